Source: an optimization exercise on an open RTL-to-GDS flow (aim: small area). Production flows keep margins and buffers that such runs may drop. RTL that was checked went through simulation tests only; none was proved equivalent to the original. The runs stand in the order in which they began. Some may have run side by side, so a run need not build on the results above it, and the first need not be the original design. Some runs may be left out. An edit can pass the tests and still lose a function that they never use. The RTL of runs 6 and 15 was laid out without a check of its function. The flow treats the clock pin as an ideal source, which a real chip does not have.

`design/flow/config.mk`:
```
export PLATFORM = sky130hd
export DESIGN_NAME = top
export DESIGN_NICKNAME = top
export VERILOG_FILES = /design/flow/design.v
export SDC_FILE = /design/flow/constraint.sdc
export NUM_CORES = 4
export LEC_CHECK = 0
export CAP_MARGIN = 20
export CORE_MARGIN = 2
export CORE_UTILIZATION = 40
export SLEW_MARGIN = 20
```
`design/flow/constraint.sdc`:
```
create_clock -name core_clock -period 10.0 [get_ports {clk}]
set_input_delay 2.0000 -clock core_clock [delete_from_list [all_inputs] [get_ports {clk}]]
set_output_delay 2.0000 -clock core_clock [all_outputs]
set_load 0.01 [all_outputs]
```
`design/flow/design.v`:
```
module lfsr #(
  parameter integer W = 64
)(
  input  wire clk,
  input  wire rstn,
  input  wire enable,
  output reg  [W-1:0] state
);
  wire feedback;
  assign feedback = state[63] ^ state[62] ^ state[60] ^ state[59];
  always @(posedge clk or negedge rstn) begin
    if (!rstn) begin
      state <= {W{1'b1}};
    end else if (enable) begin
      state <= {state[W-2:0], feedback};
    end
  end
endmodule
module uart_tx #(
  parameter integer CLK_HZ = 100_000_000,
  parameter integer BAUD   = 115200
)(
  input  wire clk,
  input  wire rstn,
  input  wire start,
  input  wire [7:0] data,
  output reg  tx,
  output reg  busy
);
  localparam integer DIV = CLK_HZ / BAUD;
  reg [15:0] divcnt;
  reg [3:0]  bitcnt;
  reg [9:0]  shreg;
  always @(posedge clk or negedge rstn) begin
    if (!rstn) begin
      tx     <= 1'b1;
      busy   <= 1'b0;
      divcnt <= 0;
      bitcnt <= 0;
      shreg  <= 10'h3FF;
    end else begin
      if (!busy) begin
        if (start) begin
          shreg  <= {1'b1, data, 1'b0};
          busy   <= 1'b1;
          divcnt <= 0;
          bitcnt <= 0;
        end
      end else begin
        if (divcnt == DIV - 1) begin
          divcnt <= 0;
          tx     <= shreg[0];
          shreg  <= {1'b1, shreg[9:1]};
          bitcnt <= bitcnt + 1'b1;
          if (bitcnt == 10) begin
            busy <= 1'b0;
            tx   <= 1'b1;
          end
        end else begin
          divcnt <= divcnt + 1'b1;
        end
      end
    end
  end
endmodule
module top #(
  parameter integer N = 64,
  parameter integer CLK_HZ = 100_000_000,
  parameter integer BAUD   = 115200,
  parameter integer K      = 5                
)(
  input  wire clk,          
  input  wire btn_start,    
  input  wire rstn,         
  output wire uart_tx_o,    
  output wire [7:0] leds,
  output wire puf_launch,           
  output wire [N-1:0] puf_challenge,  
  input  wire puf_response          
);
  reg [2:0] btn_sync;
  always @(posedge clk or negedge rstn) begin
    if (!rstn) btn_sync <= 3'b000;
    else       btn_sync <= {btn_sync[1:0], btn_start};
  end
  wire start_pulse = (btn_sync[2:1] == 2'b01);
  reg lfsr_en;
  wire [N-1:0] chal;
  lfsr #(.W(N)) u_lfsr (
    .clk(clk),
    .rstn(rstn),
    .enable(lfsr_en),
    .state(chal)
  );
  reg launch;
  wire puf_bit = puf_response;
  assign puf_launch    = launch;
  assign puf_challenge = chal;
  reg [7:0] k_cnt;
  reg [7:0] ones_cnt;
  reg voted_bit;
  reg collecting;
  reg        uart_start;
  reg [7:0]  uart_data;
  wire       uart_busy;
  uart_tx #(.CLK_HZ(CLK_HZ), .BAUD(BAUD)) u_uart (
    .clk(clk),
    .rstn(rstn),
    .start(uart_start),
    .data(uart_data),
    .tx(uart_tx_o),
    .busy(uart_busy)
  );
  function [7:0] nybble_to_hex;
    input [3:0] nyb;
    begin
      nybble_to_hex = (nyb < 10) ? (8'h30 + nyb) : (8'h41 + (nyb - 10));
    end
  endfunction
  localparam S_IDLE   = 0;
  localparam S_LAUNCH = 1;
  localparam S_WAIT   = 2;
  localparam S_COUNT  = 3;
  localparam S_VOTE   = 4;
  localparam S_PRINT  = 5;
  reg [2:0] state;
  reg [7:0] print_idx;
  reg [3:0] nyb_idx;
  assign leds = {7'b0, voted_bit};
  always @(posedge clk or negedge rstn) begin
    if (!rstn) begin
      state      <= S_IDLE;
      lfsr_en    <= 1'b0;
      launch     <= 1'b0;
      collecting <= 1'b0;
      k_cnt      <= 0;
      ones_cnt   <= 0;
      voted_bit  <= 1'b0;
      uart_start <= 1'b0;
      uart_data  <= 8'h00;
      print_idx  <= 0;
      nyb_idx    <= 0;
    end else begin
      uart_start <= 1'b0;  
      launch     <= 1'b0;  
      case (state)
        S_IDLE: begin
          if (start_pulse) begin
            lfsr_en    <= 1'b1;
            collecting <= 1'b1;
            k_cnt      <= 0;
            ones_cnt   <= 0;
            state      <= S_LAUNCH;
          end
        end
        S_LAUNCH: begin
          lfsr_en <= 1'b0;  
          launch  <= 1'b1;  
          state   <= S_WAIT;
        end
        S_WAIT: begin
          k_cnt    <= k_cnt;
          state    <= S_COUNT;
        end
        S_COUNT: begin
          ones_cnt <= ones_cnt + puf_bit;
          k_cnt    <= k_cnt + 1'b1;
          if (k_cnt == K - 1) begin
            state <= S_VOTE;
          end else begin
            launch <= 1'b1;  
            state  <= S_WAIT;
          end
        end
        S_VOTE: begin
          voted_bit <= (ones_cnt >= ((K+1)/2));
          print_idx <= 0;
          nyb_idx   <= 0;
          state     <= S_PRINT;
        end
        S_PRINT: begin
          if (!uart_busy && !uart_start) begin
            case (print_idx)
              0: begin uart_data <= "C"; uart_start <= 1'b1; print_idx <= 1; end
              1: begin uart_data <= ","; uart_start <= 1'b1; print_idx <= 2; end
              2: begin
                   uart_data  <= nybble_to_hex(chal[63:60]);
                   uart_start <= 1'b1;
                   print_idx  <= 3;
                 end
              3: begin uart_data <= nybble_to_hex(chal[59:56]); uart_start <= 1'b1; print_idx <= 4; end
              4: begin uart_data <= nybble_to_hex(chal[55:52]); uart_start <= 1'b1; print_idx <= 5; end
              5: begin uart_data <= nybble_to_hex(chal[51:48]); uart_start <= 1'b1; print_idx <= 6; end
              6: begin uart_data <= nybble_to_hex(chal[47:44]); uart_start <= 1'b1; print_idx <= 7; end
              7: begin uart_data <= nybble_to_hex(chal[43:40]); uart_start <= 1'b1; print_idx <= 8; end
              8: begin uart_data <= nybble_to_hex(chal[39:36]); uart_start <= 1'b1; print_idx <= 9; end
              9: begin uart_data <= nybble_to_hex(chal[35:32]); uart_start <= 1'b1; print_idx <= 10; end
              10: begin uart_data <= nybble_to_hex(chal[31:28]); uart_start <= 1'b1; print_idx <= 11; end
              11: begin uart_data <= nybble_to_hex(chal[27:24]); uart_start <= 1'b1; print_idx <= 12; end
              12: begin uart_data <= nybble_to_hex(chal[23:20]); uart_start <= 1'b1; print_idx <= 13; end
              13: begin uart_data <= nybble_to_hex(chal[19:16]); uart_start <= 1'b1; print_idx <= 14; end
              14: begin uart_data <= nybble_to_hex(chal[15:12]); uart_start <= 1'b1; print_idx <= 15; end
              15: begin uart_data <= nybble_to_hex(chal[11:8]);  uart_start <= 1'b1; print_idx <= 16; end
              16: begin uart_data <= nybble_to_hex(chal[7:4]);   uart_start <= 1'b1; print_idx <= 17; end
              17: begin uart_data <= nybble_to_hex(chal[3:0]);   uart_start <= 1'b1; print_idx <= 18; end
              18: begin uart_data <= ","; uart_start <= 1'b1; print_idx <= 19; end
              19: begin uart_data <= "R"; uart_start <= 1'b1; print_idx <= 20; end
              20: begin uart_data <= ","; uart_start <= 1'b1; print_idx <= 21; end
              21: begin uart_data <= (voted_bit ? "1" : "0"); uart_start <= 1'b1; print_idx <= 22; end
              22: begin uart_data <= "\n"; uart_start <= 1'b1; print_idx <= 23; end
              default: begin
                state   <= S_IDLE;
              end
            endcase
          end
        end
      endcase
    end
  end
endmodule
```
`design/flow/run.sh`:
```
#!/bin/bash
# synth_recipe.tcl (not shown) runs the flow's synth.tcl, then flattens the netlist and writes it again
# the make line also repeats each setting of config.mk as NAME=value (left out here)
make -C /OpenROAD-flow-scripts/flow DESIGN_CONFIG=/design/flow/config.mk WORK_HOME=/design/flow/orfs CLKGATE_MAP_FILE= SYNTH_SCRIPT=/design/flow/synth_recipe.tcl finish
```
==> flow_summary.toml, run 1 <==
[cts]
clkSinkCount = 133
cts_buffers = 17
cts_tree = "built"
clkTransAtPathRegs_ns = 0.06
insertion_delay_ns = 0.43
cts_max_path_buffers = 2
ctsHoldBuffers = 0
post_cts_buffers = 0
cts_resized = 0
root_buffer = "clkbuf_16"
htreeDepth = 4

[setup_path]
endpoint_kind = "primary output"
path_delay_family = "flip-flops"
cp.required_ns = 8.00
critical_path.cell_chain = "clkdlybuf4s50_1"
worstSetupStartpointType = "flip-flop"
cp_max_fo = 8
crit_type = "reg -> out"
crit_path_max_incr_delay_ns = 0.62
cp_data_arrival_time_ns = 1.63
cp_slowest_cell = "dfstp_2"
cp_num_buf_inv = 1

[synth]
async_reset_ff_share_pct = 100
synth_xor_area_share_pct = 6.61
synth_common_cells = "143 x nand2_1, 106 x o21ai_0, 74 x dfstp_2"
synth_top_area_share_pct = 21.0
synth.distinct_cells = 59
synth_area_mm2 = 0.00928
yosys_warnings = 3
synth_area_leader_cell = "dfstp_2"
synthFlopType = "dfstp_2"
synth_seq_cells = 133
yosysMostFrequentCell = "nand2_1"
synth_compound_area_share_pct = 14.9
synth-simple-area-share_pct = 18.3
synth_area_per_cell_um2 = 8.80
synth_top_family_by_area = "simple AND/OR/NAND/NOR gates"
ys_seq_area_share_pct = 36.9
synthMuxAreaShare_pct = 7.98
synth_fa_ha_area_share_pct = 9.84
synth_edf_count = 0
synth_cells = 1055
yosys-top-cells-area = "dfstp_2 21%, dfrtp_1 16%, ha_1 9.8%"

[detailed_routing]
drt_iter0_markers = 448
ant_nets = 0
routed-via-count = 7633
drt-pass1-iter-count = 5
routedWlPerCell_um = 16.9
totalWireLength_mm = 23.5
drc = 0
via_per_inst = 5.49

[sta]
max_slew_margin_pct = 34.3
timing.hold.ws_ns = 0.374
clock_skew_ns = 0.00756
fin_crit_sh_pct = 36.3
tns_ns = 0
final.min_clock_period_ns = 3.63
rsz0062_at_grt = "no"
finalMaxSlewViolations = 0
fmax_mhz = 276
hold_viol_final = 0
setup-violations-final = 0
tightestPinTransition_ns = 0.986

[floorplanning]
die_h_um = 156
die_x_um = 156
die_area_mm2 = 0.0244
coreArea_mm2 = 0.0227
pin_count = 78
rows = 55
initial_core_util_pct = 40.9

[finish]
layout-drive-gt1-share_pct = 13.3
syn2layout_area_growth_pct = 14.6
n_antenna_cell = 0
fillers = 2215
fin_nets = 1170

[place]
io_buffers = 70
post-dp-hpwl_mm = 17.1
routabilityCongestion = 0.938

[global_routing]
grt_pass1_vias = 7080
grt_pass1_wl_mm = 38.7
grt-ovfl-total = 0
antenna_found_initial = 0
grt_max_degree = 79
grt.total_usage_pct = 19.9

[run]
maxCapViolCount = 0

[status]
outcome = "no timing/DRC/antenna violations"

[worst_hold_path]
hp-class = "reg -> reg"
-- cell families after synthesis --
kind of cell	after synthesis
DFF	133
and+or+nand+nor	352
xor gates and xnor gates	70
buffers and inverters	118
other	1
muxes	70
AOI/OAI and AO/OA	238
adders and majority gates	73
-- registers in the layout, summed over array words and instances, names as in the netlist --
| signal | cells |
|---|---|
| uart_start | 1 |
| print_idx | 5 |
| u_uart.shreg | 9 |
| lfsr_en | 1 |
| ones_cnt | 8 |
| u_uart.divcnt | 16 |
| u_uart.busy | 1 |
| btn_sync | 3 |
| k_cnt | 8 |
| u_lfsr.state | 64 |
| u_uart.bitcnt | 4 |
| state | 3 |
| launch | 1 |
| voted_bit | 1 |
| uart_data | 7 |
| u_uart.tx | 1 |
-- metrics by stage --
step | instance area [um^2] | util [%] | instances | setup WS (ns)
floorplan | 9300 | - | 1061 | 7.23
global placement | 10100 | 44.5 | 1359 | 6.49
detailed placement | 10100 | 44.5 | 1359 | 6.49
CTS | 10600 | 46.8 | 1391 | 6.36
global route | 10600 | 46.8 | 1391 | 6.32
finish | 10600 | 46.8 | 1391 | 6.37
-- worst paths after layout --
check	cells after the start	slack, ns	start	to
max	1	6.37	u_lfsr.state[60]	puf_challenge[60]
min reg2reg	0	0.37	btn_sync[0]	btn_sync[1]
max reg2reg	9	7.14	u_lfsr.state[13]	uart_data[1]
min in group asynchronous	1	1.52	rstn	ones_cnt[0]
min	0	0.37	btn_sync[0]	btn_sync[1]
max in group asynchronous	2	7.07	rstn	lfsr_en
-- layer usage --
layer  wire, um  global-route usage (%)  vias to the layer above
li1           -                       -                     3799
met1      12000                    30.3                     3655
met2      10100                    28.9                      155
met3       1130                    3.30                       24
met4        389                    5.77                        0
met5          0                       0                        -
-- cells in the final DEF (no fill, tap or decap), types with 11 or more instances in the layout --
master,count
nand3_1,45
a211oi_1,15
xnor2_1,34
mux2_2,32
nand2_1,143
nor4_1,20
mux2i_1,38
nand3b_1,17
a21oi_1,43
nor3_1,12
a31oi_1,11
nor2_1,54
clkdlybuf4s50_1,69
inv_1,57
o21ai_0,106
dfstp_2,74
nand4_1,13
o22ai_1,29
ha_1,73
xor2_1,36
dfrtp_1,58
and3_1,11
clkbuf_16,17
-- final cells by class --
cell class	count	area, um^2	share of cell area, %
clock buffers	22	464	4.36
flip-flops and latches	133	3420	32.2
clock inverters	10	73.8	0.694
well taps	285	357	3.35
multi-input cells	810	5380	50.6
inverters	58	218	2.05
repair buffers	73	724	6.81
Power of run 1 is not shown: the default activity estimate is doubtful for this run.
==> run 2: changes to the inputs <==
==> design/flow/design.v (replaced) <==
module lfsr #(
  parameter integer W = 64
)(
  input  wire clk,
  input  wire rstn,
  input  wire enable,
  output reg  [W-1:0] state
);
  wire feedback = state[63] ^ state[62] ^ state[60] ^ state[59];
  always @(posedge clk or negedge rstn) begin
    if (!rstn)
      state <= {W{1'b1}};
    else if (enable)
      state <= {state[W-2:0], feedback};
  end
endmodule
module uart_tx (
  input  wire [4:0]  k,
  input  wire [3:0]  s,
  input  wire [63:0] chal,
  input  wire        voted,
  output wire        tx
);
  wire [3:0] n = chal[{~k[3:0], 2'b00} +: 4];
  wire       hi = n[3] & (n[2] | n[1]);
  wire [7:0] hex = hi ? {4'h4, 1'b0, n[2] & (n[1] | n[0]), ~(n[1] ^ n[0]), ~n[0]}
                      : {4'h3, n};
  reg  [7:0] ch;
  always @(*) begin
    if (k[4])
      ch = hex;
    else case (k[3:0])
      4'd14:   ch = 8'h43;               
      4'd1:    ch = 8'h52;               
      4'd3:    ch = {7'h18, voted};      
      4'd4:    ch = 8'h0A;               
      default: ch = 8'h2C;               
    endcase
  end
  assign tx = s[3] ? ch[s[2:0]] : ~s[0];
endmodule
module top #(
  parameter integer N = 64
)(
  input  wire clk,
  input  wire btn_start,
  input  wire rstn,
  output wire uart_tx_o,
  output wire [7:0] leds,
  output wire puf_launch,
  output wire [N-1:0] puf_challenge,
  input  wire puf_response
);
  reg [2:0] btn_sync;
  always @(posedge clk or negedge rstn) begin
    if (!rstn) btn_sync <= 3'b000;
    else       btn_sync <= {btn_sync[1:0], btn_start};
  end
  reg  [4:0] k;           
  reg  [3:0] s;           
  reg  [9:0] c;           
  reg  [1:0] ones;        
  reg        voted;
  wire idle  = (k == 5'd5);
  wire start = idle & ~btn_sync[2] & btn_sync[1];
  wire pre    = ~idle & (&c[9:4]);
  wire step   = pre & (c[3:0] == 4'd3);
  wire launch = pre & ~c[0] & (c[3:2] != 2'b00) & (c[3:2] != 2'b11 | c[1:0] == 2'b00);
  wire sample = pre &  c[0] & (c[3:2] != 2'b00) & (c[3:2] != 2'b11 | c[1:0] == 2'b01);
  wire vote   = pre & (c[3:0] == 4'd14);
  wire lng  = ~s[3] & ~s[0];
  wire tick = (c[9:3] == 7'b1101100) & (lng ? (c[2:0] == 3'b100) : (c[2:0] == 3'b011));
  always @(posedge clk) begin
    if (start) begin
      c    <= 10'd1011;
      s    <= 4'd6;
      ones <= 2'd0;
    end else begin
      c <= tick ? 10'd0 : c + 10'd1;
      if (tick) s <= (s == 4'd0) ? 4'd6 : s + 4'd1;
      if (sample & puf_response & ~&ones) ones <= ones + 2'd1;
    end
  end
  always @(posedge clk or negedge rstn) begin
    if (!rstn) begin
      k     <= 5'd5;
      voted <= 1'b0;
    end else begin
      if (start)
        k <= 5'd14;
      else if (~idle & tick & (s == 4'd0))
        k <= k + 5'd1;
      if (vote) voted <= &ones;
    end
  end
  lfsr #(.W(N)) u_lfsr (
    .clk(clk), .rstn(rstn), .enable(step), .state(puf_challenge)
  );
  wire tx;
  uart_tx u_tx (.k(k), .s(s), .chal(puf_challenge), .voted(voted), .tx(tx));
  assign uart_tx_o  = idle | tx;
  assign puf_launch = launch;
  assign leds       = {7'b0, voted};
endmodule
==> run 2 against run 1 <==
Non-clock buffer count is 1 lower. Area after synthesis down 51%. First-iteration DRC count is 55% lower. Synthesized cell count decreased by 66%. Global-route usage fell by 3.5 points. Hold slack worse by 0.019 ns. Largest cell class is now sequential cells.
==> flow_summary.toml, run 2 <==
[finish]
syn2layout_area_growth_pct = 23.3
layout-drive-gt1-share_pct = 39.9
largest_reg_flops = 64
layout_common_cells = "69 x clkdlybuf4s50_1, 66 x dfstp_2, 64 x mux2_2, 21 x nand2_1, 18 x nor2_1"
layout_commonest_cell = "clkdlybuf4s50_1"
n_antenna_cell = 0
fin_nets = 437
final_area_mm2 = 0.00559
top_regs = "u_lfsr.state (64), c (10), k (5)"
top_register = "u_lfsr.state"

[synth]
synth_area_mm2 = 0.00453
yosys-top-cells-area = "dfstp_2 38%, mux2_2 16%, mux4_2 8.0%"
yosys_warnings = 3
synth_edf_count = 0
synth.distinct_cells = 49
yosysMostFrequentCell = "dfstp_2"
synth_seq_cells = 89
async_reset_ff_share_pct = 82.0
synth_area_per_cell_um2 = 12.6
synth_common_cells = "66 x dfstp_2, 64 x mux2_2, 21 x nand2_1"
ys_seq_area_share_pct = 49.2
synthFlopType = "dfstp_2"
synth_cells = 360
synth_area_leader_cell = "dfstp_2"
synth_top_area_share_pct = 38.3

[cts]
cts_max_path_buffers = 2
ctsHoldBuffers = 0
root_buffer = "clkbuf_16"
cts_resized = 0
clkSinkCount = 89
post_cts_buffers = 0
insertion_delay_ns = 0.34
clkTransAtPathRegs_ns = 0.07
cts_buffers = 9
cts_tree = "built"
htreeDepth = 3

[detailed_routing]
routedWlPerCell_um = 17.6
drt-pass1-iter-count = 4
totalWireLength_mm = 9.94
via_per_inst = 5.45
drc = 0
ant_nets = 0
routed-via-count = 3084
drt_iter0_markers = 202

[global_routing]
grt_pass1_vias = 3046
grt.total_usage_pct = 16.5
antenna_found_initial = 0
grt-ovfl-total = 0
grt_pass1_wl_mm = 16.5
grt_max_degree = 74

[sta]
tightestPinTransition_ns = 0.892
max_slew_margin_pct = 40.5
rsz0062_at_grt = "no"
fin_crit_sh_pct = 59.5
finalWorstSetupSlack_ns = 4.05
final.min_clock_period_ns = 5.95
fmax_mhz = 168
clock_skew_ns = 0.00692
tns_ns = 0
finalMaxSlewViolations = 0
hold_viol_final = 0
setup-violations-final = 0

[floorplanning]
initial_core_util_pct = 41.4
pin_count = 78
die_area_mm2 = 0.0122
coreArea_mm2 = 0.0109
rows = 38
die_x_um = 110
die_h_um = 110

[setup_path]
reg2reg_depth = 7
crit_type = "reg -> out"
rr_startpoint = "k[1]"
crit_start = "k[0]"
cp_data_arrival_time_ns = 3.95
cp.required_ns = 8.00
endpoint_kind = "primary output"
ff2ff_setup_slack_ns = 6.63
reg2reg_to = "u_lfsr.state[31]"
worstSetupStartpointType = "flip-flop"
cp_max_fo = 22

[worst_hold_path]
hp-class = "reg -> reg"
hold_depth = 0
hold_path_startpoint = "btn_sync[0]"
hold_path_end = "btn_sync[1]"

[run]
maxCapViolCount = 0

[place]
io_buffers = 70
post-dp-hpwl_mm = 6.80
place_ws_ns = 4.41
dpl-instance-area_mm2 = 0.00528
routabilityCongestion = 0.874

[status]
outcome = "no timing/DRC/antenna violations"
## run 2: kinds of logic after synthesis
group | after synthesis | share of synthesized area (%)
flops | 89 | 49.2
mux | 83 | 24.5
simple gates | 79 | 8.56
buf+inv | 42 | 4.67
compound gates | 35 | 5.97
xor+xnor | 19 | 3.67
fa+ha+maj | 12 | 3.31
other cells | 1 | 0.0828
## run 2: through the flow
stage	std cells	utilization [%]	hold WS [ns]
after floorplan	366	-	0.331
after global placement	550	48.3	0.338
after detailed placement	550	48.3	0.341
after CTS	566	51.1	0.356
after global routing	566	51.1	0.358
final	566	51.1	0.355
## run 2: worst max path at each step
stage          cells after the start         to  slack [ns]
2_1_floorplan                     10  uart_tx_o        5.37
3_3_place_gp                      10  uart_tx_o        4.51
3_5_place_dp                      10  uart_tx_o        4.41
4_1_cts                           10  uart_tx_o        4.04
5_1_grt                           10  uart_tx_o        3.82
6_report                          10  uart_tx_o        4.05
## run 2: final cells by class
| type | instances | area, um^2 |
|---|---|---|
| repair buffers | 72 | 711 |
| flip-flops and latches | 89 | 2230 |
| clock buffers | 10 | 229 |
| clock inverters | 6 | 75.1 |
| fillers | 953 | 5350 |
| well taps | 140 | 175 |
| inverters | 14 | 52.6 |
| multi-input cells | 235 | 2110 |
## run 2: worst max-delay path, stage by stage (launching register included)
cell and delay [ns]:
dfstp_2 0.96, mux4_2 0.60, a22o_1 0.23, a221oi_2 0.26, ha_1 0.30, nand3_1 0.09, o211ai_1 0.08, nor3_1 0.17
o21ai_0 0.11, a22oi_1 0.22, clkdlybuf4s50_1 0.58
## run 2: per-layer routing
layer | GRT usage (%) | up-vias | wire length (um)
met1 | 22.8 | 1586 | 4600
met4 | 3.75 | 0 | 116
met3 | 4.23 | 12 | 452
li1 | - | 1407 | -
met2 | 26.1 | 79 | 4770
met5 | 0 | - | 0
Power of run 2 is not shown: the default activity estimate is doubtful for this run.
==> run 3: changes to the inputs <==
==> design/flow/flow/run.sh (new file) <==
#!/bin/bash
# Own layout flow: the standard synthesis, its combinational logic re-mapped
# for area by ABC (registers untouched), then the standard ORFS layout with
# small port buffers and a clock tree of small buffers.
set -euo pipefail
W=$(pwd)
P=${FLOW_PLATFORM:-sky130hd}
R=$W/orfs/results/$P/top/base
LIB=$FLOW_HOME/platforms/$P/lib/sky130_fd_sc_hd__tt_025C_1v80.lib
DU=$(grep -o "sky130_fd_sc_hd__lpflow[a-z_0-9]*\|sky130_fd_sc_hd__probe[a-z_0-9]*" $FLOW_HOME/platforms/$P/config.mk | sed 's/^/-dont_use /' | tr '\n' ' ')
ABC=$(cat $W/flow/abc.script | tr '\n' ' ')

bash standard.sh synth > $W/synth.log 2>&1
cp $R/1_2_yosys.v $W/1_2_yosys.std.v
sed -e "s#LIBFILE#$LIB#g" -e "s#DONTUSE#$DU#" -e "s#INFILE#$W/1_2_yosys.std.v#" \
    -e "s#OUTFILE#$R/1_2_yosys.v#" -e "s#OUTDIR#$W#" -e "s#TOPNAME#$FLOW_TOP#" \
    -e "s#ABCSCRIPT#$ABC#" $W/flow/resynth.ys > $W/resynth_run.ys
yosys -l $W/resynth.log -q -s $W/resynth_run.ys > /dev/null 2>&1
rm -f $R/1_synth.odb $R/1_synth.sdc

bash standard.sh \
  "BUFFER_PORTS_ARGS=-buffer_cell sky130_fd_sc_hd__buf_1" \
  "CTS_ARGS=$(cat $W/flow/cts_args.txt)" \
  finish > $W/layout.log 2>&1
==> design/flow/flow/abc.script (new file) <==
strash; dch; amap
==> design/flow/flow/cts_args.txt (new file) <==
-sink_clustering_enable -repair_clock_nets -dont_use_dummy_load -buf_list {sky130_fd_sc_hd__clkbuf_4 sky130_fd_sc_hd__clkbuf_8}
==> design/flow/flow/resynth.ys (new file) <==
# Re-map the combinational logic of the standard synthesis for area.
# Registers (and their names and cell types) are kept as they are.
read_liberty -ignore_miss_func -overwrite LIBFILE
blackbox sky130_fd_sc_hd__df* sky130_fd_sc_hd__edf* sky130_fd_sc_hd__sdf* sky130_fd_sc_hd__sedf* sky130_fd_sc_hd__dl*
read_verilog INFILE
hierarchy -top TOPNAME
flatten
rename -hide w:*.*
opt -purge
abc -liberty LIBFILE DONTUSE -script "+ABCSCRIPT"
opt_clean -purge
hilomap -singleton -hicell sky130_fd_sc_hd__conb_1 HI -locell sky130_fd_sc_hd__conb_1 LO
splitnets
opt_clean -purge
tee -o OUTDIR/resynth_stat.txt stat -liberty LIBFILE
write_verilog -noattr -nohex -nodec OUTFILE
==> design/flow/standard.sh (new file) <==
#!/bin/bash
# synth_recipe.tcl (not shown) runs the flow's synth.tcl, then flattens the netlist and writes it again
# the make line also repeats each setting of config.mk as NAME=value (left out here)
make -C /OpenROAD-flow-scripts/flow DESIGN_CONFIG=/design/flow/config.mk WORK_HOME=/design/flow/orfs CLKGATE_MAP_FILE= SYNTH_SCRIPT=/design/flow/synth_recipe.tcl "${@:-finish}"
--- a/design/flow/config.mk
+++ b/design/flow/config.mk
@@ -9,3 +9,4 @@
 export CORE_MARGIN = 2
-export CORE_UTILIZATION = 40
+export CORE_UTILIZATION = 60
+export PLACE_DENSITY = 0.7
 export SLEW_MARGIN = 20
removed: design/flow/run.sh
==> run 3 against run 2 <==
Die area fell by 40%. Critical path depth rose by 3. Largest cell class unchanged. Count of clock-buffer cells in the layout fell by 1. Sequential share of layout area rose by 9.5 points. Clock skew rose by 0.021 ns. Cell area fell by 19%.
==> flow_summary.toml, run 3 <==
[detailed_routing]
drc = 0
wl_met3_um = 571
wl_met2_mm = 4.53
routed-via-count = 3564
drt-pass1-iter-count = 5
top_layer = "met4"
routedWlPerCell_um = 16.5
drt-met1-wl_mm = 4.69
via_per_inst = 5.94
totalWireLength_mm = 9.91
drt_iter0_markers = 252
ant_nets = 0

[floorplanning]
pin_count = 78
die_h_um = 85.4
die_area_mm2 = 0.00730
initial_core_util_pct = 62.3
rows = 29
coreArea_mm2 = 0.00639
die_x_um = 85.4

[run]
maxCapViolCount = 0

[finish]
top_regs = "u_lfsr.state (64), c (10), k (5)"
multiInputGateArea_mm2 = 0.00143
n_antenna_cell = 0
largest_reg_flops = 64
layout-drive-gt1-share_pct = 15.3
fillers = 537
layout_common_cells = "94 x clkinv_1, 75 x o22ai_1, 69 x buf_1, 66 x dfstp_2, 52 x nor2_1"
fin_nets = 529
layout_commonest_cell = "clkinv_1"
syn2layout_area_growth_pct = 13.5
top_register = "u_lfsr.state"
seqCellArea_mm2 = 0.00223

[global_routing]
grt_max_degree = 74
grt_pass1_wl_mm = 16.3
grt_pass1_vias = 3315
grt.total_usage_pct = 28.6
grt-ovfl-total = 0
antenna_found_initial = 0

[cts]
clkSinkCount = 89
root_buffer = "clkbuf_8"
ctsHoldBuffers = 0
htreeDepth = 3
cts_max_path_buffers = 2
cts_buffers = 9
insertion_delay_ns = 0.36
cts_resized = 0
post_cts_buffers = 0
cts_tree = "built"
clkTransAtPathRegs_ns = 0.08

[setup_path]
crit_type = "reg -> out"
worstSetupStartpointType = "flip-flop"
cp.required_ns = 8.00
crit_path_max_incr_delay_ns = 0.71
cp_max_fo = 14
endpoint_kind = "primary output"
critical_path.cell_chain = "clkinv_1, nor2_1, clkinv_1, o22ai_1, a2111oi_0, or4_1, or2_0, a211oi_1, nor2_1, o32a_1, a311oi_1, nand2_1, buf_1"
cp_slowest_cell = "nor2_1"
cp_data_arrival_time_ns = 4.33

[synth]
synth_area_per_cell_um2 = 9.15
synth_cells = 435
yosys_warnings = 3
synth_area_mm2 = 0.00398

[sta]
finalMaxSlewViolations = 0
finalWorstSetupSlack_ns = 3.67
clock_skew_ns = 0.0284
tightestPinTransition_ns = 0.959
final.min_clock_period_ns = 6.33
hold_viol_final = 0
setup-violations-final = 0
fin_crit_sh_pct = 63.3
max_slew_margin_pct = 35.6
tns_ns = 0
fmax_mhz = 158
rsz0062_at_grt = "no"
timing.hold.ws_ns = 0.360

[place]
routabilityCongestion = 0.949
io_buffers = 70
post-dp-hpwl_mm = 7.15
place_ws_ns = 4.17

[status]
outcome = "no timing/DRC/antenna violations"

[worst_hold_path]
hp-class = "reg -> reg"
## run 3: through the flow
stage               cell area (um^2)  instances  util (%)
global placement                4390        591      68.8
floorplan                       4000        441         -
CTS                             4510        600      70.7
detailed placement              4390        591      68.8
global route                    4510        600      70.7
finish                          4510        600      70.7
## run 3: final timing paths
| kind | startpoint | end | slack (ns) | cells after the start |
|---|---|---|---|---|
| max in group asynchronous | rstn | voted | 7.56 | 2 |
| max reg2reg | k[1] | u_lfsr.state[18] | 5.83 | 9 |
| min | btn_sync[0] | btn_sync[1] | 0.36 | 0 |
| min reg2reg | btn_sync[0] | btn_sync[1] | 0.36 | 0 |
| min in group asynchronous | rstn | k[1] | 1.89 | 2 |
| max | k[0] | uart_tx_o | 3.67 | 13 |
## run 3: layout make-up
type | instances | share of cell area, %
clock buffers | 9 | 2.74
multi-input cells | 258 | 31.6
flip-flops and latches | 89 | 49.4
well taps | 77 | 2.13
repair buffers | 73 | 6.35
inverters | 94 | 7.82
## run 3: layer usage
metal  vias to the layer above  global-route usage (%)
met5                         -                       0
met4                         0                    9.67
met3                        10                    6.32
met2                       131                    41.9
met1                      1695                    42.4
li1                       1728                       -
## run 3: worst max-delay path, delay by kind of cell (launching register included)
family / cells / cell delay [ns]
compound gates: 5 / 1.05
buf+inv: 3 / 0.60
flops: 1 / 0.59
simple gates: 5 / 1.74
Power of run 3 is not shown: the default activity estimate is doubtful for this run.
==> run 4: changes to the inputs <==
==> design/flow/flow/run.sh (replaced) <==
#!/bin/bash
# Own layout flow: the standard synthesis, its combinational logic re-mapped
# for area by ABC (registers untouched; several ABC scripts are tried and the
# smallest result is kept), then the standard ORFS layout with small port
# buffers and a clock tree of small buffers.
set -euo pipefail
W=$(pwd)
P=${FLOW_PLATFORM:-sky130hd}
R=$W/orfs/results/$P/top/base
LIB=$FLOW_HOME/platforms/$P/lib/sky130_fd_sc_hd__tt_025C_1v80.lib
DU=$(grep -o "sky130_fd_sc_hd__lpflow[a-z_0-9]*\|sky130_fd_sc_hd__probe[a-z_0-9]*" $FLOW_HOME/platforms/$P/config.mk | sed 's/^/-dont_use /' | tr '\n' ' ')

bash standard.sh synth > $W/synth.log 2>&1
cp $R/1_2_yosys.v $W/1_2_yosys.std.v

best=""; bestarea=1e18; i=0
while IFS= read -r scr; do
  [[ -z "$scr" || "$scr" == \#* ]] && continue
  i=$((i+1))
  sed -e "s#LIBFILE#$LIB#g" -e "s#DONTUSE#$DU#" -e "s#INFILE#$W/1_2_yosys.std.v#" \
      -e "s#OUTFILE#$W/rs_$i.v#" -e "s#OUTDIR/resynth_stat.txt#$W/rs_$i.stat#" -e "s#TOPNAME#$FLOW_TOP#" \
      -e "s#ABCSCRIPT#$scr#" $W/flow/resynth.ys > $W/rs_$i.ys
  if timeout 600 yosys -l $W/rs_$i.log -q -s $W/rs_$i.ys > /dev/null 2>&1; then
    a=$(grep "Chip area" $W/rs_$i.stat | awk '{print $NF}')
    echo "script $i: $scr -> $a" >> $W/resynth_summary.log
    if python3 -c "import sys; sys.exit(0 if $a < $bestarea else 1)"; then best=$i; bestarea=$a; fi
  else
    echo "script $i: $scr -> failed" >> $W/resynth_summary.log
  fi
done < $W/flow/abc_scripts.txt
echo "best: $best ($bestarea)" >> $W/resynth_summary.log
cp $W/rs_$best.v $R/1_2_yosys.v
rm -f $R/1_synth.odb $R/1_synth.sdc

bash standard.sh \
  "BUFFER_PORTS_ARGS=-buffer_cell sky130_fd_sc_hd__buf_1" \
  "CTS_ARGS=$(cat $W/flow/cts_args.txt)" \
  $(cat $W/flow/make_vars.txt) \
  finish > $W/layout.log 2>&1
==> design/flow/flow/abc_scripts.txt (new file) <==
strash; dch; amap
strash; dc2; dch; amap; strash; dch; amap
strash; &get -n; &deepsyn -T 30; &put; dch; amap
strash; &get -n; &deepsyn -T 30 -S 7; &put; dch; amap
==> design/flow/flow/cts_args.txt (replaced) <==
-sink_clustering_enable -repair_clock_nets -dont_use_dummy_load -sink_clustering_size 40 -sink_clustering_max_diameter 100 -buf_list {sky130_fd_sc_hd__clkbuf_16}
==> design/flow/flow/make_vars.txt (new file) <==
SKIP_REPAIR_TIE_FANOUT=1 SLEW_MARGIN=0 CAP_MARGIN=0
removed: design/flow/flow/abc.script
==> run 4 against run 3 <==
Global-route usage fell by 0.85 points. Largest cell class unchanged. Still clean. Synthesized cell count fell by 18%. Die area shrank 2.2%. Sequential share of layout area decreased by 0.11 points.
==> flow_summary.toml, run 4 <==
[cts]
cts_tree = "built"
htreeDepth = 3
post_cts_buffers = 0
ctsHoldBuffers = 0
cts_resized = 0
clkSinkCount = 89
root_buffer = "clkbuf_16"
clkTransAtPathRegs_ns = 0.05
insertion_delay_ns = 0.33
cts_max_path_buffers = 2
cts_buffers = 9

[setup_path]
crit_type = "reg -> out"
cp.required_ns = 8.00
critical_path.cell_chain = "clkinv_1, nor2_1, and2_0, a2111oi_0, a2111o_1, nor2_1, a21oi_1, a21oi_1, a21oi_1, a311oi_1, nor3_1, nand3b_1, buf_1"
cpMostUsedCell = "a21oi_1"
worstSetupStartpointType = "flip-flop"
cp_data_arrival_time_ns = 3.99
rr_startpoint = "k[0]"
crit_start = "k[0]"
reg2reg_depth = 10
crit_path_max_incr_delay_ns = 0.86
ff2ff_setup_slack_ns = 6.20
endpoint_kind = "primary output"
cp_slowest_cell = "nor2_1"
reg2reg_to = "u_lfsr.state[20]"
cp_max_fo = 18

[place]
dp.cells = 511
io_buffers = 70
post-dp-hpwl_mm = 6.55
routabilityCongestion = 0.857

[sta]
rsz0062_at_grt = "no"
fin_crit_sh_pct = 59.9
finalMaxSlewViolations = 0
timing.hold.ws_ns = 0.347
tns_ns = 0
hold_viol_final = 0
setup-violations-final = 0
final.min_clock_period_ns = 5.99
max_slew_margin_pct = 27.3
fmax_mhz = 167
clock_skew_ns = 0.0131
tightestPinTransition_ns = 1.09

[synth]
synth_area_per_cell_um2 = 10.9
yosys_warnings = 3
synth_area_mm2 = 0.00389
synth_cells = 358

[floorplanning]
pin_count = 78
rows = 29
coreArea_mm2 = 0.00631
die_x_um = 84.5
die_area_mm2 = 0.00714
initial_core_util_pct = 61.6
die_h_um = 84.5

[finish]
largest_reg_flops = 64
final_util_pct = 71.7
fillers = 505
final-instance-count-excl-fill = 520
syn2layout_area_growth_pct = 16.4
n_antenna_cell = 0
top_regs = "u_lfsr.state (64), c (10), k (5)"
layout_commonest_cell = "buf_1"
fin_nets = 449
top_register = "u_lfsr.state"
layout_common_cells = "69 x buf_1, 66 x dfstp_2, 59 x o22a_1, 41 x nor2_1, 26 x clkinv_1"
layout-drive-gt1-share_pct = 18.7

[detailed_routing]
routedWlPerCell_um = 18.3
routed-via-count = 3333
ant_nets = 0
via_per_inst = 6.41
totalWireLength_mm = 9.52
drc = 0
drt-pass1-iter-count = 8
drt_iter0_markers = 243

[global_routing]
antenna_found_initial = 0
grt_pass1_vias = 3191
grt_max_degree = 74
grt.total_usage_pct = 27.8
grt_pass1_wl_mm = 15.9
grt-ovfl-total = 0

[worst_hold_path]
hold_depth = 0
hold_path_startpoint = "btn_sync[0]"
hold_path_end = "btn_sync[1]"
hp-class = "reg -> reg"

[run]
maxCapViolCount = 0

[status]
outcome = "no timing/DRC/antenna violations"
## run 4: worst max path at each step
stage,end,slack (ns),depth (start not counted)
floorplan,u_lfsr.state[60],0.51,7
global placement,uart_tx_o,4.62,13
detailed placement,uart_tx_o,4.45,13
CTS,uart_tx_o,4.09,13
global route,uart_tx_o,3.62,14
finish,uart_tx_o,4.01,13
## run 4: metal layers
| metal | track usage (%) | share of wire, % |
|---|---|---|
| met1 | 39.8 | 46 |
| met2 | 42.9 | 47 |
| met3 | 4.52 | 5.5 |
| met4 | 10.7 | 1.8 |
| met5 | 0 | 0 |
## run 4: area by class of cell
cell class / count / area [um^2] / share of cell area (%)
Multi-Input combinational cell: 243 / 1570 / 34.6
Inverter: 26 / 97.6 / 2.16
Sequential cell: 89 / 2230 / 49.3
Clock buffer: 9 / 225 / 4.98
Timing Repair Buffer: 76 / 309 / 6.83
Tap cell: 77 / 96.3 / 2.13
## run 4: stage by stage
stage / area [um^2] / worst slack [ns]
2_1_floorplan: 3890 / 0.514
3_3_place_gp: 4300 / 4.62
3_5_place_dp: 4300 / 4.45
4_1_cts: 4520 / 4.09
5_1_grt: 4520 / 3.62
6_report: 4520 / 4.01
## run 4: critical path: cells and delay by family, from the launching register on
| kind | cells | cell delay (ns) |
|---|---|---|
| and+or+nand+nor | 5 | 1.61 |
| buffers and inverters | 2 | 0.27 |
| DFF | 1 | 0.53 |
| AOI/OAI and AO/OA | 6 | 1.25 |
Power of run 4 is not shown: the default activity estimate is doubtful for this run.
==> run 5: changes to the inputs <==
--- a/design/flow/flow/run.sh
+++ b/design/flow/flow/run.sh
@@ -19,5 +19,6 @@
   i=$((i+1))
+  esc=${scr//&/\\&}
   sed -e "s#LIBFILE#$LIB#g" -e "s#DONTUSE#$DU#" -e "s#INFILE#$W/1_2_yosys.std.v#" \
       -e "s#OUTFILE#$W/rs_$i.v#" -e "s#OUTDIR/resynth_stat.txt#$W/rs_$i.stat#" -e "s#TOPNAME#$FLOW_TOP#" \
-      -e "s#ABCSCRIPT#$scr#" $W/flow/resynth.ys > $W/rs_$i.ys
+      -e "s#ABCSCRIPT#$esc#" $W/flow/resynth.ys > $W/rs_$i.ys
   if timeout 600 yosys -l $W/rs_$i.log -q -s $W/rs_$i.ys > /dev/null 2>&1; then
@@ -37,2 +38,3 @@
   "CTS_ARGS=$(cat $W/flow/cts_args.txt)" \
+  "POST_CTS_TCL=$W/flow/shrink_clk.tcl" \
   $(cat $W/flow/make_vars.txt) \
--- a/design/flow/flow/abc_scripts.txt
+++ b/design/flow/flow/abc_scripts.txt
@@ -4 +4,3 @@
 strash; &get -n; &deepsyn -T 30 -S 7; &put; dch; amap
+strash; &get -n; &deepsyn -I 10 -S 3; &put; dch; amap
+strash; dc2; &get -n; &dch -f; &nf -R 1000 -p; &put; strash; dch; amap
==> design/flow/flow/cts_args.txt (replaced) <==
-sink_clustering_enable -repair_clock_nets -dont_use_dummy_load -buf_list {sky130_fd_sc_hd__clkbuf_8}
==> design/flow/flow/make_vars.txt (replaced) <==
SKIP_REPAIR_TIE_FANOUT=1
==> design/flow/flow/shrink_clk.tcl (new file) <==
# Shrink clock buffers while every flip-flop clock pin keeps a slew under
# the target (placement-estimated parasitics).
proc clk_max_slew {} {
  set mx 0
  foreach pin [get_pins -hierarchical */CLK] {
    foreach p {slew_max_rise slew_max_fall} {
      set s [get_property $pin $p]
      if {$s > $mx} {set mx $s}
    }
  }
  return $mx
}
set target [expr {[info exists ::env(CLK_SLEW_TARGET)] ? $::env(CLK_SLEW_TARGET) : 0.110}]
set sizes {sky130_fd_sc_hd__clkbuf_1 sky130_fd_sc_hd__clkbuf_2 sky130_fd_sc_hd__clkbuf_4 sky130_fd_sc_hd__clkbuf_8 sky130_fd_sc_hd__clkbuf_16}
set changed 1
while {$changed} {
  set changed 0
  foreach inst [[ord::get_db_block] getInsts] {
    set m [[$inst getMaster] getName]
    set i [lsearch $sizes $m]
    if {$i <= 0} continue
    set smaller [lindex $sizes [expr $i - 1]]
    set name [$inst getName]
    replace_cell $name $smaller
    estimate_parasitics -placement
    if {[clk_max_slew] > $target} {
      replace_cell $name $m
      estimate_parasitics -placement
    } else {
      puts "shrink_clk: $name $m -> $smaller"
      set changed 1
    }
  }
}
puts "shrink_clk: max clock pin slew [clk_max_slew]"
==> run 5 against run 4 <==
Still clean on timing, DRC and antenna. Sequential share of layout area is 2.2 points higher. Count of clock-buffer cells in the layout stayed put. Cell area is 4.3% lower. First-iteration DRC count is 22% higher. Register-to-register slack worse by 0.17 ns. Core utilization is 2.7 points lower.
==> flow_summary.toml, run 5 <==
[place]
place_ws_ns = 4.36
io_buffers = 70
dp.cells = 510
routabilityCongestion = 0.948
post-dp-hpwl_mm = 7.04

[sta]
tightestPinTransition_ns = 0.870
hold_viol_final = 0
fmax_mhz = 160
rsz0062_at_grt = "no"
clock_skew_ns = 0.0358
finalWorstSetupSlack_ns = 3.75
tns_ns = 0
fin_crit_sh_pct = 62.5
setup-violations-final = 0
max_slew_margin_pct = 42.0
final.min_clock_period_ns = 6.25
finalMaxSlewViolations = 0

[setup_path]
crit_path_max_incr_delay_ns = 0.62
endpoint_kind = "primary output"
cp_slowest_cell = "dfstp_2"
cp_max_fo = 10
critical_path.cell_chain = "clkinv_1, nor2_1, clkinv_1, o21ai_0, nor3_1, nor4_1, nand2_1, and3_1, o311a_1, a21oi_1, nor2_1, or3_1, buf_1"
cp_data_arrival_time_ns = 4.25
path_delay_family = "simple AND/OR/NAND/NOR gates"
crit_type = "reg -> out"
cp_num_buf_inv = 3
reg2reg_depth = 12
cp.required_ns = 8.00
worstSetupStartpointType = "flip-flop"
ff2ff_setup_slack_ns = 6.03
worstSetupPathDepth = 13

[global_routing]
grt-ovfl-total = 0
grt.total_usage_pct = 29.4
grt_pass1_wl_mm = 16.2
antenna_found_initial = 0
grt_max_degree = 74
grt_pass1_vias = 3045

[cts]
clkSinkCount = 89
insertion_delay_ns = 0.51
clkTransAtPathRegs_ns = 0.09
cts_tree = "built"

[detailed_routing]
drt-pass1-iter-count = 7
drc = 0
totalWireLength_mm = 9.89
drt_iter0_markers = 296
via_per_inst = 6.29
ant_nets = 0
routed-via-count = 3262
routedWlPerCell_um = 19.1

[finish]
fillers = 521
layout_commonest_cell = "buf_1"
largest_reg_flops = 64
n_antenna_cell = 0
top_regs = "u_lfsr.state (64), c (10), k (5)"
layout_common_cells = "69 x buf_1, 66 x dfstp_2, 57 x o22a_1, 43 x nor2_1, 32 x clkinv_1"
top_register = "u_lfsr.state"
syn2layout_area_growth_pct = 12.6
fin_nets = 448
layout-drive-gt1-share_pct = 18.1
final-instance-count-excl-fill = 519

[floorplanning]
initial_core_util_pct = 61.3
pin_count = 78
rows = 29
die_h_um = 84.1
coreArea_mm2 = 0.00628
die_x_um = 84.1
die_area_mm2 = 0.00707

[worst_hold_path]
hp-class = "reg -> reg"
hold_depth = 0

[synth]
synth_area_per_cell_um2 = 10.7
synth_cells = 360
yosys_warnings = 3
synth_area_mm2 = 0.00385

[status]
outcome = "no timing/DRC/antenna violations"

[run]
maxCapViolCount = 0
==> run 5: routing by layer <==
metal  routed length [um]  global-route usage, %  vias up
met5                    0                      0        -
met1                 4580                   44.3     1604
met2                 4590                   43.4      110
li1                     -                      -     1536
met4                  125                   7.77        0
met3                  593                   6.23       12
==> run 5: stage by stage <==
step / util [%] / hold WS (ns) / instance area (um^2)
after floorplan: - / 0.331 / 3850
after global placement: 67.5 / 0.334 / 4230
after detailed placement: 67.5 / 0.339 / 4230
after global routing: 69.0 / 0.374 / 4330
final: 69.0 / 0.358 / 4330
==> run 5: area by class of cell <==
type | instances | area, um^2 | share of cell area, %
flip-flops and latches | 89 | 2230 | 51.5
clock buffers | 9 | 96.3 | 2.22
well taps | 77 | 96.3 | 2.22
inverters | 32 | 120 | 2.77
repair buffers | 73 | 287 | 6.62
multi-input cells | 239 | 1500 | 34.7
==> run 5: path summary, 6_finish.rpt <==
kind	start	endpoint
min in group asynchronous	rstn	voted
min	btn_sync[0]	btn_sync[1]
min reg2reg	btn_sync[0]	btn_sync[1]
max reg2reg	k[0]	u_lfsr.state[62]
max	k[0]	uart_tx_o
max in group asynchronous	rstn	k[3]
==> run 5: worst register-to-register path: cells and delay by family, from the launching register on <==
family | cells | cell delay, ns
buffers and inverters | 6 | 1.71
AND/OR/NAND/NOR | 5 | 1.42
flip-flops | 1 | 0.62
AO/OA/AOI/OAI | 1 | 0.15
Power of run 5 is not shown: the default activity estimate is doubtful for this run.
==> run 6: changes to the inputs <==
--- a/design/flow/design.v
+++ b/design/flow/design.v
@@ -39,3 +39,3 @@
   end
-  assign tx = s[3] ? ch[s[2:0]] : ~s[0];
+  assign tx = s[3] ? ch[s[2:0]] : ~(s[1] & s[0]);
 endmodule
@@ -63,21 +63,32 @@
   reg        voted;
-  wire idle  = (k == 5'd5);
+  wire quiet = ~k[4] & k[2] & ~k[1] & k[0];    
+  wire idle  = quiet & ~k[3];
+  wire pre   = quiet &  k[3];
   wire start = idle & ~btn_sync[2] & btn_sync[1];
-  wire pre    = ~idle & (&c[9:4]);
-  wire step   = pre & (c[3:0] == 4'd3);
-  wire launch = pre & ~c[0] & (c[3:2] != 2'b00) & (c[3:2] != 2'b11 | c[1:0] == 2'b00);
-  wire sample = pre &  c[0] & (c[3:2] != 2'b00) & (c[3:2] != 2'b11 | c[1:0] == 2'b01);
-  wire vote   = pre & (c[3:0] == 4'd14);
-  wire lng  = ~s[3] & ~s[0];
-  wire tick = (c[9:3] == 7'b1101100) & (lng ? (c[2:0] == 3'b100) : (c[2:0] == 3'b011));
+  wire step   = pre & (s == 4'd0);
+  wire launch = pre &  s[0] & (s <= 4'd9);
+  wire sample = pre & ~s[0] & (s != 4'd0) & (s <= 4'd10);
+  wire vote   = pre & (s == 4'd11);
+  wire go     = pre & (s == 4'd12);
+  wire tick = &c;
+  wire lng  = (s == 4'd15) | (s == 4'd0);       
   always @(posedge clk) begin
-    if (start) begin
-      c    <= 10'd1011;
-      s    <= 4'd6;
+    if (go)
+      c <= 10'h006;
+    else if (tick)
+      c <= lng ? 10'h006 : 10'h00c;
+    else
+      c <= {c[8:0], c[9] ^ c[6]};
+    if (start)
+      s <= 4'd0;
+    else if (go)
+      s <= 4'd6;
+    else if (pre)
+      s <= s + 4'd1;
+    else if (tick)
+      s <= (s == 4'd0) ? 4'd6 : s + 4'd1;
+    if (start)
       ones <= 2'd0;
-    end else begin
-      c <= tick ? 10'd0 : c + 10'd1;
-      if (tick) s <= (s == 4'd0) ? 4'd6 : s + 4'd1;
-      if (sample & puf_response & ~&ones) ones <= ones + 2'd1;
-    end
+    else if (sample & puf_response & ~&ones)
+      ones <= ones + 2'd1;
   end
@@ -89,4 +100,4 @@
       if (start)
-        k <= 5'd14;
-      else if (~idle & tick & (s == 4'd0))
+        k <= 5'd13;
+      else if (go | (~quiet & tick & (s == 4'd0)))
         k <= k + 5'd1;
@@ -100,3 +111,3 @@
   uart_tx u_tx (.k(k), .s(s), .chal(puf_challenge), .voted(voted), .tx(tx));
-  assign uart_tx_o  = idle | tx;
+  assign uart_tx_o  = quiet | tx;
   assign puf_launch = launch;
==> design/flow/flow/run.sh (replaced) <==
#!/bin/bash
# Own layout flow: the standard synthesis, its combinational logic re-mapped
# for area (flow/resynth.py; registers untouched), then the standard ORFS
# layout with buf_1 port buffers, one tie cell for all constant outputs, and
# clock buffers shrunk after CTS while the clock pin slews stay low.
set -euo pipefail
W=$(pwd)
P=${FLOW_PLATFORM:-sky130hd}
R=$W/orfs/results/$P/top/base

bash standard.sh synth > $W/synth.log 2>&1
cp $R/1_2_yosys.v $W/1_2_yosys.std.v
mkdir -p $W/resynth
python3 $W/flow/resynth.py $W/1_2_yosys.std.v $W/1_2_yosys.rs.v $W/resynth > $W/resynth.log 2>&1
cp $W/resynth/resynth_summary.log $W/resynth_summary.log
cp $W/1_2_yosys.rs.v $R/1_2_yosys.v
rm -f $R/1_synth.odb $R/1_synth.sdc

bash standard.sh \
  "BUFFER_PORTS_ARGS=-buffer_cell sky130_fd_sc_hd__buf_1" \
  "CTS_ARGS=$(cat $W/flow/cts_args.txt)" \
  "POST_CTS_TCL=$W/flow/shrink_clk.tcl" \
  $(cat $W/flow/make_vars.txt) \
  finish > $W/layout.log 2>&1
==> design/flow/flow/abc_scripts.txt (replaced) <==
strash; dch; amap
strash; dc2; dch; amap; strash; dch; amap
strash; &get -n; &deepsyn -T 30; &put; dch; amap
strash; &get -n; &deepsyn -T 30 -S 7; &put; dch; amap
==> design/flow/flow/resynth.py (new file) <==
#!/usr/bin/env python3
"""Re-map the combinational logic of the standard synthesis for area.

Registers keep their instance names and cell types. Each ABC script in
abc_scripts.txt is tried twice: on all the logic, and with the 2:1 muxes that
feed flip-flop D pins kept out of ABC and mapped afterwards to a22o cells that
share one inverter per select net. The smallest netlist is kept.

usage: resynth.py STD_NETLIST OUT_NETLIST WORKDIR
"""
import os, re, subprocess, sys

std, out, work = sys.argv[1:4]
here = os.path.dirname(os.path.abspath(__file__))
plat = os.environ.get("FLOW_PLATFORM", "sky130hd")
top = os.environ.get("FLOW_TOP", "top")
flow_home = os.environ["FLOW_HOME"]
lib = f"{flow_home}/platforms/{plat}/lib/sky130_fd_sc_hd__tt_025C_1v80.lib"
cfg = open(f"{flow_home}/platforms/{plat}/config.mk").read()
dont_use = sorted(set(re.findall(r"sky130_fd_sc_hd__(?:lpflow|probe)\w*", cfg)))
du_args = " ".join(f"-dont_use {c}" for c in dont_use)
SEQ = r"sky130_fd_sc_hd__(df|edf|sdf|sedf|dl)"


def keep_muxes(src):
    """Rename mux2 cells whose output drives a flip-flop D pin to KEEPMUX."""
    insts = list(re.finditer(r"^\s*(sky130_fd_sc_hd__\w+)\s+(\S+)\s*\((.*?)\);", src, re.M | re.S))
    dnets = set()
    for m in insts:
        if re.match(SEQ, m.group(1)):
            d = re.search(r"\.D\(([^)]*)\)", m.group(3))
            if d:
                dnets.add(d.group(1).strip())
    parts, last, n = [], 0, 0
    for m in insts:
        if re.match(r"sky130_fd_sc_hd__mux2_\d", m.group(1)):
            x = re.search(r"\.X\(([^)]*)\)", m.group(3))
            if x and x.group(1).strip() in dnets:
                parts += [src[last:m.start(1)], "KEEPMUX"]
                last = m.end(1)
                n += 1
    parts.append(src[last:])
    return "".join(parts), n


def map_kept(src):
    """KEEPMUX -> a22o_1, with one clkinv_1 per select net."""
    invs = {}

    def pin(body, p):
        return re.search(r"\." + p + r"\(([^)]*)\)", body).group(1).strip()

    def rep(m):
        ind, name, body = m.group(1), m.group(2), m.group(3)
        a0, a1, s, x = (pin(body, p) for p in ("A0", "A1", "S", "X"))
        sn = invs.setdefault(s, f"keepmux_sn_{len(invs)}")
        return (f"{ind}sky130_fd_sc_hd__a22o_1 {name} (\n    .A1({s}),\n    .A2({a1}),\n"
                f"    .B1({sn}),\n    .B2({a0}),\n    .X({x})\n  );")

    src = re.sub(r"^(\s*)KEEPMUX\s+(\S+)\s*\((.*?)\);", rep, src, flags=re.M | re.S)
    decl = "".join(f"  wire {sn};\n  sky130_fd_sc_hd__clkinv_1 {sn}_inv (\n    .A({s}),\n    .Y({sn})\n  );\n"
                   for s, sn in invs.items())
    i = src.rfind("endmodule")
    return src[:i] + decl + src[i:]


def yosys(script, log):
    with open(log, "w") as f:
        return subprocess.run(["yosys", "-q", "-l", log + ".yosys", "-p", script],
                              stdout=f, stderr=subprocess.STDOUT, timeout=900).returncode == 0


def area(netlist, log):
    st = netlist + ".stat"
    ok = yosys(f"read_liberty -lib {lib}; read_verilog {netlist}; hierarchy -top {top}; "
               f"tee -q -o {st} stat -liberty {lib}", log)
    if not ok:
        return None
    m = re.search(r"Chip area for module .*?: ([\d.]+)", open(st).read())
    return float(m.group(1)) if m else None


def run(idx, scr, keep):
    tag = f"rs_{idx}_{'k' if keep else 'p'}"
    inp = std
    if keep:
        text, n = keep_muxes(open(std).read())
        if n == 0:
            return None, None
        inp = f"{work}/{tag}_in.v"
        open(inp, "w").write(text)
        open(f"{work}/keepmux_bb.v", "w").write(
            "(* blackbox *)\nmodule KEEPMUX(input A0, input A1, input S, output X);\nendmodule\n")
    mid = f"{work}/{tag}_mid.v"
    scr_q = scr.replace('"', '\\"')
    script = f"""
read_liberty -ignore_miss_func -overwrite -setattr liberty_cell {lib}
blackbox sky130_fd_sc_hd__df* sky130_fd_sc_hd__edf* sky130_fd_sc_hd__sdf* sky130_fd_sc_hd__sedf* sky130_fd_sc_hd__dl*
{'read_verilog -lib ' + work + '/keepmux_bb.v' if keep else ''}
read_verilog {inp}
hierarchy -top {top}
flatten
rename -hide w:*.*
opt -purge
abc -liberty {lib} {du_args} -script "+{scr_q}"
opt_clean -purge
hilomap -singleton -hicell sky130_fd_sc_hd__conb_1 HI -locell sky130_fd_sc_hd__conb_1 LO
splitnets
opt_clean -purge
write_verilog -noattr -nohex -nodec {mid}
"""
    if not yosys(script, f"{work}/{tag}.log"):
        return None, None
    res = f"{work}/{tag}.v"
    text = open(mid).read()
    open(res, "w").write(map_kept(text) if keep else text)
    return area(res, f"{work}/{tag}_area.log"), res


scripts = [l.strip() for l in open(f"{here}/abc_scripts.txt") if l.strip() and not l.startswith("#")]
best = (area(std, f"{work}/rs_std_area.log"), std)
with open(f"{work}/resynth_summary.log", "w") as log:
    log.write(f"standard synthesis: {best[0]}\n")
    for i, scr in enumerate(scripts, 1):
        for keep in (False, True):
            try:
                a, res = run(i, scr, keep)
            except subprocess.TimeoutExpired:
                a, res = None, None
            log.write(f"script {i} keep={keep}: {scr} -> {a}\n")
            log.flush()
            if a is not None and (best[0] is None or a < best[0]):
                best = (a, res)
    log.write(f"best: {best[1]} ({best[0]})\n")
open(out, "w").write(open(best[1]).read())
removed: design/flow/flow/resynth.ys
==> run 6 against run 5 <==
Critical path depth is the same. Die area grew 0.31%. Final cell count grew 1.7%. Count of clock-buffer cells in the layout is the same. Core utilization grew 0.12 points. Maximum frequency grew 3.8%. Sequential share of layout area shrank 0.089 points.
==> flow_summary.toml, run 6 <==
[sta]
timing.hold.ws_ns = 0.361
final.min_clock_period_ns = 6.02
finalMaxSlewViolations = 0
max_slew_margin_pct = 43.6
setup-violations-final = 0
hold_viol_final = 0
fin_crit_sh_pct = 60.2
fmax_mhz = 166
rsz0062_at_grt = "no"
tns_ns = 0
clock_skew_ns = 0.0369
tightestPinTransition_ns = 0.846

[place]
dp.cells = 519
post-dp-hpwl_mm = 6.62
io_buffers = 70
routabilityCongestion = 0.893

[finish]
n_antenna_cell = 0
multiInputGateArea_mm2 = 0.00152
largest_reg_flops = 64
top_regs = "u_lfsr.state (64), c (10), k (5)"
layout_commonest_cell = "nor2_1"
fin_nets = 457
top_register = "u_lfsr.state"
layout-drive-gt1-share_pct = 17.5
seqCellArea_mm2 = 0.00223
syn2layout_area_growth_pct = 12.4
layout_common_cells = "72 x nor2_1, 69 x buf_1, 68 x a22o_1, 66 x dfstp_2, 28 x clkinv_1"
fillers = 519
final-instance-count-excl-fill = 528

[floorplanning]
pin_count = 78
rows = 29
die_h_um = 84.2
die_area_mm2 = 0.00709
die_x_um = 84.2
initial_core_util_pct = 61.5
coreArea_mm2 = 0.00628

[cts]
cts_tree = "built"
clkTransAtPathRegs_ns = 0.10
insertion_delay_ns = 0.54
clkSinkCount = 89

[setup_path]
cp.required_ns = 8.00
cp_max_fo = 12
cp_data_arrival_time_ns = 4.02
worstSetupStartpointType = "flip-flop"
endpoint_kind = "primary output"
crit_type = "reg -> out"

[detailed_routing]
drc = 0
routedWlPerCell_um = 17.9
via_per_inst = 6.33
totalWireLength_mm = 9.45
ant_nets = 0
drt-pass1-iter-count = 5
routed-via-count = 3344
drt_iter0_markers = 240

[synth]
synth_cells = 369
synth_area_per_cell_um2 = 10.5
yosys_warnings = 3
synth_area_mm2 = 0.00386

[status]
outcome = "no timing/DRC/antenna violations"

[global_routing]
grt_pass1_vias = 3118
antenna_found_initial = 0
grt-ovfl-total = 0
grt_max_degree = 74
grt_pass1_wl_mm = 15.8
grt.total_usage_pct = 28.3

[worst_hold_path]
hp-class = "reg -> reg"

[run]
maxCapViolCount = 0
run 6: worst max-delay path: stages, from the launching register on:
cell,delay [ns]
dfstp_2,0.57
clkinv_1,0.11
nor2_1,0.40
clkinv_1,0.46
o21ai_0,0.27
nor4_1,0.08
nor4_1,0.41
nor2b_1,0.23
nor2_1,0.09
or3_1,0.33
a31oi_1,0.21
nor3_1,0.08
nand2b_1,0.11
buf_1,0.15
run 6: cell type report:
class / instances / share of cell area [%]
flip-flops and latches: 89 / 51.4
multi-input cells: 252 / 35.1
repair buffers: 73 / 6.61
inverters: 28 / 2.42
clock buffers: 9 / 2.22
well taps: 77 / 2.22
run 6: worst paths after layout:
kind	startpoint	end	slack (ns)	depth (start not counted)
worst max-delay path	k[0]	uart_tx_o	3.98	13
worst min-delay path	btn_sync[0]	btn_sync[1]	0.36	0
worst max register to register	k[0]	k[3]	6.16	13
worst min register to register	btn_sync[0]	btn_sync[1]	0.36	0
max in group asynchronous	rstn	btn_sync[2]	7.78	2
min in group asynchronous	rstn	k[4]	1.68	2
run 6: layer usage:
metal / track usage [%] / wire (um)
met3: 4.62 / 616
met5: 0 / 0
met2: 42.4 / 4300
met1: 41.3 / 4270
met4: 12.5 / 260
run 6: metrics by stage:
stage | setup slack [ns] | area, um^2 | util, %
6_report | 3.98 | 4340 | 69.1
5_1_grt | 3.73 | 4340 | 69.1
3_5_place_dp | 4.63 | 4240 | 67.6
3_3_place_gp | 4.89 | 4240 | 67.6
2_1_floorplan | 5.34 | 3860 | -
Power of run 6 is not shown: the default activity estimate is doubtful for this run.
==> run 7: changes to the inputs <==
--- a/design/flow/design.v
+++ b/design/flow/design.v
@@ -39,3 +39,3 @@
   end
-  assign tx = s[3] ? ch[s[2:0]] : ~(s[1] & s[0]);
+  assign tx = s[3] ? ch[s[2:0]] : ~s[0];
 endmodule
@@ -63,32 +63,21 @@
   reg        voted;
-  wire quiet = ~k[4] & k[2] & ~k[1] & k[0];    
-  wire idle  = quiet & ~k[3];
-  wire pre   = quiet &  k[3];
+  wire idle  = (k == 5'd5);
   wire start = idle & ~btn_sync[2] & btn_sync[1];
-  wire step   = pre & (s == 4'd0);
-  wire launch = pre &  s[0] & (s <= 4'd9);
-  wire sample = pre & ~s[0] & (s != 4'd0) & (s <= 4'd10);
-  wire vote   = pre & (s == 4'd11);
-  wire go     = pre & (s == 4'd12);
-  wire tick = &c;
-  wire lng  = (s == 4'd15) | (s == 4'd0);       
+  wire pre    = ~idle & (&c[9:4]);
+  wire step   = pre & (c[3:0] == 4'd3);
+  wire launch = pre & ~c[0] & (c[3:2] != 2'b00) & (c[3:2] != 2'b11 | c[1:0] == 2'b00);
+  wire sample = pre &  c[0] & (c[3:2] != 2'b00) & (c[3:2] != 2'b11 | c[1:0] == 2'b01);
+  wire vote   = pre & (c[3:0] == 4'd14);
+  wire lng  = ~s[3] & ~s[0];
+  wire tick = (c[9:3] == 7'b1101100) & (lng ? (c[2:0] == 3'b100) : (c[2:0] == 3'b011));
   always @(posedge clk) begin
-    if (go)
-      c <= 10'h006;
-    else if (tick)
-      c <= lng ? 10'h006 : 10'h00c;
-    else
-      c <= {c[8:0], c[9] ^ c[6]};
-    if (start)
-      s <= 4'd0;
-    else if (go)
-      s <= 4'd6;
-    else if (pre)
-      s <= s + 4'd1;
-    else if (tick)
-      s <= (s == 4'd0) ? 4'd6 : s + 4'd1;
-    if (start)
+    if (start) begin
+      c    <= 10'd1011;
+      s    <= 4'd6;
       ones <= 2'd0;
-    else if (sample & puf_response & ~&ones)
-      ones <= ones + 2'd1;
+    end else begin
+      c <= tick ? 10'd0 : c + 10'd1;
+      if (tick) s <= (s == 4'd0) ? 4'd6 : s + 4'd1;
+      if (sample & puf_response & ~&ones) ones <= ones + 2'd1;
+    end
   end
@@ -100,4 +89,4 @@
       if (start)
-        k <= 5'd13;
-      else if (go | (~quiet & tick & (s == 4'd0)))
+        k <= 5'd14;
+      else if (~idle & tick & (s == 4'd0))
         k <= k + 5'd1;
@@ -111,3 +100,3 @@
   uart_tx u_tx (.k(k), .s(s), .chal(puf_challenge), .voted(voted), .tx(tx));
-  assign uart_tx_o  = quiet | tx;
+  assign uart_tx_o  = idle | tx;
   assign puf_launch = launch;
--- a/design/flow/flow/resynth.py
+++ b/design/flow/flow/resynth.py
@@ -82,4 +82,4 @@
 
-def run(idx, scr, keep):
-    tag = f"rs_{idx}_{'k' if keep else 'p'}"
+def run(idx, scr, keep, keep4):
+    tag = f"rs_{idx}_{'k' if keep else 'p'}{'4' if keep4 else ''}"
     inp = std
@@ -98,2 +98,3 @@
 blackbox sky130_fd_sc_hd__df* sky130_fd_sc_hd__edf* sky130_fd_sc_hd__sdf* sky130_fd_sc_hd__sedf* sky130_fd_sc_hd__dl*
+{'blackbox sky130_fd_sc_hd__mux4*' if keep4 else ''}
 {'read_verilog -lib ' + work + '/keepmux_bb.v' if keep else ''}
@@ -124,8 +125,8 @@
     for i, scr in enumerate(scripts, 1):
-        for keep in (False, True):
+        for keep, keep4 in ((False, False), (True, False)):
             try:
-                a, res = run(i, scr, keep)
+                a, res = run(i, scr, keep, keep4)
             except subprocess.TimeoutExpired:
                 a, res = None, None
-            log.write(f"script {i} keep={keep}: {scr} -> {a}\n")
+            log.write(f"script {i} keep={keep} keep4={keep4}: {scr} -> {a}\n")
             log.flush()
==> run 7 against run 6 <==
Global-route usage is 1.1 points higher. Area after synthesis is 0.32% lower. Cell area is 0.17% lower. Final cell count is 1.7% lower. First-iteration DRC count is 23% higher. Still clean on timing, DRC and antenna.
==> flow_summary.toml, run 7 <==
[status]
outcome = "no timing/DRC/antenna violations"

[finish]
fin_nets = 448
final_area_mm2 = 0.00433
largest_reg_flops = 64
layout-drive-gt1-share_pct = 18.1
top_register = "u_lfsr.state"
fillers = 521
syn2layout_area_growth_pct = 12.6
n_antenna_cell = 0
top_regs = "u_lfsr.state (64), c (10), k (5)"
layout_commonest_cell = "buf_1"
layout_common_cells = "69 x buf_1, 66 x dfstp_2, 57 x o22a_1, 43 x nor2_1, 32 x clkinv_1"

[cts]
clkTransAtPathRegs_ns = 0.09
cts_tree = "built"
insertion_delay_ns = 0.51
clkSinkCount = 89

[sta]
timing.hold.ws_ns = 0.358
hold_viol_final = 0
tightestPinTransition_ns = 0.870
finalMaxSlewViolations = 0
clock_skew_ns = 0.0358
setup-violations-final = 0
finalWorstSetupSlack_ns = 3.75
max_slew_margin_pct = 42.0
fmax_mhz = 160
tns_ns = 0
final.min_clock_period_ns = 6.25
rsz0062_at_grt = "no"
fin_crit_sh_pct = 62.5

[synth]
synth_cells = 360
synth_area_per_cell_um2 = 10.7
yosys_warnings = 3
synth_area_mm2 = 0.00385

[floorplanning]
coreArea_mm2 = 0.00628
initial_core_util_pct = 61.3
rows = 29
die_area_mm2 = 0.00707
die_h_um = 84.1
die_x_um = 84.1
pin_count = 78

[detailed_routing]
drt-pass1-iter-count = 7
routedWlPerCell_um = 19.1
ant_nets = 0
via_per_inst = 6.29
totalWireLength_mm = 9.89
routed-via-count = 3262
drt_iter0_markers = 296
drc = 0

[place]
post-dp-hpwl_mm = 7.04
io_buffers = 70
dpl-instance-area_mm2 = 0.00423
routabilityCongestion = 0.948
place_ws_ns = 4.36

[global_routing]
grt_pass1_wl_mm = 16.2
grt.total_usage_pct = 29.4
grt-ovfl-total = 0
grt_pass1_vias = 3045
antenna_found_initial = 0
grt_max_degree = 74

[setup_path]
worstSetupStartpointType = "flip-flop"
cp.required_ns = 8.00
cp_max_fo = 10
endpoint_kind = "primary output"
cp_data_arrival_time_ns = 4.25
crit_type = "reg -> out"

[run]
maxCapViolCount = 0

[worst_hold_path]
hp-class = "reg -> reg"
-- run 7: layout make-up --
class                           count  area, um^2  area share, %
Timing Repair Buffer               73         287           6.62
Inverter                           32         120           2.77
Multi-Input combinational cell    239        1500           34.7
Clock buffer                        9        96.3           2.22
Tap cell                           77        96.3           2.22
Sequential cell                    89        2230           51.5
-- run 7: final timing paths --
path                        startpoint          endpoint  slack [ns]  depth (start not counted)
max                               k[0]         uart_tx_o        3.75                         13
max in group asynchronous         rstn              k[3]        7.72                          2
min                        btn_sync[0]       btn_sync[1]        0.36                          0
min reg2reg                btn_sync[0]       btn_sync[1]        0.36                          0
min in group asynchronous         rstn             voted        1.67                          2
max reg2reg                       k[0]  u_lfsr.state[62]        6.03                         12
-- run 7: metrics by stage --
step | utilization, % | cells
2_1_floorplan | - | 360
3_3_place_gp | 67.5 | 510
3_5_place_dp | 67.5 | 510
5_1_grt | 69.0 | 519
6_report | 69.0 | 519
-- run 7: per-layer routing --
layer	GRT usage, %	vias to the layer above	share of wire (%)
met4	7.77	0	1.3
met3	6.23	12	6.0
li1	-	1536	-
met5	0	-	0
met1	44.3	1604	46
met2	43.4	110	46
-- run 7: worst max-delay path, stage by stage (launching register included) --
cell and delay, ns:
dfstp_2 0.62, clkinv_1 0.18, nor2_1 0.49, clkinv_1 0.36, o21ai_0 0.25, nor3_1 0.06, nor4_1 0.49, nand2_1 0.15
and3_1 0.22, o311a_1 0.34, a21oi_1 0.11, nor2_1 0.05, or3_1 0.30, buf_1 0.14
Power of run 7 is not shown: the default activity estimate is doubtful for this run.
==> run 8: changes to the inputs <==
--- a/design/flow/design.v
+++ b/design/flow/design.v
@@ -27,15 +27,13 @@
                       : {4'h3, n};
-  reg  [7:0] ch;
-  always @(*) begin
-    if (k[4])
-      ch = hex;
-    else case (k[3:0])
-      4'd14:   ch = 8'h43;               
-      4'd1:    ch = 8'h52;               
-      4'd3:    ch = {7'h18, voted};      
-      4'd4:    ch = 8'h0A;               
-      default: ch = 8'h2C;               
-    endcase
-  end
-  assign tx = s[3] ? ch[s[2:0]] : ~s[0];
+  wire [7:0] other;
+  assign other[7] = 1'b0;
+  assign other[6] = k[3] ? ~k[0] : (k[0] & ~k[1]);
+  assign other[5] = k[3] ?  k[0] : (~k[2] & (k[1] | ~k[0]));
+  assign other[4] = k[0] & ~k[3];
+  assign other[3] = ~(k[3] ^ k[0]);
+  assign other[2] = k[3] ?  k[0] : (~k[0] & ~k[2]);
+  assign other[1] = ~other[5];
+  assign other[0] = k[3] ? ~k[0] : (k[0] & k[1] & voted);
+  wire [7:0] ch = k[4] ? hex : other;
+  assign tx = s[3] ? ch[s[2:0]] : ~(s[1] & s[0]);
 endmodule
@@ -61,23 +59,38 @@
   reg  [9:0] c;           
-  reg  [1:0] ones;        
   reg        voted;
-  wire idle  = (k == 5'd5);
+  wire quiet = ~k[4] & k[2] & ~k[1] & k[0];    
+  wire idle  = quiet & ~k[3];
+  wire pre   = quiet &  k[3];
   wire start = idle & ~btn_sync[2] & btn_sync[1];
-  wire pre    = ~idle & (&c[9:4]);
-  wire step   = pre & (c[3:0] == 4'd3);
-  wire launch = pre & ~c[0] & (c[3:2] != 2'b00) & (c[3:2] != 2'b11 | c[1:0] == 2'b00);
-  wire sample = pre &  c[0] & (c[3:2] != 2'b00) & (c[3:2] != 2'b11 | c[1:0] == 2'b01);
-  wire vote   = pre & (c[3:0] == 4'd14);
-  wire lng  = ~s[3] & ~s[0];
-  wire tick = (c[9:3] == 7'b1101100) & (lng ? (c[2:0] == 3'b100) : (c[2:0] == 3'b011));
+  wire step   = pre & (s == 4'd0);
+  wire launch = pre &  s[0] & ~(s[3] & s[1]);
+  wire sample = pre & ~s[0] & (s != 4'd0) & ~(s[3] & s[2]);
+  wire vote   = pre & s[3] & s[1] & s[0];
+  wire go     = pre & s[3] & s[2];
+  wire tick = &c;
+  wire lng  = (s == 4'd15) | (s == 4'd0);       
+  wire [1:0] ones = c[1:0];
   always @(posedge clk) begin
-    if (start) begin
-      c    <= 10'd1011;
-      s    <= 4'd6;
-      ones <= 2'd0;
-    end else begin
-      c <= tick ? 10'd0 : c + 10'd1;
-      if (tick) s <= (s == 4'd0) ? 4'd6 : s + 4'd1;
-      if (sample & puf_response & ~&ones) ones <= ones + 2'd1;
+    if (go)
+      c <= 10'h006;
+    else if (tick & ~pre)
+      c <= lng ? 10'h006 : 10'h00c;
+    else begin
+      c[9:2] <= c[8:1];
+      if (start)
+        c[1:0] <= 2'd0;
+      else if (pre) begin
+        if (sample & puf_response & ~&ones)
+          c[1:0] <= ones + 2'd1;
+      end else
+        c[1:0] <= {c[0], c[9] ^ c[6]};
     end
+    if (start)
+      s <= 4'd0;
+    else if (go)
+      s <= 4'd6;
+    else if (pre)
+      s <= s + 4'd1;
+    else if (tick)
+      s <= (s == 4'd0) ? 4'd6 : s + 4'd1;
   end
@@ -89,4 +102,4 @@
       if (start)
-        k <= 5'd14;
-      else if (~idle & tick & (s == 4'd0))
+        k <= 5'd13;
+      else if (go | (~quiet & tick & (s == 4'd0)))
         k <= k + 5'd1;
@@ -100,3 +113,3 @@
   uart_tx u_tx (.k(k), .s(s), .chal(puf_challenge), .voted(voted), .tx(tx));
-  assign uart_tx_o  = idle | tx;
+  assign uart_tx_o  = quiet | tx;
   assign puf_launch = launch;
==> run 8 against run 7 <==
Via count down 0.67%. Global-route usage shrank 1.1 points. Area after synthesis shrank 1.7%. Core utilization is 2.0 points higher. Clock skew grew 0.00072 ns. Hold slack improved by 0.043 ns.
==> flow_summary.toml, run 8 <==
[sta]
clock_skew_ns = 0.0366
max_slew_margin_pct = 42.9
rsz0062_at_grt = "no"
finalMaxSlewViolations = 0
finalWorstSetupSlack_ns = 4.08
fin_crit_sh_pct = 59.2
setup-violations-final = 0
final.min_clock_period_ns = 5.92
hold_viol_final = 0
tns_ns = 0
tightestPinTransition_ns = 0.856
timing.hold.ws_ns = 0.402
fmax_mhz = 169

[detailed_routing]
via_per_inst = 6.35
drt_iter0_markers = 306
routed-via-count = 3240
drc = 0
ant_nets = 0
drt-pass1-iter-count = 8
routedWlPerCell_um = 19.0
totalWireLength_mm = 9.68

[synth]
yosys_warnings = 2
synth_cells = 353
synth_area_mm2 = 0.00378
synth_area_per_cell_um2 = 10.7

[place]
routabilityCongestion = 0.953
place_ws_ns = 4.61
post-dp-hpwl_mm = 6.85
io_buffers = 70
dp.cells = 501

[finish]
fin_nets = 441
final-instance-count-excl-fill = 510
syn2layout_area_growth_pct = 12.4
layout-drive-gt1-share_pct = 18.2
largest_reg_flops = 64
n_antenna_cell = 0
layout_commonest_cell = "buf_1"
top_regs = "u_lfsr.state (64), c (10), k (5)"
top_register = "u_lfsr.state"
fillers = 475
layout_common_cells = "69 x buf_1, 66 x dfstp_2, 65 x a22o_1, 57 x nor2_1, 34 x clkinv_1"

[global_routing]
globalRouteMet3Util_pct = 5.67
antenna_found_initial = 0
top_usage_layer = "met1"
use_met2_pct = 41.3
grt.total_usage_pct = 28.3
grt_max_degree = 74
grt-ovfl-total = 0
grt_pass1_vias = 3003
grt_pass1_wl_mm = 15.5
grt_use_met1_pct = 42.1

[cts]
clkSinkCount = 87
cts_tree = "built"
insertion_delay_ns = 0.50
clkTransAtPathRegs_ns = 0.09

[setup_path]
critical_path.cell_chain = "clkinv_1, nor2_1, a222oi_1, o311a_1, nor4_1, nor2_1, nor2_1, nand2_1, clkinv_1, nor2b_1, o311ai_0, o311ai_0, nand3_1, nand2_1, buf_1"
rr_startpoint = "k[0]"
crit_path_max_incr_delay_ns = 0.62
endpoint_kind = "primary output"
cp.required_ns = 8.00
crit_type = "reg -> out"
cp_max_fo = 8
reg2reg_to = "u_lfsr.state[25]"
cp_slowest_cell = "dfstp_2"
cpMostUsedCell = "nor2_1"
cp_data_arrival_time_ns = 3.92
path_delay_family = "simple AND/OR/NAND/NOR gates"
ff2ff_setup_slack_ns = 6.75
worstSetupStartpointType = "flip-flop"
cp_num_buf_inv = 3
reg2reg_depth = 11

[floorplanning]
die_x_um = 83.4
coreArea_mm2 = 0.00599
die_area_mm2 = 0.00695
initial_core_util_pct = 63.1
rows = 28
pin_count = 78
die_h_um = 83.4

[status]
outcome = "no timing/DRC/antenna violations"

[worst_hold_path]
hp-class = "reg -> reg"
hold_depth = 0
hold_path_end = "btn_sync[2]"
hold_path_startpoint = "btn_sync[1]"

[run]
maxCapViolCount = 0
==> run 8: worst register-to-register path, cell delays in order, from the launching register on <==
cell and delay, ns:
dfstp_2 0.57, clkinv_1 0.20, nor2_1 0.17, nand3_1 0.16, nor2_1 0.34, clkinv_1 0.21, nor2_1 0.24, clkinv_1 0.09
buf_4 0.31, clkinv_1 0.10, buf_4 0.51, a22o_1 0.28
==> run 8: cell type report <==
class | count | area (um^2) | share of cell area (%)
well taps | 75 | 93.8 | 2.21
multi-input cells | 232 | 1460 | 34.4
inverters | 34 | 128 | 3.00
flip-flops and latches | 87 | 2190 | 51.5
repair buffers | 73 | 287 | 6.74
clock buffers | 9 | 90.1 | 2.12
==> run 8: how the worst max path moves through the flow <==
stage | start | end | slack, ns | cells after the start
after global placement | k[2] | uart_tx_o | 4.73 | 15
after floorplan | k[2] | uart_tx_o | 5.39 | 14
final | k[2] | uart_tx_o | 4.08 | 15
after detailed placement | k[2] | uart_tx_o | 4.61 | 15
after global routing | k[2] | uart_tx_o | 3.66 | 15
==> run 8: layer usage <==
metal	vias to the layer above	part of all wire, %
met5	-	0
met4	0	1.3
met3	15	8.3
met2	153	45
met1	1577	46
li1	1495	-
==> run 8: through the flow <==
step | utilization, % | instance area [um^2]
after floorplan | - | 3780
after global placement | 69.4 | 4160
after detailed placement | 69.4 | 4160
after global routing | 70.9 | 4250
final | 70.9 | 4250
Power of run 8 is not shown: the default activity estimate is doubtful for this run.
==> run 9: changes to the inputs <==
==> design/flow/flow/abc_scripts.txt (replaced) <==
strash; dch; amap
strash; dc2; dch; amap; strash; dch; amap
strash; &get -n; &deepsyn -T 30 -S 1; &put; dch; amap
strash; &get -n; &deepsyn -T 30 -S 2; &put; dch; amap
strash; &get -n; &deepsyn -T 30 -S 3; &put; dch; amap
strash; &get -n; &deepsyn -T 30 -S 4; &put; dch; amap
strash; &get -n; &deepsyn -T 30 -S 5; &put; dch; amap
strash; &get -n; &deepsyn -T 30 -S 6; &put; dch; amap
--- a/design/flow/flow/resynth.py
+++ b/design/flow/flow/resynth.py
@@ -82,13 +82,11 @@
 
-def run(idx, scr, keep, keep4):
+def run(idx, scr, keep, keep4, src=None):
     tag = f"rs_{idx}_{'k' if keep else 'p'}{'4' if keep4 else ''}"
-    inp = std
-    if keep:
+    inp = src or std
+    if keep and src is None:
         text, n = keep_muxes(open(std).read())
         if n == 0:
-            return None, None
+            return None, None, None
         inp = f"{work}/{tag}_in.v"
         open(inp, "w").write(text)
-        open(f"{work}/keepmux_bb.v", "w").write(
-            "(* blackbox *)\nmodule KEEPMUX(input A0, input A1, input S, output X);\nendmodule\n")
     mid = f"{work}/{tag}_mid.v"
@@ -113,3 +111,3 @@
     if not yosys(script, f"{work}/{tag}.log"):
-        return None, None
+        return None, None, None
     res = f"{work}/{tag}.v"
@@ -117,3 +115,3 @@
     open(res, "w").write(map_kept(text) if keep else text)
-    return area(res, f"{work}/{tag}_area.log"), res
+    return area(res, f"{work}/{tag}_area.log"), res, mid
 
@@ -121,16 +119,37 @@
 scripts = [l.strip() for l in open(f"{here}/abc_scripts.txt") if l.strip() and not l.startswith("#")]
-best = (area(std, f"{work}/rs_std_area.log"), std)
-with open(f"{work}/resynth_summary.log", "w") as log:
-    log.write(f"standard synthesis: {best[0]}\n")
-    for i, scr in enumerate(scripts, 1):
-        for keep, keep4 in ((False, False), (True, False)):
-            try:
-                a, res = run(i, scr, keep, keep4)
-            except subprocess.TimeoutExpired:
-                a, res = None, None
-            log.write(f"script {i} keep={keep} keep4={keep4}: {scr} -> {a}\n")
-            log.flush()
-            if a is not None and (best[0] is None or a < best[0]):
-                best = (a, res)
-    log.write(f"best: {best[1]} ({best[0]})\n")
+open(f"{work}/keepmux_bb.v", "w").write(
+    "(* blackbox *)\nmodule KEEPMUX(input A0, input A1, input S, output X);\nendmodule\n")
+
+
+def job(j):
+    i, scr, keep, src = j
+    try:
+        return run(i, scr, keep, False, src)
+    except subprocess.TimeoutExpired:
+        return None, None, None
+
+
+from concurrent.futures import ThreadPoolExecutor
+best = (area(std, f"{work}/rs_std_area.log"), std, None, None)
+log = open(f"{work}/resynth_summary.log", "w")
+log.write(f"standard synthesis: {best[0]}\n")
+rounds = int(os.environ.get("RESYNTH_ROUNDS", "3"))
+for rnd in range(rounds):
+    if rnd == 0:
+        jobs = [(i, scr, keep, None) for i, scr in enumerate(scripts, 1) for keep in (False, True)]
+    else:
+        # start again from the best netlist so far (its kept muxes stay kept)
+        if best[2] is None:
+            break
+        jobs = [(100 * rnd + i, scr, best[3], best[2]) for i, scr in enumerate(scripts, 1)]
+    with ThreadPoolExecutor(int(os.environ.get("NUM_CORES", "4"))) as ex:
+        results = list(ex.map(job, jobs))
+    for (i, scr, keep, src), (a, res, mid) in zip(jobs, results):
+        log.write(f"round {rnd} script {i} keep={keep}: {scr} -> {a}\n")
+        if a is not None and (best[0] is None or a < best[0]):
+            best = (a, res, mid, keep)
+    log.write(f"round {rnd} best: {best[1]} ({best[0]})\n")
+    log.flush()
+log.write(f"best: {best[1]} ({best[0]})\n")
+log.close()
 open(out, "w").write(open(best[1]).read())
==> run 9 against run 8 <==
Register-to-register slack got worse by 0.60 ns. Still clean on timing, DRC and antenna. Routed wire length shrank 3.9%. Critical path type unchanged. Synthesized cell count is 2.3% lower. Setup slack lost 0.69 ns. Die area is 1.5% lower. Largest cell class unchanged. Area after synthesis down 1.6%. Maximum frequency shrank 10%. Hold slack worse by 0.038 ns. Sequential share of layout area rose by 0.68 points. Global-route usage is 0.46 points higher.
==> flow_summary.toml, run 9 <==
[setup_path]
ff2ff_setup_slack_ns = 6.15
cp_data_arrival_time_ns = 4.61
path_delay_family = "simple AND/OR/NAND/NOR gates"
critical_path.cell_chain = "clkinv_1, nor2_1, clkinv_1, o211ai_1, nor4_1, nor4_1, clkinv_1, o21ai_0, nor2_1, a21oi_1, nand4_1, nand3_1, nor3_1, or2_0, o211ai_1, buf_1"
cp_slowest_cell = "nor2_1"
cpMostUsedCell = "clkinv_1"
cp_max_fo = 11
worstSetupStartpointType = "flip-flop"
reg2reg_depth = 13
endpoint_kind = "primary output"
crit_type = "reg -> out"
cp.required_ns = 8.00
cp_num_buf_inv = 4
worstSetupPathDepth = 16
crit_path_max_incr_delay_ns = 0.65

[global_routing]
grt_pass1_vias = 2793
grt_max_degree = 74
antenna_found_initial = 0
grt_pass1_wl_mm = 14.4
grt-ovfl-total = 0
grt.total_usage_pct = 28.7

[worst_hold_path]
hold_depth = 0
hp-class = "reg -> reg"

[detailed_routing]
via_per_inst = 6.48
drc = 0
routed-via-count = 3257
totalWireLength_mm = 9.31
routedWlPerCell_um = 18.5
drt-pass1-iter-count = 7
drt_iter0_markers = 296
ant_nets = 0

[finish]
layout_common_cells = "69 x buf_1, 66 x dfstp_2, 64 x a22o_1, 56 x nor2_1, 28 x clkinv_1"
top_register = "u_lfsr.state"
layout-drive-gt1-share_pct = 18.9
top_regs = "u_lfsr.state (64), c (10), k (5)"
largest_reg_flops = 64
n_antenna_cell = 0
fin_nets = 434
syn2layout_area_growth_pct = 12.7
layout_commonest_cell = "buf_1"

[sta]
tightestPinTransition_ns = 0.897
max_slew_margin_pct = 40.0
setup-violations-final = 0
final.min_clock_period_ns = 6.61
hold_viol_final = 0
clock_skew_ns = 0.0344
fin_crit_sh_pct = 66.1
tns_ns = 0
finalMaxSlewViolations = 0
rsz0062_at_grt = "no"
fmax_mhz = 151

[floorplanning]
die_area_mm2 = 0.00685
pin_count = 78
initial_core_util_pct = 62.5
rows = 28
die_x_um = 82.8
coreArea_mm2 = 0.00596
die_h_um = 82.8

[synth]
yosys_warnings = 2
synth_cells = 345
synth_area_mm2 = 0.00372
synth_area_per_cell_um2 = 10.8

[place]
routabilityCongestion = 0.872
post-dp-hpwl_mm = 6.50
io_buffers = 70

[cts]
insertion_delay_ns = 0.54
cts_tree = "built"
clkTransAtPathRegs_ns = 0.08
clkSinkCount = 87

[run]
maxCapViolCount = 0

[status]
outcome = "no timing/DRC/antenna violations"
## run 9: cell types whose count changed in the layout (fill, tap and decap cells not counted), moves of 4 or more
| cell | before | now |
|---|---|---|
| nor3_1 | 9 | 14 |
| a222oi_1 | 3 | 8 |
| o311ai_0 | 4 | 0 |
| clkinv_1 | 34 | 28 |
| a21oi_1 | 9 | 15 |
## run 9: area by class of cell
type                       count  area [um^2]
inverter                      28          105
tap                           75         93.8
multi-input combinational    230         1430
clock buffer                   9         83.8
fill                         482         1760
sequential                    87         2190
timing repair buffer          74          294
## run 9: worst paths after layout
path	from	end
worst max register to register	k[0]	k[4]
worst min-delay path	btn_sync[0]	btn_sync[1]
max in group asynchronous	rstn	voted
worst min register to register	btn_sync[0]	btn_sync[1]
min in group asynchronous	rstn	k[1]
worst max-delay path	k[0]	uart_tx_o
## run 9: metal layers
| metal | global-route usage [%] | share of wire [%] | vias to the layer above |
|---|---|---|---|
| met3 | 5.87 | 8.2 | 15 |
| li1 | - | - | 1471 |
| met5 | 0 | 0 | - |
| met2 | 40.6 | 45 | 169 |
| met4 | 10.3 | 1.5 | 0 |
| met1 | 43.7 | 45 | 1602 |
## run 9: through the flow
step                instance area, um^2  instances  setup slack (ns)  hold slack (ns)  utilization (%)
floorplan                          3720        345              4.93            0.331                -
global placement                   4110        494              4.41            0.333             69.0
detailed placement                 4110        494              4.09            0.351             69.0
global route                       4200        503              2.88            0.378             70.4
finish                             4200        503              3.39            0.364             70.4
Power of run 9 is not shown: the default activity estimate is doubtful for this run.
==> run 10: changes to the inputs <==
--- a/design/flow/flow/shrink_clk.tcl
+++ b/design/flow/flow/shrink_clk.tcl
@@ -12,3 +12,3 @@
 }
-set target [expr {[info exists ::env(CLK_SLEW_TARGET)] ? $::env(CLK_SLEW_TARGET) : 0.110}]
+set target [expr {[info exists ::env(CLK_SLEW_TARGET)] ? $::env(CLK_SLEW_TARGET) : 0.118}]
 set sizes {sky130_fd_sc_hd__clkbuf_1 sky130_fd_sc_hd__clkbuf_2 sky130_fd_sc_hd__clkbuf_4 sky130_fd_sc_hd__clkbuf_8 sky130_fd_sc_hd__clkbuf_16}
--- a/design/flow/config.mk
+++ b/design/flow/config.mk
@@ -9,4 +9,4 @@
 export CORE_MARGIN = 2
-export CORE_UTILIZATION = 60
-export PLACE_DENSITY = 0.7
+export CORE_UTILIZATION = 72
+export PLACE_DENSITY = 0.82
 export SLEW_MARGIN = 20
==> run 10 against run 9 <==
Still clean. Hold slack lost 0.0058 ns. Synthesized cell count fell by 1.7%. Sequential share of layout area increased by 0.062 points. Flip-flop and latch count is the same. Area after synthesis is 0.37% higher. Register-to-register slack got worse by 0.72 ns. Count of clock-buffer cells in the layout did not move. Non-clock buffer count decreased by 1. Routed wire length up 3.5%. Cell area fell by 0.12%. Critical endpoint unchanged.
==> flow_summary.toml, run 10 <==
[status]
outcome = "no timing/DRC/antenna violations"

[setup_path]
cp_data_arrival_time_ns = 4.57
worstSetupStartpointType = "flip-flop"
cp.required_ns = 8.00
cp_max_fo = 9
endpoint_kind = "primary output"
crit_type = "reg -> out"

[sta]
max_slew_margin_pct = 44.7
clock_skew_ns = 0.0365
rsz0062_at_grt = "no"
hold_viol_final = 0
tns_ns = 0
finalMaxSlewViolations = 0
setup-violations-final = 0
fmax_mhz = 152
fin_crit_sh_pct = 65.7
final.min_clock_period_ns = 6.57
tightestPinTransition_ns = 0.830

[floorplanning]
die_x_um = 76.0
initial_core_util_pct = 74.1
pin_count = 78
coreArea_mm2 = 0.00504
die_area_mm2 = 0.00578
rows = 26
die_h_um = 76.0

[synth]
synth_area_per_cell_um2 = 11.0
synth_cells = 339
yosys_warnings = 2
synth_area_mm2 = 0.00373

[run]
maxCapViolCount = 0

[cts]
cts_tree = "built"
insertion_delay_ns = 0.72
clkSinkCount = 87
clkTransAtPathRegs_ns = 0.12

[finish]
syn2layout_area_growth_pct = 12.2
final_area_mm2 = 0.00419
top_register = "u_lfsr.state"
largest_reg_flops = 64
layout_common_cells = "69 x buf_1, 66 x dfstp_2, 65 x a22o_1, 39 x nor2_1, 28 x clkinv_1"
n_antenna_cell = 0
layout_commonest_cell = "buf_1"
fin_nets = 427
top_regs = "u_lfsr.state (64), c (10), k (5)"
layout-drive-gt1-share_pct = 18.8
final_util_pct = 83.1

[detailed_routing]
totalWireLength_mm = 9.63
drc = 0
ant_nets = 0
drt-pass1-iter-count = 8
drt_iter0_markers = 363
via_per_inst = 6.66
routedWlPerCell_um = 19.6
routed-via-count = 3271

[global_routing]
grt_pass1_wl_mm = 15.7
grt_pass1_vias = 3047
grt.total_usage_pct = 34.6
antenna_found_initial = 0
grt-ovfl-total = 0
grt_max_degree = 74

[place]
dpl-instance-area_mm2 = 0.00411
routabilityCongestion = 0.940
post-dp-hpwl_mm = 6.64
io_buffers = 70

[worst_hold_path]
hp-class = "reg -> reg"
## run 10: area by class of cell
type	count	area [um^2]
clock buffers	9	76.3
fillers	297	852
inverters	28	105
multi-input cells	224	1450
flip-flops and latches	87	2190
well taps	70	87.6
repair buffers	73	287
## run 10: critical path, stage by stage, from the launching register on
cell,delay (ns)
dfstp_2,0.58
clkinv_1,0.15
nor2_1,0.58
clkinv_1,0.33
nor2b_1,0.18
a2111oi_0,0.08
a2111o_1,0.41
a21oi_1,0.21
clkinv_1,0.11
nor2_1,0.18
nand2_1,0.08
nand2_1,0.12
nor4_1,0.05
nor3_1,0.14
nand2_1,0.09
o21a_1,0.18
a211o_1,0.25
buf_1,0.13
## run 10: layer usage
layer | GRT usage, % | routed length, um | vias up
met1 | 50.1 | 4040 | 1599
met4 | 11.6 | 159 | 0
met3 | 4.74 | 857 | 16
li1 | - | - | 1456
met5 | 0 | 0 | -
met2 | 54.9 | 4580 | 200
## run 10: final timing paths
kind                             start     endpoint  slack, ns  depth (start not counted)
setup reg to reg                  k[0]         k[4]       5.43                         14
max in group asynchronous         rstn         k[4]       7.97                          2
hold reg to reg            btn_sync[0]  btn_sync[1]       0.36                          0
hold / removal             btn_sync[0]  btn_sync[1]       0.36                          0
setup / recovery                  k[0]    uart_tx_o       3.43                         17
min in group asynchronous         rstn         k[1]       1.49                          2
## run 10: through the flow
stage / cells / worst slack [ns] / hold WS (ns)
final: 491 / 3.43 / 0.358
after detailed placement: 482 / 4.30 / 0.337
after global routing: 491 / 3.12 / 0.365
after floorplan: 339 / 4.90 / 0.331
after global placement: 482 / 4.45 / 0.337
Power of run 10 is not shown: the default activity estimate is doubtful for this run.
==> run 11: changes to the inputs <==
--- a/design/flow/flow/shrink_clk.tcl
+++ b/design/flow/flow/shrink_clk.tcl
@@ -12,3 +12,3 @@
 }
-set target [expr {[info exists ::env(CLK_SLEW_TARGET)] ? $::env(CLK_SLEW_TARGET) : 0.118}]
+set target [expr {[info exists ::env(CLK_SLEW_TARGET)] ? $::env(CLK_SLEW_TARGET) : 0.114}]
 set sizes {sky130_fd_sc_hd__clkbuf_1 sky130_fd_sc_hd__clkbuf_2 sky130_fd_sc_hd__clkbuf_4 sky130_fd_sc_hd__clkbuf_8 sky130_fd_sc_hd__clkbuf_16}
--- a/design/flow/config.mk
+++ b/design/flow/config.mk
@@ -9,4 +9,4 @@
 export CORE_MARGIN = 2
-export CORE_UTILIZATION = 72
-export PLACE_DENSITY = 0.82
+export CORE_UTILIZATION = 80
+export PLACE_DENSITY = 0.9
 export SLEW_MARGIN = 20
==> run 11 against run 10 <==
The run now fails in global placement. Synthesized cell count up 1.8%. Area after synthesis down 0.37%.
==> flow_summary.toml, run 11 <==
[floorplanning]
die_x_um = 72.2
rows = 24
pin_count = 78
initial_core_util_pct = 84.3
die_h_um = 72.2

[synth]
synth_area_mm2 = 0.00372
synth_area_per_cell_um2 = 10.8
yosys_warnings = 2
synth_cells = 345

[place]
io_buffers = 70

[status]
outcome = "stopped before the end"
failed_stage = "global placement"
error = "[ERROR GPL-0301] Utilization 100.824 % exceeds 100%."
==> run 12: changes to the inputs <==
--- a/design/flow/design.v
+++ b/design/flow/design.v
@@ -75,3 +75,3 @@
       c <= 10'h006;
-    else if (tick & ~pre)
+    else if (tick & ~quiet)
       c <= lng ? 10'h006 : 10'h00c;
--- a/design/flow/config.mk
+++ b/design/flow/config.mk
@@ -9,4 +9,4 @@
 export CORE_MARGIN = 2
-export CORE_UTILIZATION = 80
-export PLACE_DENSITY = 0.9
+export CORE_UTILIZATION = 72
+export PLACE_DENSITY = 0.82
 export SLEW_MARGIN = 20
==> run 12 against run 11 <==
Now clean on timing, DRC and antenna. Area after synthesis is 0.94% higher. Synthesized cell count is 1.7% lower.
==> flow_summary.toml, run 12 <==
[global_routing]
grt_pass1_wl_mm = 15.9
grt-ovfl-total = 0
grt_max_degree = 74
grt_pass1_vias = 3044
grt.total_usage_pct = 35.4
antenna_found_initial = 0

[setup_path]
worstSetupStartpointType = "flip-flop"
cp.required_ns = 8.00
cp_data_arrival_time_ns = 4.30
endpoint_kind = "primary output"
cp_max_fo = 9
reg2reg_depth = 12
crit_start = "k[0]"
rr_startpoint = "k[0]"
crit_type = "reg -> out"

[finish]
fillers = 329
seqCellArea_mm2 = 0.00219
layout-drive-gt1-share_pct = 18.8
layout_commonest_cell = "buf_1"
top_register = "u_lfsr.state"
syn2layout_area_growth_pct = 12.3
multiInputGateArea_mm2 = 0.00146
final_util_pct = 83.1
fin_nets = 427
top_regs = "u_lfsr.state (64), c (10), k (5)"
layout_common_cells = "69 x buf_1, 66 x dfstp_2, 64 x a22o_1, 43 x nor2_1, 29 x clkinv_1"
largest_reg_flops = 64
n_antenna_cell = 0

[detailed_routing]
ant_nets = 0
routed-via-count = 3291
totalWireLength_mm = 9.76
routedWlPerCell_um = 19.9
via_per_inst = 6.70
drt_iter0_markers = 388
drc = 0
drt-pass1-iter-count = 6

[floorplanning]
coreArea_mm2 = 0.00507
die_area_mm2 = 0.00581
die_x_um = 76.2
pin_count = 78
initial_core_util_pct = 74.0
die_h_um = 76.2
rows = 26

[worst_hold_path]
hold_depth = 0
hp-class = "reg -> reg"
hold_path_startpoint = "btn_sync[1]"

[place]
place_ws_ns = 4.30
post-dp-hpwl_mm = 6.81
routabilityCongestion = 1.00
io_buffers = 70

[cts]
clkSinkCount = 87
clkTransAtPathRegs_ns = 0.10
insertion_delay_ns = 0.43
cts_tree = "built"

[sta]
rsz0062_at_grt = "no"
final.min_clock_period_ns = 6.30
tns_ns = 0
fmax_mhz = 159
setup-violations-final = 0
fin_crit_sh_pct = 63.0
finalMaxSlewViolations = 0
tightestPinTransition_ns = 0.842
max_slew_margin_pct = 43.5
clock_skew_ns = 0.0329
timing.hold.ws_ns = 0.379
hold_viol_final = 0
finalWorstSetupSlack_ns = 3.70

[synth]
synth_cells = 339
synth_area_per_cell_um2 = 11.1
yosys_warnings = 2
synth_area_mm2 = 0.00376

[run]
maxCapViolCount = 0

[status]
outcome = "no timing/DRC/antenna violations"
-- run 12: area by class of cell --
cell class / instances / share of cell area (%)
Sequential cell: 87 / 51.9
Multi-Input combinational cell: 223 / 34.6
Timing Repair Buffer: 73 / 6.80
Inverter: 29 / 2.58
Tap cell: 70 / 2.08
Clock buffer: 9 / 2.05
-- run 12: worst paths after layout --
kind                       slack [ns]     endpoint
min in group asynchronous        1.76         k[1]
max in group asynchronous        7.68  btn_sync[1]
max reg2reg                      5.93         k[3]
min reg2reg                      0.38  btn_sync[2]
max                              3.70    uart_tx_o
min                              0.38  btn_sync[2]
-- run 12: layer usage --
layer	GRT usage [%]	vias to the layer above	share of wire (%)
li1	-	1473	-
met1	51.6	1568	41
met2	51.5	223	45
met3	11.0	27	11
met4	10.9	0	2.3
met5	0	-	0
-- run 12: critical path, cell delays in order, from the launching register on --
cell and delay [ns]:
dfstp_2 0.61, clkinv_1 0.22, nor2_1 0.49, clkinv_1 0.31
o21ai_0 0.24, nor3_1 0.06, or4_1 0.61, o21ai_0 0.28
nor2_1 0.12, a21oi_1 0.13, a31oi_1 0.05, a21oi_1 0.16
a311oi_1 0.06, or3b_1 0.39, buf_1 0.14
-- run 12: through the flow --
stage	cells	instance area [um^2]
floorplan	339	3760
global placement	482	4130
detailed placement	482	4130
global route	491	4220
finish	491	4220
Power of run 12 is not shown: the default activity estimate is doubtful for this run.
==> run 13: changes to the inputs <==
--- a/design/flow/config.mk
+++ b/design/flow/config.mk
@@ -9,4 +9,4 @@
 export CORE_MARGIN = 2
-export CORE_UTILIZATION = 72
-export PLACE_DENSITY = 0.82
+export CORE_UTILIZATION = 76
+export PLACE_DENSITY = 0.86
 export SLEW_MARGIN = 20
==> run 13 against run 12 <==
Still clean on timing, DRC and antenna. Setup slack worse by 0.011 ns. Hold slack worse by 0.0014 ns. Count of clock-buffer cells in the layout stayed put. Final cell count is 0.61% lower. Global-route usage is 4.2 points higher. Via count is 4.0% higher. Critical path type unchanged. Highest routed layer unchanged.
==> flow_summary.toml, run 13 <==
[status]
outcome = "no timing/DRC/antenna violations"

[sta]
fin_crit_sh_pct = 63.1
fmax_mhz = 158
rsz0062_at_grt = "no"
hold_viol_final = 0
setup-violations-final = 0
clock_skew_ns = 0.0314
finalMaxSlewViolations = 0
tightestPinTransition_ns = 0.837
final.min_clock_period_ns = 6.31
tns_ns = 0
max_slew_margin_pct = 44.2

[setup_path]
rr_startpoint = "k[0]"
cp_slowest_cell = "dfrtp_1"
endpoint_kind = "primary output"
critical_path.cell_chain = "clkinv_1, nor2_1, a221o_1, a221oi_1, a21oi_1, clkinv_1, a221oi_1, o21ai_0, nor2_1, clkinv_1, o2111ai_1, o211ai_1, a21oi_1, a311oi_1, or3b_1, buf_1"
crit_path_max_incr_delay_ns = 0.56
cp.required_ns = 8.00
cp_max_fo = 11
cp_data_arrival_time_ns = 4.31
worstSetupStartpointType = "flip-flop"
cpMostUsedCell = "clkinv_1"
crit_type = "reg -> out"
reg2reg_depth = 13
reg2reg_to = "k[4]"
ff2ff_setup_slack_ns = 5.88

[cts]
clkSinkCount = 87
cts_tree = "built"
clkTransAtPathRegs_ns = 0.11
insertion_delay_ns = 0.45

[finish]
seqCellArea_mm2 = 0.00219
n_antenna_cell = 0
syn2layout_area_growth_pct = 12.0
multiInputGateArea_mm2 = 0.00146
top_regs = "u_lfsr.state (64), c (10), k (5)"
fin_nets = 427
top_register = "u_lfsr.state"
layout_common_cells = "69 x buf_1, 66 x dfstp_2, 64 x a22o_1, 43 x nor2_1, 29 x clkinv_1"
layout_commonest_cell = "buf_1"
layout-drive-gt1-share_pct = 18.8
fillers = 242
largest_reg_flops = 64

[run]
maxCapViolCount = 0

[global_routing]
grt_max_degree = 74
use_met2_pct = 62.1
grt.total_usage_pct = 39.7
antenna_found_initial = 0
grt-ovfl-total = 0
grt_pass1_wl_mm = 16.0
top_usage_layer = "met2"
grt_pass1_vias = 3117
globalRouteMet3Util_pct = 9.49
grt_use_met1_pct = 52.6

[floorplanning]
die_x_um = 74.3
coreArea_mm2 = 0.00475
pin_count = 78
die_h_um = 74.3
rows = 25
die_area_mm2 = 0.00552
initial_core_util_pct = 79.0

[worst_hold_path]
hold_path_end = "btn_sync[1]"
hold_depth = 0
hp-class = "reg -> reg"
hold_path_startpoint = "btn_sync[0]"

[detailed_routing]
ant_nets = 0
routedWlPerCell_um = 21.2
totalWireLength_mm = 10.4
routed-via-count = 3423
drc = 0
via_per_inst = 7.01
drt_iter0_markers = 541
drt-pass1-iter-count = 6

[place]
io_buffers = 70
routabilityCongestion = 0.944
post-dp-hpwl_mm = 7.19

[synth]
synth_cells = 339
synth_area_per_cell_um2 = 11.1
yosys_warnings = 2
synth_area_mm2 = 0.00376
==> run 13: how the worst max path moves through the flow <==
stage / from / end / slack, ns / cells past startpoint
after detailed placement: k[0] / uart_tx_o / 4.29 / 14
final: k[3] / uart_tx_o / 3.69 / 16
after global routing: k[0] / uart_tx_o / 3.39 / 14
after floorplan: k[0] / uart_tx_o / 4.86 / 13
after global placement: k[0] / uart_tx_o / 4.46 / 14
==> run 13: layer usage <==
| metal | routed length, um | vias up |
|---|---|---|
| met1 | 3890 | 1609 |
| met4 | 406 | 0 |
| met5 | 0 | - |
| met2 | 4860 | 293 |
| met3 | 1190 | 50 |
| li1 | - | 1471 |
==> run 13: layout make-up <==
cell class | count | share of cell area [%]
Clock buffer | 9 | 1.90
Inverter | 29 | 2.59
Multi-Input combinational cell | 223 | 34.7
Sequential cell | 87 | 52.1
Tap cell | 67 | 1.99
Timing Repair Buffer | 73 | 6.81
==> run 13: worst max-delay path: cells and delay by family (launching register included) <==
family | cells | cell delay (ns)
AOI/OAI and AO/OA | 9 | 1.57
buffers and inverters | 4 | 0.64
DFF | 1 | 0.56
and+or+nand+nor | 3 | 1.10
==> run 13: stage by stage <==
stage	util (%)	area [um^2]	instances	worst slack, ns	hold slack, ns
global route	88.5	4210	488	3.39	0.383
finish	88.5	4210	488	3.69	0.378
global placement	86.8	4130	479	4.46	0.332
detailed placement	86.8	4130	479	4.29	0.357
floorplan	-	3760	339	4.86	0.331
Power of run 13 is not shown: the default activity estimate is doubtful for this run.
==> run 14: changes to the inputs <==
==> design/flow/flow/abc_scripts.txt (replaced) <==
strash; dch; amap
strash; dc2; dch; amap; strash; dch; amap
strash; &get -n; &deepsyn -T 45 -S 1; &put; dch; amap
strash; &get -n; &deepsyn -T 45 -S 2; &put; dch; amap
strash; &get -n; &deepsyn -T 45 -S 3; &put; dch; amap
strash; &get -n; &deepsyn -T 45 -S 4; &put; dch; amap
strash; &get -n; &deepsyn -T 45 -S 5; &put; dch; amap
strash; &get -n; &deepsyn -T 45 -S 6; &put; dch; amap
strash; &get -n; &deepsyn -T 45 -S 7; &put; dch; amap
strash; &get -n; &deepsyn -T 45 -S 8; &put; dch; amap
strash; &get -n; &deepsyn -T 45 -S 9; &put; dch; amap
strash; &get -n; &deepsyn -T 45 -S 10; &put; dch; amap
strash; &get -n; &deepsyn -T 45 -S 11; &put; dch; amap
strash; &get -n; &deepsyn -T 45 -S 12; &put; dch; amap
--- a/design/flow/config.mk
+++ b/design/flow/config.mk
@@ -9,4 +9,4 @@
 export CORE_MARGIN = 2
-export CORE_UTILIZATION = 76
-export PLACE_DENSITY = 0.86
+export CORE_UTILIZATION = 72
+export PLACE_DENSITY = 0.82
 export SLEW_MARGIN = 20
==> run 14 against run 13 <==
Flip-flop and latch count unchanged. Still clean. Non-clock buffer count stayed put. Core utilization fell by 5.3 points. Routed wire length shrank 7.5%. Count of clock-buffer cells in the layout stayed put. Maximum frequency rose by 11%. First-iteration DRC count down 32%. Via count shrank 2.6%. Final cell count increased by 1.8%.
==> flow_summary.toml, run 14 <==
[floorplanning]
initial_core_util_pct = 74.1
die_h_um = 76.0
coreArea_mm2 = 0.00504
die_x_um = 76.0
die_area_mm2 = 0.00578
rows = 26
pin_count = 78

[sta]
tns_ns = 0
rsz0062_at_grt = "no"
max_slew_margin_pct = 44.3
hold_viol_final = 0
fin_crit_sh_pct = 56.8
setup-violations-final = 0
fmax_mhz = 176
final.min_clock_period_ns = 5.68
tightestPinTransition_ns = 0.836
clock_skew_ns = 0.0383
finalMaxSlewViolations = 0

[setup_path]
cp_slowest_cell = "nor2_1"
reg2reg_to = "u_lfsr.state[37]"
rr_startpoint = "k[2]"
worstSetupStartpointType = "flip-flop"
crit_type = "reg -> out"
crit_path_max_incr_delay_ns = 0.56
cp_num_buf_inv = 2
critical_path.cell_chain = "clkinv_1, nor2_1, a222oi_1, a32o_1, a221oi_1, nor2_1, nor2_1, nand2_1, o2111ai_1, o2111ai_1, nand3_1, nand3_1, buf_1"
endpoint_kind = "primary output"
cp_max_fo = 10
cpMostUsedCell = "nor2_1"
cp_data_arrival_time_ns = 3.68
cp.required_ns = 8.00
path_delay_family = "compound AO/OA/AOI/OAI gates"
crit_start = "k[1]"
reg2reg_depth = 11
ff2ff_setup_slack_ns = 6.10

[synth]
synth_area_per_cell_um2 = 10.8
yosys_warnings = 2
synth_area_mm2 = 0.00373
synth_cells = 345

[status]
outcome = "no timing/DRC/antenna violations"

[cts]
cts_tree = "built"
clkSinkCount = 87
insertion_delay_ns = 0.53
clkTransAtPathRegs_ns = 0.10

[worst_hold_path]
hp-class = "reg -> reg"
hold_path_startpoint = "btn_sync[0]"
hold_depth = 0
hold_path_end = "btn_sync[1]"

[finish]
layout-drive-gt1-share_pct = 18.5
n_antenna_cell = 0
top_regs = "u_lfsr.state (64), c (10), k (5)"
layout_commonest_cell = "buf_1"
layout_common_cells = "69 x buf_1, 66 x dfstp_2, 64 x a22o_1, 55 x nor2_1, 26 x clkinv_1"
largest_reg_flops = 64
fin_nets = 433
final-instance-count-excl-fill = 497
syn2layout_area_growth_pct = 12.3
final_area_mm2 = 0.00419
fillers = 309
final_util_pct = 83.2
top_register = "u_lfsr.state"

[global_routing]
grt.total_usage_pct = 35.2
grt-ovfl-total = 0
grt_max_degree = 74
grt_pass1_wl_mm = 15.9
grt_pass1_vias = 3102
antenna_found_initial = 0

[place]
routabilityCongestion = 0.915
io_buffers = 70
post-dp-hpwl_mm = 6.61
dpl-instance-area_mm2 = 0.00411
dp.cells = 488

[detailed_routing]
drt-pass1-iter-count = 6
via_per_inst = 6.71
drt_iter0_markers = 366
routedWlPerCell_um = 19.3
totalWireLength_mm = 9.58
drc = 0
ant_nets = 0
routed-via-count = 3335

[run]
maxCapViolCount = 0
==> run 14: cell count changes in the layout (fill, tap and decap cells not counted), moves of 4 or more <==
cell | before | now
nor2_1 | 43 | 55
a311oi_1 | 4 | 0
nor4_1 | 2 | 7
nor2b_1 | 8 | 4
==> run 14: how the worst max path moves through the flow <==
stage | to | depth (start not counted)
2_1_floorplan | uart_tx_o | 14
3_3_place_gp | uart_tx_o | 14
3_5_place_dp | uart_tx_o | 13
5_1_grt | uart_tx_o | 14
6_report | uart_tx_o | 13
==> run 14: per-stage QoR <==
step	worst slack, ns	hold slack (ns)
3_5_place_dp	4.98	0.343
2_1_floorplan	5.49	0.331
6_report	4.32	0.391
3_3_place_gp	5.08	0.332
5_1_grt	4.05	0.400
==> run 14: worst register-to-register path, stage by stage, from the launching register on <==
cell and delay, ns:
dfstp_2 0.58, clkinv_1 0.08, nor2_1 0.57, nand3_1 0.31
nor2_1 0.31, clkinv_1 0.25, nor2_1 0.16, clkinv_1 0.07
buf_4 0.31, clkinv_1 0.44, buf_4 0.48, a22o_1 0.24
==> run 14: final cells by class <==
cell class | count | area, um^2 | share of cell area, %
inverter | 26 | 97.6 | 2.33
sequential | 87 | 2190 | 52.2
multi-input combinational | 232 | 1450 | 34.5
timing repair buffer | 73 | 287 | 6.83
tap | 70 | 87.6 | 2.09
clock buffer | 9 | 83.8 | 2.00
==> run 14: metal layers <==
layer  share of wire [%]  vias to the layer above  track usage, %
li1                    -                     1481               -
met4                 2.0                        0            12.2
met3                  10                       24            7.58
met2                  48                      206            55.5
met5                   0                        -               0
met1                  40                     1624            49.4
Power of run 14 is not shown: the default activity estimate is doubtful for this run.
==> run 15: changes to the inputs <==
--- a/design/flow/design.v
+++ b/design/flow/design.v
@@ -64,7 +64,7 @@
   wire start = idle & ~btn_sync[2] & btn_sync[1];
-  wire step   = pre & (s == 4'd0);
-  wire launch = pre &  s[0] & ~(s[3] & s[1]);
-  wire sample = pre & ~s[0] & (s != 4'd0) & ~(s[3] & s[2]);
-  wire vote   = pre & s[3] & s[1] & s[0];
-  wire go     = pre & s[3] & s[2];
+  wire step   = pre & (s == 4'd9);
+  wire launch = pre & ~s[0] & (s != 4'd4);
+  wire sample = pre &  s[0] & (s != 4'd9) & (s != 4'd5);
+  wire vote   = pre & (s == 4'd4);
+  wire go     = pre & (s == 4'd5);
   wire tick = &c;
@@ -88,5 +88,3 @@
     if (start)
-      s <= 4'd0;
-    else if (go)
-      s <= 4'd6;
+      s <= 4'd9;
     else if (pre)
==> run 15 against run 14 <==
Maximum frequency down 8.8%. Via count is 0.99% lower. Still clean on timing, DRC and antenna. Highest routed layer unchanged. Global-route usage decreased by 0.11 points. Synthesized cell count down 2.3%. Core utilization decreased by 0.21 points. Final cell count is 1.6% lower. Register-to-register slack worse by 0.46 ns. Setup slack got worse by 0.55 ns. Sequential share of layout area decreased by 0.20 points. Cell area rose by 0.39%. Area after synthesis up 0.44%. Routed wire length shrank 0.30%.
==> flow_summary.toml, run 15 <==
[status]
outcome = "no timing/DRC/antenna violations"

[setup_path]
cp_slowest_cell = "dfstp_2"
cp_data_arrival_time_ns = 4.23
cp.required_ns = 8.00
cp_num_buf_inv = 3
worstSetupStartpointType = "flip-flop"
cp_max_fo = 9
path_delay_family = "simple AND/OR/NAND/NOR gates"
crit_type = "reg -> out"
critical_path.cell_chain = "clkinv_1, nor2_1, clkinv_1, o22ai_1, nor3_1, nor4_1, a21oi_1, nor2b_1, or3_1, a31oi_1, nor4b_1, nand2b_1, buf_1"
crit_path_max_incr_delay_ns = 0.56
cpMostUsedCell = "clkinv_1"
endpoint_kind = "primary output"

[finish]
final_area_mm2 = 0.00421
layout_common_cells = "69 x buf_1, 67 x a22o_1, 66 x dfstp_2, 34 x nor2_1, 27 x clkinv_1"
syn2layout_area_growth_pct = 12.2
layout_commonest_cell = "buf_1"
layout-drive-gt1-share_pct = 18.9
n_antenna_cell = 0
fin_nets = 425
largest_reg_flops = 64
final-instance-count-excl-fill = 489
fillers = 328
top_regs = "u_lfsr.state (64), c (10), k (5)"
multiInputGateArea_mm2 = 0.00146
seqCellArea_mm2 = 0.00219
top_register = "u_lfsr.state"

[global_routing]
grt-ovfl-total = 0
grt.total_usage_pct = 35.1
grt_pass1_vias = 3106
grt_pass1_wl_mm = 16.0
grt_max_degree = 74
antenna_found_initial = 0

[detailed_routing]
drt_iter0_markers = 413
via_per_inst = 6.75
wl_met2_mm = 4.40
routed-via-count = 3302
ant_nets = 0
top_layer = "met4"
wl_met3_um = 945
drc = 0
drt-pass1-iter-count = 5
drt-met1-wl_mm = 3.91
routedWlPerCell_um = 19.5
totalWireLength_mm = 9.55

[cts]
clkTransAtPathRegs_ns = 0.09
clkSinkCount = 87
insertion_delay_ns = 0.52
cts_tree = "built"

[synth]
yosys_warnings = 2
synth_cells = 337
synth_area_mm2 = 0.00375
synth_area_per_cell_um2 = 11.1

[place]
dpl-instance-area_mm2 = 0.00413
dp.cells = 480
io_buffers = 70
routabilityCongestion = 0.954
post-dp-hpwl_mm = 6.65

[sta]
tightestPinTransition_ns = 0.840
final.min_clock_period_ns = 6.23
max_slew_margin_pct = 44.0
tns_ns = 0
hold_viol_final = 0
clock_skew_ns = 0.0394
fmax_mhz = 161
fin_crit_sh_pct = 62.3
setup-violations-final = 0
timing.hold.ws_ns = 0.353
rsz0062_at_grt = "no"
finalMaxSlewViolations = 0

[worst_hold_path]
hp-class = "reg -> reg"

[floorplanning]
rows = 26
die_area_mm2 = 0.00580
pin_count = 78
die_h_um = 76.2
die_x_um = 76.2
coreArea_mm2 = 0.00507
initial_core_util_pct = 73.9

[run]
maxCapViolCount = 0
[run 15: final cells by class]
| type | count | area share [%] |
|---|---|---|
| flip-flops and latches | 87 | 52.0 |
| repair buffers | 73 | 6.81 |
| multi-input cells | 223 | 34.7 |
| well taps | 70 | 2.08 |
| clock buffers | 9 | 1.99 |
| inverters | 27 | 2.41 |
[run 15: final timing paths]
| kind | start | cells past startpoint | end | slack [ns] |
|---|---|---|---|---|
| max in group asynchronous | rstn | 2 | voted | 7.76 |
| min in group asynchronous | rstn | 2 | k[1] | 1.70 |
| worst max-delay path | k[0] | 13 | uart_tx_o | 3.77 |
| worst min-delay path | btn_sync[0] | 0 | btn_sync[1] | 0.35 |
| worst max register to register | k[0] | 14 | k[4] | 5.64 |
| worst min register to register | btn_sync[0] | 0 | btn_sync[1] | 0.35 |
[run 15: metrics by stage]
stage,util (%),setup slack [ns]
floorplan,-,5.18
global placement,81.3,4.73
detailed placement,81.3,4.46
global route,82.9,3.44
finish,82.9,3.77
[run 15: layer usage]
layer,vias to the layer above,track usage [%]
met1,1578,51.8
met2,222,50.6
li1,1473,-
met5,-,0
met3,29,7.23
met4,0,16.7
Power of run 15 is not shown: the default activity estimate is doubtful for this run.
==> run 16: changes to the inputs <==
--- a/design/flow/design.v
+++ b/design/flow/design.v
@@ -64,7 +64,7 @@
   wire start = idle & ~btn_sync[2] & btn_sync[1];
-  wire step   = pre & (s == 4'd9);
-  wire launch = pre & ~s[0] & (s != 4'd4);
-  wire sample = pre &  s[0] & (s != 4'd9) & (s != 4'd5);
-  wire vote   = pre & (s == 4'd4);
-  wire go     = pre & (s == 4'd5);
+  wire step   = pre & (s == 4'd0);
+  wire launch = pre &  s[0] & ~(s[3] & s[1]);
+  wire sample = pre & ~s[0] & (s != 4'd0) & ~(s[3] & s[2]);
+  wire vote   = pre & s[3] & s[1] & s[0];
+  wire go     = pre & s[3] & s[2];
   wire tick = &c;
@@ -88,3 +88,5 @@
     if (start)
-      s <= 4'd9;
+      s <= 4'd0;
+    else if (go)
+      s <= 4'd6;
     else if (pre)
==> design/flow/flow/abc_scripts.txt (replaced) <==
strash; dch; amap
strash; dc2; dch; amap; strash; dch; amap
strash; &get -n; &deepsyn -T 60 -S 1; &put; dch; amap
strash; &get -n; &deepsyn -T 60 -S 2; &put; dch; amap
strash; &get -n; &deepsyn -T 60 -S 3; &put; dch; amap
strash; &get -n; &deepsyn -T 60 -S 4; &put; dch; amap
strash; &get -n; &deepsyn -T 60 -S 5; &put; dch; amap
strash; &get -n; &deepsyn -T 60 -S 6; &put; dch; amap
strash; &get -n; &deepsyn -T 60 -S 7; &put; dch; amap
strash; &get -n; &deepsyn -T 60 -S 8; &put; dch; amap
strash; &get -n; &deepsyn -T 60 -S 9; &put; dch; amap
strash; &get -n; &deepsyn -T 60 -S 10; &put; dch; amap
strash; &get -n; &deepsyn -T 60 -S 11; &put; dch; amap
strash; &get -n; &deepsyn -T 60 -S 12; &put; dch; amap
strash; &get -n; &deepsyn -T 60 -S 13; &put; dch; amap
strash; &get -n; &deepsyn -T 60 -S 14; &put; dch; amap
strash; &get -n; &deepsyn -T 60 -S 15; &put; dch; amap
strash; &get -n; &deepsyn -T 60 -S 16; &put; dch; amap
--- a/design/flow/flow/resynth.py
+++ b/design/flow/flow/resynth.py
@@ -135,3 +135,3 @@
 log.write(f"standard synthesis: {best[0]}\n")
-rounds = int(os.environ.get("RESYNTH_ROUNDS", "3"))
+rounds = int(os.environ.get("RESYNTH_ROUNDS", "4"))
 for rnd in range(rounds):
==> run 16 against run 15 <==
Hold slack gained 0.028 ns. Count of clock-buffer cells in the layout is the same. Still clean on timing, DRC and antenna. Global-route usage shrank 1.1 points. Via count grew 0.70%. Die area shrank 0.60%. Flip-flop and latch count is the same. Non-clock buffer count is the same. Largest cell class unchanged.
==> flow_summary.toml, run 16 <==
[place]
routabilityCongestion = 0.981
dp.cells = 484
io_buffers = 70
dpl-instance-area_mm2 = 0.00410
post-dp-hpwl_mm = 6.55

[setup_path]
worstSetupStartpointType = "flip-flop"
cpMostUsedCell = "nor2_1"
cp_slowest_cell = "nor2_1"
reg2reg_depth = 11
crit_path_max_incr_delay_ns = 0.59
crit_type = "reg -> out"
critical_path.cell_chain = "clkinv_1, nor2_1, a222oi_1, and3_1, a21oi_1, clkinv_1, a221oi_1, nor2_1, nor2_1, nand2_1, a21oi_1, o21ai_0, o2111ai_1, nand3_1, nand3b_1, buf_1"
cp_max_fo = 11
cp_data_arrival_time_ns = 3.88
cp.required_ns = 8.00
endpoint_kind = "primary output"

[sta]
rsz0062_at_grt = "no"
tns_ns = 0
setup-violations-final = 0
tightestPinTransition_ns = 0.935
hold_viol_final = 0
finalMaxSlewViolations = 0
final.min_clock_period_ns = 5.88
fmax_mhz = 170
fin_crit_sh_pct = 58.8
max_slew_margin_pct = 36.8
clock_skew_ns = 0.0389

[global_routing]
globalRouteMet3Util_pct = 6.43
grt-ovfl-total = 0
grt_pass1_vias = 3122
grt.total_usage_pct = 34.0
top_usage_layer = "met2"
use_met2_pct = 51.8
grt_max_degree = 74
grt_pass1_wl_mm = 15.5
antenna_found_initial = 0
grt_use_met1_pct = 47.5

[status]
outcome = "no timing/DRC/antenna violations"

[finish]
syn2layout_area_growth_pct = 12.5
n_antenna_cell = 0
largest_reg_flops = 64
layout-drive-gt1-share_pct = 18.7
final_area_mm2 = 0.00419
fillers = 310
final-instance-count-excl-fill = 493
layout_common_cells = "69 x buf_1, 66 x dfstp_2, 64 x a22o_1, 47 x nor2_1, 24 x clkinv_1"
fin_nets = 429
layout_commonest_cell = "buf_1"
top_register = "u_lfsr.state"
top_regs = "u_lfsr.state (64), c (10), k (5)"

[worst_hold_path]
hp-class = "reg -> reg"
hold_depth = 0

[detailed_routing]
routedWlPerCell_um = 19.4
drc = 0
routed-via-count = 3325
totalWireLength_mm = 9.55
drt-pass1-iter-count = 11
ant_nets = 0
drt_iter0_markers = 420
via_per_inst = 6.74

[synth]
yosys_warnings = 2
synth_cells = 341
synth_area_per_cell_um2 = 10.9
synth_area_mm2 = 0.00373

[floorplanning]
pin_count = 78
die_h_um = 76.0
die_area_mm2 = 0.00577
die_x_um = 76.0
initial_core_util_pct = 73.9
rows = 26
coreArea_mm2 = 0.00504

[cts]
cts_tree = "built"
clkTransAtPathRegs_ns = 0.10
insertion_delay_ns = 0.54
clkSinkCount = 87

[run]
maxCapViolCount = 0
run 16: cell types whose count changed in the layout (fill, tap and decap cells not counted), moves of 3 or more:
cell / delta
a222oi_1: +5
o22ai_1: -7
a22o_1: -3
a221oi_1: -4
o221ai_1: -3
nor2_1: +13
or2_0: -3
clkinv_1: -3
nand3_1: -3
a211oi_1: +3
nand2_1: +8
run 16: worst paths after layout:
path,to,slack [ns],start
hold / removal,btn_sync[2],0.38,btn_sync[1]
setup reg to reg,k[3],6.41,k[2]
min in group asynchronous,k[1],1.67,rstn
setup / recovery,uart_tx_o,4.12,k[2]
hold reg to reg,btn_sync[2],0.38,btn_sync[1]
max in group asynchronous,btn_sync[1],7.79,rstn
run 16: critical path: cells and delay by family (launching register included):
kind,cells,cell delay [ns]
AO/OA/AOI/OAI,6,0.98
flip-flops,1,0.58
AND/OR/NAND/NOR,7,1.40
buffers and inverters,3,0.37
run 16: area by class of cell:
type	instances	area (um^2)	share of cell area [%]
sequential	87	2190	52.2
multi-input combinational	230	1450	34.5
timing repair buffer	73	287	6.84
clock buffer	9	90.1	2.15
inverter	24	90.1	2.15
tap	70	87.6	2.09
run 16: per-layer routing:
layer	part of all wire (%)	vias up	routed length (um)
met3	9.4	43	895
met4	3.4	0	325
met5	0	-	0
met2	46	228	4430
met1	41	1579	3890
li1	-	1475	-
run 16: metrics by stage:
| step | setup WS [ns] | util (%) | hold slack, ns |
|---|---|---|---|
| 2_1_floorplan | 5.37 | - | 0.331 |
| 3_3_place_gp | 5.04 | 81.3 | 0.335 |
| 3_5_place_dp | 4.85 | 81.3 | 0.354 |
| 5_1_grt | 3.82 | 83.1 | 0.380 |
| 6_report | 4.12 | 83.1 | 0.381 |
Power of run 16 is not shown: the default activity estimate is doubtful for this run.

==> port drivers added, routing unchanged <==
How much do the figures lean on ideal ports? The routed layouts below were timed once more, with nothing changed but the port constraints.
Step 1 sets driving cells, clkbuf_16 on the clock port and buf_2 on the other inputs (assumed; they add their load-dependent delay and slew).
Step 2 adds t to the input delays and takes it off the output delays; t is the mean of the earliest and latest rising clock arrival at the registers after step 1. Input paths then give back, and output paths get back, about the clock's delay inside the block.
a / b / c = no drivers / after step 1 / after step 2; a / b = the first two.
run | t (ns) | setup slack, ns | hold WS [ns] | worst setup path at the end | worst data-port slew with drivers (ns)
run 1 | 0.468 | 6.371 / 6.325 / 6.617 | 0.374 / 0.374 / 0.374 | input, reset recovery | 0.04
run 2 | 0.369 | 4.048 / 4.013 / 4.382 | 0.355 / 0.355 / 0.355 | register to output | 0.03
run 3 | 0.373 | 3.667 / 3.635 / 4.009 | 0.360 / 0.360 / 0.360 | register to output | 0.03
run 4 | 0.359 | 4.014 / 3.981 / 4.340 | 0.347 / 0.347 / 0.347 | register to output | 0.03
run 5 | 0.523 | 3.745 / 3.717 / 4.240 | 0.358 / 0.358 / 0.358 | register to output | 0.03
run 6 | 0.552 | 3.976 / 3.949 / 4.501 | 0.361 / 0.361 / 0.361 | register to output | 0.03
run 7 | 0.523 | 3.745 / 3.717 / 4.240 | 0.358 / 0.358 / 0.358 | register to output | 0.03
run 8 | 0.509 | 4.078 / 4.049 / 4.558 | 0.402 / 0.402 / 0.402 | register to output | 0.03
run 9 | 0.545 | 3.392 / 3.366 / 3.912 | 0.364 / 0.364 / 0.364 | register to output | 0.03
run 10 | 0.732 | 3.426 / 3.395 / 4.127 | 0.358 / 0.358 / 0.358 | register to output | 0.03
run 12 | 0.441 | 3.700 / 3.673 / 4.113 | 0.379 / 0.379 / 0.379 | register to output | 0.03
run 13 | 0.459 | 3.689 / 3.660 / 4.118 | 0.378 / 0.378 / 0.378 | register to output | 0.03
run 14 | 0.538 | 4.322 / 4.293 / 4.830 | 0.391 / 0.391 / 0.391 | register to output | 0.03
run 15 | 0.526 | 3.771 / 3.744 / 4.270 | 0.353 / 0.353 / 0.353 | register to output | 0.03
run 16 | 0.545 | 4.125 / 4.097 / 4.643 | 0.381 / 0.381 / 0.381 | register to output | 0.04
After both steps every run listed still meets setup and hold. Setup slack includes reset recovery checks.
